What follows belongs to an exercise in optimizing a design on an open flow for small area, a short achievable clock period and few clock cycles; a production flow would make more cautious choices.
At most, simulation tests tie the RTL to the original design; equivalence was not proved.
Runs are listed by start time; runs that overlapped did not see each other's results, and the first one shown may already differ from the original design.
The series may have gaps, and a smaller design here may also do less where the tests do not look.
Function not checked in run 2: the RTL went through the layout flow alone.
Power and IR drop assume default switching activity.

==> design/flow/design.v <==
module ALU(
    input [31:0] Src_A,
    input [31:0] Src_B,
    input [1:0] ALUControl,
    output reg [31:0] ALUResult,
    output [3:0] ALUFlags
    );
    wire N, Z, C, V;
    reg Cout;
    always @(*) begin
        Cout = 1'b0;
        case(ALUControl)
            2'b00:  {Cout, ALUResult} = Src_A + Src_B;
            2'b01:  {Cout, ALUResult} = Src_A + ~Src_B + 1'b1;
            2'b10:  ALUResult = Src_A & Src_B;
            2'b11:  ALUResult = Src_A | Src_B;
            default: ALUResult = 32'd0;
        endcase
    end 
    assign N = ALUResult[31];
    assign Z = ~(|ALUResult);
    assign C = (~ALUControl[1]) & (Cout); 
    assign V =  (~ALUControl[1]) & (Src_A[31] ^ ALUResult[31]) & ~(Src_A[31]^Src_B[31]^ALUControl[0]);
    assign ALUFlags = {N, Z, C, V};
endmodule
module Shifter(
    input [1:0] Sh, 
    input [4:0] Shamt5,
    input [31:0] ShIn,
    output reg [31:0] ShOut
    );
        wire [31:0] ShOutLSL;
        wire [31:0] ShOutLSR;
        wire [31:0] ShOutASR;
        wire [31:0] ShOutROR;
        wire [31:0] ShOutA_LSL;
        wire [31:0] ShOutB_LSL;
        wire [31:0] ShOutC_LSL;
        wire [31:0] ShOutD_LSL;
        wire [31:0] ShOutA_LSR;
        wire [31:0] ShOutB_LSR;
        wire [31:0] ShOutC_LSR;
        wire [31:0] ShOutD_LSR;
        wire [31:0] ShOutA_ASR;
        wire [31:0] ShOutB_ASR;
        wire [31:0] ShOutC_ASR;
        wire [31:0] ShOutD_ASR;
        wire [31:0] ShOutA_ROR;
        wire [31:0] ShOutB_ROR;
        wire [31:0] ShOutC_ROR;
        wire [31:0] ShOutD_ROR;    
        assign ShOutA_LSL = (~Shamt5[4])?(ShIn):({ShIn[15:0],16'b0});
        assign ShOutB_LSL = (~Shamt5[3])?(ShOutA_LSL):({ShOutA_LSL[23:0],8'b0});
        assign ShOutC_LSL = (~Shamt5[2])?(ShOutB_LSL):({ShOutB_LSL[27:0],4'b0});
        assign ShOutD_LSL = (~Shamt5[1])?(ShOutC_LSL):({ShOutC_LSL[29:0],2'b0});
        assign ShOutLSL = (~Shamt5[0])?(ShOutD_LSL):({ShOutD_LSL[30:0],1'b0});
        assign ShOutA_LSR = (~Shamt5[4])?(ShIn):({16'b0,ShIn[31:16]});
        assign ShOutB_LSR = (~Shamt5[3])?(ShOutA_LSR):({8'b0,ShOutA_LSR[31:8]});
        assign ShOutC_LSR = (~Shamt5[2])?(ShOutB_LSR):({4'b0,ShOutB_LSR[31:4]});
        assign ShOutD_LSR = (~Shamt5[1])?(ShOutC_LSR):({2'b0,ShOutC_LSR[31:2]});
        assign ShOutLSR = (~Shamt5[0])?(ShOutD_LSR):({1'b0,ShOutD_LSR[31:1]});
        assign ShOutA_ASR = (~Shamt5[4])?(ShIn):({{16{ShIn[31]}},ShIn[31:16]});
        assign ShOutB_ASR = (~Shamt5[3])?(ShOutA_ASR):({{8{ShIn[31]}},ShOutA_ASR[31:8]});
        assign ShOutC_ASR = (~Shamt5[2])?(ShOutB_ASR):({{4{ShIn[31]}},ShOutB_ASR[31:4]});
        assign ShOutD_ASR = (~Shamt5[1])?(ShOutC_ASR):({{2{ShIn[31]}},ShOutC_ASR[31:2]});
        assign ShOutASR = (~Shamt5[0])?(ShOutD_ASR):({{ShIn[31]},ShOutD_ASR[31:1]});
        assign ShOutA_ROR = (~Shamt5[4])?(ShIn):({ShIn[15:0],ShIn[31:16]});
        assign ShOutB_ROR = (~Shamt5[3])?(ShOutA_ROR):({ShOutA_ROR[7:0],ShOutA_ROR[31:8]});
        assign ShOutC_ROR = (~Shamt5[2])?(ShOutB_ROR):({ShOutB_ROR[3:0],ShOutB_ROR[31:4]});
        assign ShOutD_ROR = (~Shamt5[1])?(ShOutC_ROR):({ShOutC_ROR[1:0],ShOutC_ROR[31:2]});
        assign ShOutROR = (~Shamt5[0])?(ShOutD_ROR):({ShOutD_ROR[0],ShOutD_ROR[31:1]});    
        always@(*)begin
            case(Sh)
                2'b00: ShOut = ShOutLSL;
                2'b01: ShOut = ShOutLSR;
                2'b10: ShOut = ShOutASR;
                2'b11: ShOut = ShOutROR;
                default: ShOut = ShOutLSL;
            endcase
        end
endmodule 
module Extend(
    input [1:0] ImmSrc,
    input [23:0] InstrImm,
    output reg [31:0] ExtImm
    );  
     always@(*)begin
        case(ImmSrc)
            2'b00:  ExtImm = {24'b0,InstrImm[7:0]};
            2'b01:  ExtImm = {20'b0,InstrImm[11:0]};
            2'b10:  ExtImm = {{6{InstrImm[23]}},InstrImm[23:0],2'b0};
            default:  ExtImm = {24'b0,InstrImm[7:0]};
        endcase
    end
endmodule
module RegisterFile(
    input CLK,
    input WE3,  
    input [3:0] A1, 
    input [3:0] A2, 
    input [3:0] A3, 
    input [31:0] WD3, 
    input [31:0] R15, 
    output [31:0] RD1, 
    output [31:0] RD2 
    );
    reg [31:0] RegBank[0:14] ;
    assign RD1 = (A1== 4'd15)? R15:RegBank[A1];
    assign RD2 = (A2== 4'd15) ? R15: RegBank[A2];
    always@(posedge CLK)begin
        if(WE3)begin
            RegBank[A3] <= WD3;
        end
    end
endmodule
module ProgramCounter(
    input CLK,
    input Reset,
    input PCSrc,
    input [31:0] Result,
    input Busy,
    output reg [31:0] PC,
    output [31:0] PC_Plus_4
); 
always @(posedge CLK or posedge Reset)begin
    if(Reset)begin
        PC <= 32'b0;
    end
    else begin
       if(Busy)begin
        PC <= PC;
       end
       else if( PCSrc )begin
            PC <= Result;  
        end
        else         begin            PC <= PC_Plus_4;        end
    end
end
assign PC_Plus_4 = PC + 32'd4;
endmodule
module CondLogic(
    input CLK,
    input PCS,
    input RegW,
    input MemW,
    input [1:0] FlagW,
    input [3:0] Cond,
    input [3:0] ALUFlags, 
    input NoWrite,  
    output PCSrc,
    output RegWrite,
    output MemWrite,
    output reg CondEx
    ); 
    reg N, Z, C, V;
assign PCSrc = PCS & CondEx;
assign RegWrite = RegW & CondEx & ~NoWrite;
assign MemWrite = MemW & CondEx;
always @(posedge CLK) begin
    if(FlagW[1] & CondEx) {N, Z} <= ALUFlags[3:2];
    if(FlagW[0] & CondEx) {C, V} <= ALUFlags[1:0];
    else begin
        N <= N;
        Z <= Z;
        C <= C;
        V <= V;
    end
end
    always@(*)begin
        case(Cond)
            4'b0000: CondEx = Z;
            4'b0001: CondEx = ~Z;
            4'b0010: CondEx = C;
            4'b0011: CondEx = ~C;
            4'b0100: CondEx = N;
            4'b0101: CondEx = ~N;
            4'b0110: CondEx = V;
            4'b0111: CondEx = ~V;
            4'b1000: CondEx = (~Z)&C;
            4'b1001: CondEx = Z | (~C);
            4'b1010: CondEx = ~(N^V);
            4'b1011: CondEx = N^V;
            4'b1100: CondEx = (~Z)&(~(N^V));
            4'b1101: CondEx = Z | (N^V);
            4'b1110: CondEx = 1'b1;
            default: CondEx = 1'b1; 
        endcase
    end    
endmodule
module Decoder(
    input [31:0] Instr,
	input CondEx, 
    output PCS,
    output reg RegW, 
    output reg MemW, 
    output reg MemtoReg,
    output reg ALUSrc,
    output reg [1:0] ImmSrc,
    output reg [2:0] RegSrc,
    output reg [1:0] ALUControl,
    output reg [1:0] FlagW,
    output reg NoWrite,
    output reg M_Start,
    output reg MCycleOp,
    output reg Mwrite
    ); 
    reg [1:0] ALUOp; 
    reg Branch;
    wire [1:0] op = Instr[27:26];
    wire funct_I = Instr[25];
    wire [3:0] funct_cmd = Instr[24:21];
    wire funct_S = Instr[20];
    wire funct_U = Instr[23];
    assign PCS = ((Instr[15:12] == 4'd15)&RegW)|Branch;
    always@(*)   begin
        M_Start = 1'b0; MCycleOp = 1'b0; Mwrite = 1'b0;
        casex({op, funct_I, funct_U, funct_S})
            5'b00_0_x_x:begin     
               if( Instr[7:4]==4'b1001 && Instr[24:21] == 4'b0000)begin 
                   Branch = 1'b0;
                   MemtoReg = 1'b0;
                   MemW = 1'b0;
                   ALUSrc = 1'b0;
                   ImmSrc = 2'bxx;
                   RegW = 1'b1;
                   RegSrc[1:0] = 2'b00;
                   RegSrc[2] = CondEx;
                   M_Start = CondEx;
                   ALUOp = 2'b00;   
                   MCycleOp = 1'b0;
                   Mwrite = 1'b1;
               end
               else      begin  
                Branch = 1'b0;
                MemtoReg = 1'b0;
                MemW = 1'b0;
                ALUSrc = 1'b0;
                ImmSrc = 2'bxx;
                RegW = 1'b1;
                RegSrc = 3'b000;
                ALUOp = 2'b11;
                M_Start = 1'b0;
                MCycleOp = 1'b0;
                Mwrite = 1'b0;                
                end
        end
            5'b00_1_x_x:    begin             
            Branch = 1'b0;
            MemtoReg = 1'b0;
            MemW = 1'b0;
            ALUSrc = 1'b1;
            ImmSrc = 2'b00;
            RegW = 1'b1;
            RegSrc = 3'b0x0;
            ALUOp = 2'b11;
            M_Start = 1'b0;
            MCycleOp = 1'b0;
            Mwrite = 1'b0;   
            end
            5'b01_x_0_0:   begin 
            Branch = 1'b0;
            MemtoReg = 1'bx;
            MemW = 1'b1;
            ALUSrc = 1'b1;
            ImmSrc = 2'b01;
            RegW = 1'b0;
            RegSrc = 3'b010;
            ALUOp = 2'b01;
            M_Start = 1'b0;
            MCycleOp = 1'b0;
            Mwrite = 1'b0;   
            end
            5'b01_x_1_0:  begin 
            Branch = 1'b0;
            MemtoReg = 1'bx;
            MemW = 1'b1;
            ALUSrc = 1'b1;
            ImmSrc = 2'b01;
            RegW = 1'b0;
            RegSrc = 3'b010;
            ALUOp = 2'b00;
            M_Start = 1'b0;
            MCycleOp = 1'b0;
            Mwrite = 1'b0;   
            end
            5'b01_x_0_1:     begin 
             Branch = 1'b0;
             MemtoReg = 1'b1;
             MemW = 1'b0;
             ALUSrc = 1'b1;
             ImmSrc = 2'b01;
             RegW = 1'b1;
             RegSrc = 3'b0x0;
             ALUOp = 2'b01;
             M_Start = 1'b0;
             MCycleOp = 1'b0;
             Mwrite = 1'b0;   
            end
            5'b01_x_1_1:   
            begin
                    if(Instr[25:20] == 6'b111111 && Instr[7:4] == 4'b1111)begin 
                                Branch = 1'b0;
                                MemtoReg = 1'b1;
                                MemW = 1'b0;
                                ALUSrc = 1'b1;
                                ImmSrc = 2'b01;
                                RegW = 1'b1;
                                ALUOp = 2'b00;  
                                RegSrc[1:0] = 2'bx0;
                                RegSrc[2] = CondEx;
                                M_Start = CondEx;
                                ALUOp = 2'b00;   
                                MCycleOp = 1'b1;
                                Mwrite = 1'b1;
                     end
                     else         begin 
                    Branch = 1'b0;
                    MemtoReg = 1'b1;
                    MemW = 1'b0;
                    ALUSrc = 1'b1;
                    ImmSrc = 2'b01;
                    RegW = 1'b1;
                    RegSrc = 3'b0x0;
                    ALUOp = 2'b00;
                     M_Start = 1'b0;
                    MCycleOp = 1'b0;
                    Mwrite = 1'b0;  
                    end
              end
            5'b10_x_xx:    {Branch, MemtoReg, MemW, ALUSrc, ImmSrc, RegW, RegSrc, ALUOp,M_Start, MCycleOp,Mwrite}   = 15'b1_0_0_1_10_0_0x1_00_0_0_0;
            default:    {Branch, MemtoReg, MemW, ALUSrc, ImmSrc, RegW, RegSrc, ALUOp}   = 15'b0000xx100011000;
        endcase
    end
        always @(*) begin
            casex({ALUOp, funct_cmd, funct_S})
                7'b00_xxxx_x: {ALUControl, FlagW, NoWrite} = 5'b00_00_0;
                7'b01_xxxx_x: {ALUControl, FlagW, NoWrite} = 5'b01_00_0;
                7'b11_0100_0: {ALUControl, FlagW, NoWrite} = 5'b00_00_0;
                7'b11_0100_1: {ALUControl, FlagW, NoWrite} = 5'b00_11_0;
                7'b11_0010_0: {ALUControl, FlagW, NoWrite} = 5'b01_00_0;
                7'b11_0010_1: {ALUControl, FlagW, NoWrite} = 5'b01_11_0;
                7'b11_0000_0: {ALUControl, FlagW, NoWrite} = 5'b10_00_0;
                7'b11_0000_1: {ALUControl, FlagW, NoWrite} = 5'b10_10_0;
                7'b11_1100_0: {ALUControl, FlagW, NoWrite} = 5'b11_00_0;
                7'b11_1100_1: {ALUControl, FlagW, NoWrite} = 5'b11_10_0;
                7'b11_1010_1: {ALUControl, FlagW, NoWrite} = 5'b01_11_1;
                7'b11_1011_1: {ALUControl, FlagW, NoWrite} = 5'b00_11_1;
                default:   {ALUControl, FlagW, NoWrite} = 5'b11111;
            endcase
        end
endmodule
module ControlUnit(
    input [31:0] Instr,
    input [3:0] ALUFlags,
    input CLK,
    output MemtoReg,
    output MemWrite,
    output ALUSrc,
    output [1:0] ImmSrc,
    output RegWrite,
    output [2:0] RegSrc,
    output [1:0] ALUControl,	
    output PCSrc,
    output M_Start,
    output MCycleOp,
    output Mwrite
    ); 
    wire NoWrite;    
    wire [3:0] Cond;
    wire PCS, RegW, MemW;
    wire [1:0] FlagW;
    wire CondEx;
    assign Cond=Instr[31:28];
    CondLogic CondLogic1(
     CLK,
     PCS,
     RegW,
     MemW,
     FlagW,
     Cond,
     ALUFlags,
     NoWrite,
     PCSrc,
     RegWrite,
     MemWrite,
     CondEx
    );
    Decoder Decoder1(
     Instr,
      CondEx,
     PCS,
     RegW,
     MemW,
     MemtoReg,
     ALUSrc,
     ImmSrc,
     RegSrc,
     ALUControl,
     FlagW,
     NoWrite,
     M_Start,
     MCycleOp,
     Mwrite
    );
endmodule
module MCycle
  #(parameter width = 32)  
   (
     input CLK,    
     input RESET,  
     input Start,  
     input MCycleOp,  
     input [width-1:0] Operand1,  
     input [width-1:0] Operand2,  
     output [width-1:0] Result,   
     output reg Busy,  
     output reg done 
   );
  localparam IDLE = 1'b0;
  localparam COMPUTING = 1'b1;
  reg state, n_state;
  always @(posedge CLK or posedge RESET)
  begin
    if(RESET)
      state <= IDLE;
    else
      state <= n_state;
  end
  always @(*)
  begin
    case(state)
      IDLE:
      begin
        if(Start)
        begin
          n_state = COMPUTING;
          Busy = 1'b1;
        end
        else
        begin
          n_state = IDLE;
          Busy = 1'b0;
        end
      end
      COMPUTING:
      begin
        if(~done)
        begin
          n_state = COMPUTING ;
          Busy = 1'b1 ;
        end
        else
        begin
          n_state = IDLE;
          Busy = 1'b0;
        end
      end
    endcase
  end
  reg [5:0] count;  
  reg [2*width-1:0] temp_sum;
  reg [2*width-1:0] shifted_op1;
   wire signed [2*width:0] Remainder;   
   assign Remainder = $signed({{1'b0},temp_sum}) - $signed({{1'b0},shifted_op1}); 
  always@(posedge CLK or posedge RESET)
  begin: COMPUTING_PROCESS  
    if( RESET ) 
    begin
      count <= 0 ;
      temp_sum <= 0 ; 
      shifted_op1 <= 0 ;
      done <= 0;
    end
    else if(state == IDLE)
    begin
      if(n_state == COMPUTING)
      begin
        count <= 0 ;
        temp_sum <= {{width{1'b0}},Operand1} ; 
        shifted_op1 <= {  Operand2, {width{1'b0}} } ; 
        done <= 0;
      end
      else begin 
        count <= count ;
        temp_sum <= temp_sum ;
        shifted_op1 <= shifted_op1;
        done <= done;      
      end
    end
    else if(n_state == COMPUTING)
    begin
      if( ~MCycleOp )
      begin  
        if(count == width-1)
        begin  
          done <= 1'b1 ;
          count <= 0;
        end
        else
        begin
          done <= 1'b0;
          count <= count + 1;
        end
        if(temp_sum[0])begin  
            temp_sum <= (shifted_op1 + temp_sum)>>1;
        end
        else begin 
            temp_sum <= temp_sum>>1;
        end
      end
      else
      begin  
        if(count == width) 
        begin  
          done <= 1'b1 ;
          count <= 0;
        end
        else
        begin
          done <= 1'b0;
          count <= count + 1;
        end
        if(Remainder[2*width])begin  
            temp_sum <= temp_sum <<1;
        end
        else begin
            temp_sum <= {Remainder[2*width-2:0],1'b1}; 
        end
      end
    end
  end
  assign Result = temp_sum[width-1:0];
endmodule
module ARM(
    input CLK,
    input Reset,
    input [31:0] Instr,
    input [31:0] ReadData,
    output MemWrite,
    output [31:0] PC,
    output [31:0] ALUResult,
    output [31:0] WriteData
); 
    wire PCSrc;
    wire [31:0] Result, PC_Plus_4;
    wire Busy;
    ProgramCounter u_ProgramCounter(
    	.CLK       (CLK       ),
        .Reset     (Reset     ),
        .PCSrc     (PCSrc     ),
        .Result    (Result    ),
        .Busy(Busy),
        .PC        (PC        ),
        .PC_Plus_4 (PC_Plus_4 )
    );
    wire [3:0] ALUFlags;
    wire MemtoReg;
    wire ALUSrc;
    wire [1:0] ImmSrc;
    wire RegWrite;
    wire [2:0] RegSrc;
    wire [1:0] ALUControl;
    wire M_Start;
    wire MCycleOp;
    wire Mwrite;
    wire [31:0] M_result;
    wire done; 
    ControlUnit u_ControlUnit(
    	.Instr      (Instr      ),
        .ALUFlags   (ALUFlags   ),
        .CLK        (CLK        ),
        .MemtoReg   (MemtoReg   ),
        .MemWrite   (MemWrite   ),
        .ALUSrc     (ALUSrc     ),
        .ImmSrc     (ImmSrc     ),
        .RegWrite   (RegWrite   ),
        .RegSrc     (RegSrc     ),
        .ALUControl (ALUControl ),
        .PCSrc      (PCSrc      ),
        .M_Start(M_Start),
        .MCycleOp(MCycleOp),
        .Mwrite(Mwrite)
    );
    wire [31:0] Src_A, Src_B, RD2,RD1;
    wire [3:0] RA1;   assign RA1 = (RegSrc[2])?(Instr[11:8]):((RegSrc[0])?(4'd15):(Instr[19:16]));
    wire [3:0] RA2;   assign RA2 = (RegSrc[2])?(Instr[3:0]):((RegSrc[1])?(Instr[15:12]):(Instr[3:0]));
    wire [3:0] RA3;   assign RA3 = (RegSrc[2])?(Instr[19:16]):(Instr[15:12]);
    wire [31:0] PC_Plus_8;
    assign PC_Plus_8 = PC_Plus_4 + 32'd4;
    RegisterFile u_RegisterFile(
    	.CLK (CLK ),
        .WE3 (RegWrite & (~Busy) ), 
        .A1  (RA1  ),
        .A2  (RA2  ),
        .A3  (RA3  ),
        .WD3 (Result ),
        .R15 ( PC_Plus_8),
        .RD1 (RD1),
        .RD2 (RD2 )
    );
    assign WriteData = RD2;
    wire [31:0] ExtImm;
    wire [31:0] shift_output;
    assign Src_B = (ALUSrc) ? (ExtImm ): (shift_output);
    assign Src_A= RD1;
    Shifter u_Shifter(
    	.Sh     (Instr[6:5] ),
        .Shamt5 (Instr[11:7] ),
        .ShIn   (RD2   ),
        .ShOut  (shift_output )
    );
    Extend u_Extend(
    	.ImmSrc   (ImmSrc   ),
        .InstrImm (Instr[23:0] ),
        .ExtImm   (ExtImm   )
    );
    ALU u_ALU(
    	.Src_A      (Src_A      ),
        .Src_B      (Src_B      ),
        .ALUControl (ALUControl ),
        .ALUResult  (ALUResult  ),
        .ALUFlags   (ALUFlags   )
    );
    assign Result = (RegSrc[2])?(M_result):((MemtoReg)?(ReadData):(ALUResult)); 
        MCycle     #(.width(32))    u_MCycle(
         .CLK(CLK),    
         .RESET(Reset),  
         .Start(M_Start),  
         .MCycleOp(MCycleOp),  
         .Operand1(RD1),  
         .Operand2(RD2),  
         .Result(M_result),   
         .Busy(Busy)
    );
endmodule
==> design/flow/run.sh <==
#!/bin/bash
# synth_recipe.tcl (not shown) runs the flow's synth.tcl, then flattens the netlist and writes it again
# the make line also repeats each setting of config.mk as NAME=value (left out here)
make -C /OpenROAD-flow-scripts/flow DESIGN_CONFIG=/design/flow/config.mk WORK_HOME=/design/flow/orfs CLKGATE_MAP_FILE= SYNTH_SCRIPT=/design/flow/synth_recipe.tcl finish
==> design/flow/config.mk <==
export PLATFORM = sky130hd
export DESIGN_NAME = ARM
export DESIGN_NICKNAME = ARM
export VERILOG_FILES = /design/flow/design.v
export SDC_FILE = /design/flow/constraint.sdc
export NUM_CORES = 4
export LEC_CHECK = 0
export CAP_MARGIN = 20
export CORE_MARGIN = 2
export CORE_UTILIZATION = 35
export SETUP_SLACK_MARGIN = 0.8
export SLEW_MARGIN = 20
==> design/flow/constraint.sdc <==
create_clock -name core_clock -period 14.0 [get_ports {CLK}]
set_input_delay 2.8000 -clock core_clock [delete_from_list [all_inputs] [get_ports {CLK}]]
set_output_delay 2.8000 -clock core_clock [all_outputs]
set_load 0.01 [all_outputs]
==> results.sh, run 1 <==
export IMPL_crit_slowest_cell="mux4_2"
export IMPL_dieArea_sq_um=147000
export IMPL_worstSetupEndpoint="ALUResult[19]"
export IMPL_drv_slew=0
export IMPL_overflow=0
export IMPL_routed_via_density=6.49
export IMPL_yosys_cell_types_count=126
export IMPL_ys_flop_type="edfxtp_1"
export IMPL_clock_latency_ns=0.75
export IMPL_dp_hpwl_um=215000
export IMPL_finalCritPeriodShare_pct=93.9
export IMPL_globalplace_congestion=1.07
export IMPL_synth_most_common_cell="nand2_1"
export IMPL_cts_tree="built"
export IMPL_start_kind="input pin"
export IMPL_io_pins=163
export IMPL_layout_cells_non_filler=8709
export IMPL_async_flop_share_pct=21.9
export IMPL_rows=139
export IMPL_grt_pass1_wl_um=400000
export IMPL_routed_wl_um=288000
export IMPL_worst_hold_path_type="register to register"
export IMPL_synth_edff_count=484
export IMPL_syn2layout_area_growth_pct=30.6
export IMPL_drv_cap=0
export IMPL_arrival_ns=10.35
export IMPL_clk_path_buf_depth=3
export IMPL_synth_top_area_cell="edfxtp_1"
export IMPL_synth_simple_gate_area_share_pct=18.8
export IMPL_max_slew_margin_pct=19.0
export IMPL_yosysWarnings=8
export IMPL_netlist_top_cells_area="edfxtp_1, dfrtp_1, nand2_1"
export IMPL_clk_pin_slew_ns=0.05
export IMPL_required_ns=11.20
export IMPL_coreArea_sq_um=143000
export IMPL_startpoint="Instr[20]"
export IMPL_p_leak_nw=25.9
export IMPL_htreeDepth=3
export IMPL_synth_mux_area_share_pct=6.15
export IMPL_cp_common_cell="buf_4"
export IMPL_synth_common_cells="nand2_1, edfxtp_1, nor2_1, a21oi_1, o21ai_0"
export IMPL_setup_viol=0
export IMPL_r2r_end="u_ControlUnit.CondLogic1.Z"
export IMPL_worst_slew_pin_slew_ns=1.21
export IMPL_track_usage_pct=37.7
export IMPL_grt_pass1_vias=53100
export IMPL_ctsHoldBuffers=0
export IMPL_drive_gt1_share_pct=24.8
export IMPL_outcome="timing/DRC/antenna clean"
export IMPL_worst_slack_ns=0.849
export IMPL_dp_cells=8500
export IMPL_clkSinkCount=620
export IMPL_setup_worst_path_end_class="primary output"
export IMPL_postSynthAreaPerCell_sq_um=8.54
export IMPL_reg2regPathDepth=33
export IMPL_finClkSkew_ns=0.0886
export IMPL_grt_start_max_net_pins=76
export IMPL_port_buffers=162
export IMPL_grt_antenna_before_repair=18
export IMPL_dieWidth_um=384
export IMPL_dr_pass1_iters=6
export IMPL_path_max_fanout=7
export IMPL_r2r_start="u_ProgramCounter.PC[3]"
export IMPL_synth_xor_area_share_pct=1.97
export IMPL_ant_nets=0
export IMPL_dp_slack_ns=-0.730
export IMPL_drt_iter0_drc=7828
export IMPL_root_buffer="clkbuf_16"
export IMPL_cts_buffers=75
export IMPL_fin_crit_ns=13.15
export IMPL_synth_area_sq_um=50500
export IMPL_rsz0062_at_grt="yes"
export IMPL_ir_drop_v=0.000300
export IMPL_syn_inst=5916
export IMPL_max_stage_delay_ns=0.57
export IMPL_finalHoldViolCount=0
export IMPL_synth_compound_area_share_pct=27.4
export IMPL_synth_top_area_share_pct=28.8
export IMPL_synth_top_family_by_area="compound AO/OA/AOI/OAI gates"
export IMPL_powerDensity_nw_per_um2=134
export IMPL_drc=0
export IMPL_die_y_um=384
export IMPL_fmax_ghz=0.0760
export IMPL_criticalPathCategory="input pin to primary output"
export IMPL_wl_per_cell_um=33.1
export IMPL_nNetsFinal=6978
export IMPL_vias=56500
export IMPL_synth_seq_cells=620
export IMPL_synthAdderAreaFrac_pct=4.27
export IMPL_seq_area_frac_synth_pct=35.5
export IMPL_regToRegSetupSlack_ns=3.03
export IMPL_start_util_pct=35.2
[layout by cell type, fill, tap and decap left out, drive strengths merged, types with 67 or more instances in the layout]
| cell | Yosys | layout |
|---|---|---|
| buf | 164 | 1068 |
| nand2 | 822 | 822 |
| edfxtp | 484 | 484 |
| nor2 | 420 | 420 |
| a21oi | 388 | 388 |
| o21ai | 383 | 383 |
| inv | 251 | 254 |
| a211oi | 241 | 241 |
| mux2i | 206 | 206 |
| ha | 166 | 166 |
| nor3 | 151 | 151 |
| clkdlybuf4s50 | 0 | 140 |
| dfrtp | 136 | 136 |
| nand3 | 131 | 131 |
| a31oi | 121 | 121 |
| and3 | 101 | 101 |
| clkbuf | 316 | 99 |
| xnor2 | 74 | 74 |
| o211ai | 74 | 74 |
| a311oi | 67 | 67 |
[cell type report]
cell class,instances,area [sq um]
Inverter,253,955
Timing Repair Buffer,1228,10700
Tap cell,1903,2380
Sequential cell,620,17900
Antenna cell,5,12.5
Clock buffer,91,1970
Multi-Input combinational cell,4564,31400
Fill cell,14000,77500
Clock inverter,45,692
[cell families (layout without fill, tap and decap cells)]
family,Yosys count,after routing
buffers and inverters,733,1617
other,0,5
flip-flops,620,620
AND/OR/NAND/NOR,2008,2008
multiplexers,280,280
XOR/XNOR,111,111
adder cells (fa/ha/maj),170,170
AO/OA/AOI/OAI,1994,1995
[power breakdown]
part           total [mW]  internal, mW  leakage (nW)  switching [mW]
sequential           2.43          2.20          6.09           0.229
clock                2.14          1.23          1.29           0.914
combinational        4.26          1.66          18.5            2.60
total                8.83          5.09          25.9            3.74
[per-stage QoR]
| stage | hold WS, ns | setup TNS, ns | area [sq um] | power, mW | util [%] |
|---|---|---|---|---|---|
| CTS | 0.495 | 0 | 64700 | 8.64 | 45.1 |
| finish | 0.489 | 0 | 66000 | 8.83 | 46.0 |
| detailed placement | 0.483 | -5.85 | 61200 | 6.42 | 42.6 |
| global placement | 0.466 | -5.86 | 61100 | 6.41 | 42.6 |
| global route | 0.527 | 0 | 66000 | 9.13 | 46.0 |
| floorplan | 0.450 | 0 | 50500 | 4.41 | - |
[how the worst min path moves through the flow]
stage                              from                       end  slack (ns)  depth (start not counted)
2_1_floorplan  u_MCycle.shifted_op1[63]  u_MCycle.shifted_op1[63]        0.45                          2
3_3_place_gp   u_MCycle.shifted_op1[63]  u_MCycle.shifted_op1[63]        0.47                          2
3_5_place_dp   u_MCycle.shifted_op1[63]  u_MCycle.shifted_op1[63]        0.48                          2
4_1_cts        u_MCycle.shifted_op1[63]  u_MCycle.shifted_op1[63]        0.50                          2
5_1_grt        u_MCycle.shifted_op1[63]  u_MCycle.shifted_op1[63]        0.53                          2
6_report       u_MCycle.shifted_op1[63]  u_MCycle.shifted_op1[63]        0.49                          2
[worst max-delay path: cells and delay by family]
| family | cells | cell delay (ns) |
|---|---|---|
| AND/OR/NAND/NOR | 7 | 1.65 |
| AO/OA/AOI/OAI | 12 | 2.20 |
| multiplexers | 1 | 0.57 |
| adder cells (fa/ha/maj) | 1 | 0.36 |
| buffers and inverters | 15 | 2.73 |
[per-layer routing]
| layer | track usage [%] | vias to the layer above | wire (um) |
|---|---|---|---|
| li1 | - | 24100 | - |
| met1 | 48.3 | 27800 | 111000 |
| met2 | 57.1 | 3702 | 123000 |
| met3 | 8.53 | 876 | 30900 |
| met4 | 24.1 | 16 | 22700 |
| met5 | 0 | - | 95 |
[state kept, by name, indices dropped and copies added, names as in the netlist]
register / cells
u_ControlUnit.CondLogic1.V: 1
u_MCycle.count: 6
u_MCycle.temp_sum: 64
u_MCycle.shifted_op1: 32
u_ControlUnit.CondLogic1.Z: 1
u_RegisterFile.RegBank: 480
u_ProgramCounter.PC: 32
u_ControlUnit.CondLogic1.C: 1
u_MCycle.state: 1
u_ControlUnit.CondLogic1.N: 1
u_MCycle.done: 1
[repair_timing]
item                       CTS  global route
gates resized for setup    156           187
buffers inserted            25            36
cloned                       2             5
pin swaps                   36            69
setup endpoints to repair   29            26
Testbench counts, summed over its fixed seeds: cycles 44,737.
==> inputs of run 2 (changes only) <==
==> design/flow/design.v (replaced) <==
module ARM(
    input CLK,
    input Reset,
    input [31:0] Instr,
    input [31:0] ReadData,
    output MemWrite,
    output [31:0] PC,
    output [31:0] ALUResult,
    output [31:0] WriteData
);
    reg [31:0] pc_r;
    reg [31:0] ir;
    reg        id_valid;
    reg        ex_valid;
    reg [3:0]  ex_cond;
    reg        ex_dp, ex_ld, ex_st, ex_mul, ex_div, ex_b;
    reg [1:0]  ex_aluop;           
    reg        ex_fcv, ex_we;
    reg        ex_useimm;
    reg [7:0]  ex_imm8;
    reg [1:0]  ex_sh;
    reg [4:0]  ex_shamt;
    reg [3:0]  ex_rd;
    reg [31:0] ex_A, ex_B;
    reg [31:0] ex_addr;
    reg        fN, fZ, fC, fV;
    reg        m_busy;
    reg [31:0] m_R;
    reg [4:0]  m_cnt;
    reg [31:0] rf [0:14];
    assign PC = pc_r;
    reg cond_ok;
    always @(*) begin
        case (ex_cond)
            4'b0000: cond_ok = fZ;
            4'b0001: cond_ok = ~fZ;
            4'b0010: cond_ok = fC;
            4'b0011: cond_ok = ~fC;
            4'b0100: cond_ok = fN;
            4'b0101: cond_ok = ~fN;
            4'b0110: cond_ok = fV;
            4'b0111: cond_ok = ~fV;
            4'b1000: cond_ok = ~fZ & fC;
            4'b1001: cond_ok = fZ | ~fC;
            4'b1010: cond_ok = ~(fN ^ fV);
            4'b1011: cond_ok = fN ^ fV;
            4'b1100: cond_ok = ~fZ & ~(fN ^ fV);
            4'b1101: cond_ok = fZ | (fN ^ fV);
            default: cond_ok = 1'b1;
        endcase
    end
    wire ex_go = ex_valid & cond_ok;
    wire [4:0] sa = ex_shamt;
    wire [63:0] rot_in = {ex_B, ex_B};
    wire [31:0] ror_out = rot_in >> sa;
    wire [31:0] lsl_out = ex_B << sa;
    wire [31:0] lsr_out = ex_B >> sa;
    wire [31:0] asr_out = $signed(ex_B) >>> sa;
    reg  [31:0] sh_out;
    always @(*) begin
        case (ex_sh)
            2'b00: sh_out = lsl_out;
            2'b01: sh_out = lsr_out;
            2'b10: sh_out = asr_out;
            default: sh_out = ror_out;
        endcase
    end
    wire [31:0] srcB = ex_useimm ? {24'b0, ex_imm8} : sh_out;
    wire        sub  = ex_aluop[0];
    wire [32:0] sum  = {1'b0, ex_A} + {1'b0, sub ? ~srcB : srcB} + {32'b0, sub};
    reg  [31:0] alu_out;
    always @(*) begin
        case (ex_aluop)
            2'b10: alu_out = ex_A & srcB;
            2'b11: alu_out = ex_A | srcB;
            default: alu_out = sum[31:0];
        endcase
    end
    wire cout  = sum[32] ^ sub;
    wire aN    = alu_out[31];
    wire aZ    = ~|alu_out;
    wire aV    = (ex_A[31] ^ sum[31]) & ~(ex_A[31] ^ srcB[31] ^ sub);
    always @(posedge CLK) begin
        if (ex_go & ex_fcv) begin fN <= aN; fZ <= aZ; fC <= cout; fV <= aV; end
    end
    wire [31:0] m_P = m_busy ? m_R : 32'd0;
    wire [31:0] mul_res = m_P + (ex_B[0] ? ex_A : 32'd0)
                              + (ex_B[1] ? {ex_A[30:0], 1'b0} : 32'd0)
                              + (ex_B[2] ? {ex_A[29:0], 2'b0} : 32'd0)
                              + (ex_B[3] ? {ex_A[28:0], 3'b0} : 32'd0);
    wire mul_done = (ex_B[31:4] == 28'd0) | (ex_A[27:0] == 28'd0);
    function [5:0] clz32;
        input [31:0] x;
        integer k;
        begin
            clz32 = 6'd32;
            for (k = 0; k < 32; k = k + 1)
                if (x[k]) clz32 = 6'd31 - k[5:0];
        end
    endfunction
    wire [5:0] clzA = clz32(ex_A);
    wire [5:0] clzB = clz32(ex_B);
    wire       divB0 = (ex_B == 32'd0);
    wire       div_small = clzB < clzA;          
    wire [5:0] div_diff = clzB - clzA;
    wire       div_ge = ~cout;                    
    wire [31:0] div_q = {m_R[30:0], div_ge};
    wire       div_done = m_busy ? (m_cnt == 5'd0) : (divB0 | div_small);
    wire [31:0] div_res = m_busy ? div_q : {32{divB0}};
    wire m_done = ex_mul ? mul_done : div_done;
    wire stall_ex = ex_go & (ex_mul | ex_div) & ~m_done;
    assign ALUResult = ex_addr;
    assign WriteData = ex_B;
    assign MemWrite  = ex_go & ex_st;
    wire        wb_we = ex_go & ex_we & ~stall_ex;
    wire [31:0] wb_d  = ex_ld ? ReadData : ex_mul ? mul_res : ex_div ? div_res : alu_out;
    always @(posedge CLK)
        if (wb_we) rf[ex_rd] <= wb_d;
    wire br_taken = ex_go & ex_b;
    wire [3:0] d_cond = ir[31:28];
    wire [1:0] d_op   = ir[27:26];
    wire       d_I    = ir[25];
    wire [3:0] d_cmd  = ir[24:21];
    wire       d_S    = ir[20];
    wire       d_mul  = (d_op == 2'b00) & ~d_I & (ir[7:4] == 4'b1001) & (d_cmd == 4'b0000);
    wire       d_dp   = (d_op == 2'b00) & ~d_mul;
    wire       d_div  = (d_op == 2'b01) & (ir[25:20] == 6'b111111) & (ir[7:4] == 4'b1111);
    wire       d_mem  = (d_op == 2'b01) & ~d_div;
    wire       d_ld   = d_mem & ir[20];
    wire       d_st   = d_mem & ~ir[20];
    wire       d_b    = (d_op == 2'b10);
    wire       d_md   = d_mul | d_div;
    wire [3:0] ra1 = d_md ? ir[11:8] : ir[19:16];
    wire [3:0] ra2 = d_st ? ir[15:12] : ir[3:0];
    wire [3:0] d_rd = d_md ? ir[19:16] : ir[15:12];
    reg [1:0] d_aluop;
    always @(*) begin
        case (d_cmd)
            4'b0000: d_aluop = 2'b10;
            4'b1100: d_aluop = 2'b11;
            4'b0010, 4'b1010: d_aluop = 2'b01;
            default: d_aluop = 2'b00;
        endcase
        if (d_div) d_aluop = 2'b01;
    end
    wire d_arith = (d_cmd == 4'b0100) | (d_cmd == 4'b0010) | (d_cmd == 4'b1010) | (d_cmd == 4'b1011);
    wire d_cmpn  = (d_cmd[3:1] == 3'b101);
    wire d_fcv = d_dp & d_S & d_arith;
    wire d_we  = (d_dp & ~d_cmpn) | d_ld | d_md;
    wire [31:0] rf1 = rf[ra1];
    wire [31:0] rf2 = rf[ra2];
    wire [31:0] rd1 = (wb_we && ex_rd == ra1) ? wb_d : rf1;
    wire [31:0] rd2 = (wb_we && ex_rd == ra2) ? wb_d : rf2;
    wire [31:0] pc_plus4 = pc_r + 32'd4;
    wire [31:0] m_off = ir[23] ? {20'b0, ir[11:0]} : -{20'b0, ir[11:0]};
    wire [31:0] b_off = {{6{ir[23]}}, ir[23:0], 2'b00};
    wire [31:0] d_addr = d_b ? (pc_plus4 + b_off) : (rf1 + m_off);
    wire stall_id = id_valid & d_mem & ex_valid & ex_we & (ex_rd == ir[19:16]);
    always @(posedge CLK or posedge Reset) begin
        if (Reset) begin
            pc_r     <= 32'd0;
            id_valid <= 1'b0;
            ex_valid <= 1'b0;
            m_busy   <= 1'b0;
        end else begin
            m_busy <= stall_ex;
            if (br_taken) begin
                pc_r     <= ex_addr;
                id_valid <= 1'b0;
                ex_valid <= 1'b0;
            end else if (stall_ex) begin
            end else if (stall_id) begin
                ex_valid <= 1'b0;
            end else begin
                pc_r     <= pc_plus4;
                id_valid <= 1'b1;
                ex_valid <= id_valid;
            end
        end
    end
    always @(posedge CLK) begin
        if (~stall_ex & ~stall_id & ~br_taken)
            ir <= Instr;
        if (stall_ex) begin
            if (ex_mul) begin
                m_R  <= mul_res;
                ex_A <= {ex_A[27:0], 4'b0};
                ex_B <= {4'b0, ex_B[31:4]};
            end else if (~m_busy) begin
                m_R      <= 32'd0;
                m_cnt    <= div_diff[4:0];
                ex_shamt <= div_diff[4:0];
                ex_sh    <= 2'b00;
            end else begin
                m_R      <= div_q;
                m_cnt    <= m_cnt - 5'd1;
                if (div_ge) ex_A <= sum[31:0];
                ex_B     <= {1'b0, sh_out[31:1]};
                ex_shamt <= 5'd0;
            end
        end else begin
            ex_cond   <= d_cond;
            ex_dp     <= d_dp;
            ex_ld     <= d_ld;
            ex_st     <= d_st;
            ex_mul    <= d_mul;
            ex_div    <= d_div;
            ex_b      <= d_b;
            ex_aluop  <= d_aluop;
            ex_fcv    <= d_fcv;
            ex_we     <= d_we;
            ex_useimm <= d_I & d_dp;
            ex_imm8   <= ir[7:0];
            ex_sh     <= d_md ? 2'b00 : ir[6:5];
            ex_shamt  <= d_md ? 5'd0 : ir[11:7];
            ex_rd     <= d_rd;
            ex_A      <= rd1;
            ex_B      <= rd2;
            ex_addr   <= d_addr;
        end
    end
endmodule
==> run 2 against run 1 <==
  * Still clean on timing, DRC and antenna
  * Clock power down 11%
  * First-iteration DRC count decreased by 25%
  * Sequential power up 67%
  * Via count shrank 19%
  * Core utilization fell by 6.7 points
  * Synthesized cell count down 10%
  * Cell count is 16% lower
  * Count of clock-buffer cells in the layout up 1
  * Hold slack lost 0.069 ns
  * Worst setup slack better by 4.7 ns
  * Clock skew decreased by 0.047 ns
  * Critical endpoint is now rf[8][28]
==> results.sh, run 2 <==
export IMPL_syn2layout_area_growth_pct=11.5
export IMPL_grt_pass1_wl_um=301000
export IMPL_syn_inst=5295
export IMPL_routed_wl_um=208000
export IMPL_final_cell_mix="nand2_1, edfxtp_1, nor2_1, nand3_1, a21oi_1"
export IMPL_ir_drop_v=0.000199
export IMPL_nNetsFinal=5549
export IMPL_r2r_end="rf[8][28]"
export IMPL_clkPwrFrac_pct=10.8
export IMPL_p_sw_share_pct=50.4
export IMPL_synth_seq_cells=717
export IMPL_path_max_fanout=45
export IMPL_synth_xor_area_share_pct=3.67
export IMPL_fmax_ghz=0.119
export IMPL_n_fill_cell=14700
export IMPL_rsz0062_at_grt="no"
export IMPL_criticalPathCategory="register to register"
export IMPL_finalHoldViolCount=0
export IMPL_worst_hold_path_type="register to register"
export IMPL_vias=45600
export IMPL_r2r_start="ex_shamt[0]"
export IMPL_final_setup_tns_ns=0
export IMPL_seq_area_frac_synth_pct=40.5
export IMPL_ctsHoldBuffers=0
export IMPL_cts_setup_buffers=0
export IMPL_cts_resized=0
export IMPL_grt_antenna_before_repair=9
export IMPL_finClkSkew_ns=0.0417
export IMPL_routed_via_density=6.21
export IMPL_synthAdderAreaFrac_pct=7.07
export IMPL_p_leak_nw=21.5
export IMPL_arrival_ns=8.67
export IMPL_io_pins=163
export IMPL_drc=0
export IMPL_dp_slack_ns=5.87
export IMPL_yosysWarnings=1
export IMPL_synth_simple_gate_area_share_pct=17.2
export IMPL_track_usage_pct=26.4
export IMPL_p_int_mw=8.77
export IMPL_dieWidth_um=392
export IMPL_reg2regPathDepth=20
export IMPL_wl_per_cell_um=28.4
export IMPL_dieArea_sq_um=154000
export IMPL_coreArea_sq_um=150000
export IMPL_drt_iter0_drc=5839
export IMPL_fin_crit_ns=8.42
export IMPL_netSwitchingPower_mw=8.90
export IMPL_drive_gt1_share_pct=10.6
export IMPL_synth_top_family_by_area="simple AND/OR/NAND/NOR gates"
export IMPL_setup_viol=0
export IMPL_synth_top_area_cell="edfxtp_1"
export IMPL_clkSinkCount=717
export IMPL_powerDensity_nw_per_um2=301
export IMPL_clk_path_buf_depth=3
export IMPL_synth_top_area_share_pct=38.9
export IMPL_worst_slew_pin_slew_ns=1.30
export IMPL_start_kind="register"
export IMPL_regToRegSetupSlack_ns=5.58
export IMPL_clock_latency_ns=0.66
export IMPL_grt_start_max_net_pins=178
export IMPL_rows=142
export IMPL_max_slew_margin_pct=12.9
export IMPL_outcome="timing/DRC/antenna clean"
export IMPL_startpoint="ex_shamt[0]"
export IMPL_cts_tree="built"
export IMPL_finalCritPeriodShare_pct=60.1
export IMPL_cts_buffers=75
export IMPL_start_util_pct=35.2
export IMPL_synth_mux_area_share_pct=11.3
export IMPL_layout_commonest_cell="nand2_1"
export IMPL_setup_worst_path_end_class="register"
export IMPL_clk_pin_slew_ns=0.07
export IMPL_async_flop_share_pct=4.88
export IMPL_die_y_um=392
export IMPL_postSynthAreaPerCell_sq_um=9.95
export IMPL_largest_reg_flops=480
export IMPL_required_ns=14.25
export IMPL_synth_common_cells="nand2_1, edfxtp_1, nor2_1, clkbuf_1, nand3_1"
export IMPL_netlist_top_cells_area="edfxtp_1, mux4_2, nand2_1"
export IMPL_grt_pass1_vias=43200
export IMPL_worst_slack_ns=5.58
export IMPL_dp_hpwl_um=140000
export IMPL_ys_flop_type="edfxtp_1"
export IMPL_drv_slew=0
export IMPL_dr_pass1_iters=8
export IMPL_drv_cap=0
export IMPL_timing_hold_ws_ns=0.420
export IMPL_port_buffers=162
export IMPL_synth_most_common_cell="nand2_1"
export IMPL_globalplace_congestion=0.988
export IMPL_overflow=0
export IMPL_yosys_cell_types_count=100
export IMPL_synth_area_sq_um=52700
export IMPL_pwr_share_comb_pct=66.1
export IMPL_ant_nets=0
export IMPL_htreeDepth=3
export IMPL_regMostFlops="rf"
export IMPL_seqPwrFrac_pct=23.0
export IMPL_worstSetupEndpoint="rf[8][28]"
export IMPL_root_buffer="clkbuf_16"
export IMPL_synth_edff_count=682
export IMPL_synth_compound_area_share_pct=15.6
[run 2: cell type report]
cell class	instances	area, sq um	area share (%)
Multi-Input combinational cell	4023	29200	49.8
Tap cell	2016	2520	4.29
Clock inverter	41	319	0.543
Antenna cell	5	12.5	0.0213
Sequential cell	717	21400	36.4
Timing Repair Buffer	314	2840	4.83
Inverter	126	480	0.818
Clock buffer	92	1980	3.37
[run 2: worst min path at each step]
stage	startpoint	end	slack [ns]	cells past startpoint
finish	ir[30]	ex_cond[2]	0.42	0
global route	ir[31]	ex_cond[3]	0.43	0
CTS	ir[31]	ex_cond[3]	0.42	0
detailed placement	ir[31]	ex_cond[3]	0.41	0
floorplan	ir[28]	ex_cond[0]	0.40	0
global placement	ir[29]	ex_cond[1]	0.41	0
[run 2: cell families after synthesis]
kind of cell | after synthesis
AO/OA/AOI/OAI | 1211
XOR/XNOR | 221
AND/OR/NAND/NOR | 1991
flip-flops | 717
buffers and inverters | 555
multiplexers | 354
adder cells (fa/ha/maj) | 246
[run 2: power by group through the flow]
stage	combinational, mW	sequential (mW)	clock (mW)
finish	11.7	4.07	1.91
global route	12.4	4.08	2.02
CTS	11.3	4.05	1.94
detailed placement	11.2	4.09	0
global placement	11.2	4.09	0
floorplan	7.17	3.91	0
[run 2: metal layers]
metal | share of wire [%] | wire [um] | track usage [%] | vias up
met4 | 7.4 | 15500 | 17.1 | 4
met1 | 38 | 79400 | 34.1 | 22400
li1 | - | - | - | 19700
met2 | 44 | 92400 | 40.6 | 2857
met3 | 10 | 21000 | 5.03 | 636
met5 | 0.011 | 23 | 0 | -
[run 2: metrics by stage]
stage	cells	area [sq um]	power, mW	util (%)
after floorplan	5295	52700	11.1	-
after global placement	7195	56400	15.3	37.7
after detailed placement	7195	56400	15.3	37.7
after CTS	7328	58700	17.3	39.2
after global routing	7329	58700	18.5	39.3
final	7334	58800	17.7	39.3
[run 2: critical path, cell delays in order, from the launching register on]
cell      delay (ns)
edfxtp_1        0.32
buf_4           0.49
buf_4           0.69
mux2_2          0.28
nand3_1         0.17
a311oi_1        0.55
o21ai_0         0.15
a31oi_1         0.56
mux2i_1         0.41
xnor2_1         0.22
ha_1            0.39
and3_1          0.20
a221o_1         0.36
a22o_1          0.24
a221o_1         0.33
and3_1          0.19
or3_1           0.34
a31oi_1         0.41
a221oi_1        0.15
a221oi_1        1.01
inv_1           0.51
==> inputs of run 3 (changes only) <==
==> design/flow/design.v (replaced) <==
module ARM(
    input CLK,
    input Reset,
    input [31:0] Instr,
    input [31:0] ReadData,
    output MemWrite,
    output [31:0] PC,
    output [31:0] ALUResult,
    output [31:0] WriteData
);
    reg [31:0] pc_r;
    reg [31:0] ir;
    reg [3:0]  ra1, ra2;
    reg        id_valid;
    reg        ex_valid;
    reg [3:0]  ex_cond;
    reg        ex_ld, ex_st, ex_mul, ex_div, ex_b;
    reg [1:0]  ex_aluop;           
    reg        ex_fcv, ex_we;
    reg        ex_useimm;
    reg [7:0]  ex_imm8;
    reg [1:0]  ex_sh;              
    reg [4:0]  ex_shamt;           
    reg [4:0]  ex_rot;             
    reg [3:0]  ex_rd;
    reg [31:0] ex_A, ex_B;
    reg [31:0] ex_addr;            
    reg        fN, fZ, fC, fV;
    reg        m_busy;
    reg [4:0]  m_cnt;
    reg [31:0] rf [0:14];
    assign PC = pc_r;
    function cond_pass;
        input [3:0] c;
        input N, Z, C, V;
        begin
            case (c)
                4'b0000: cond_pass = Z;
                4'b0001: cond_pass = ~Z;
                4'b0010: cond_pass = C;
                4'b0011: cond_pass = ~C;
                4'b0100: cond_pass = N;
                4'b0101: cond_pass = ~N;
                4'b0110: cond_pass = V;
                4'b0111: cond_pass = ~V;
                4'b1000: cond_pass = ~Z & C;
                4'b1001: cond_pass = Z | ~C;
                4'b1010: cond_pass = ~(N ^ V);
                4'b1011: cond_pass = N ^ V;
                4'b1100: cond_pass = ~Z & ~(N ^ V);
                4'b1101: cond_pass = Z | (N ^ V);
                default: cond_pass = 1'b1;
            endcase
        end
    endfunction
    wire cond_ok = cond_pass(ex_cond, fN, fZ, fC, fV);
    wire ex_go = ex_valid & cond_ok;
    wire [31:0] r0 = ex_rot[4] ? {ex_B[15:0], ex_B[31:16]} : ex_B;
    wire [31:0] r1 = ex_rot[3] ? {r0[7:0], r0[31:8]} : r0;
    wire [31:0] r2 = ex_rot[2] ? {r1[3:0], r1[31:4]} : r1;
    wire [31:0] r3 = ex_rot[1] ? {r2[1:0], r2[31:2]} : r2;
    wire [31:0] rot = ex_rot[0] ? {r3[0], r3[31:1]} : r3;
    reg  [31:0] kill;
    integer i;
    always @(*) begin
        for (i = 0; i < 32; i = i + 1)
            kill[i] = ((ex_sh == 2'b00) & (i < ex_shamt)) |
                      (~ex_sh[1] & ex_sh[0] | ex_sh[1] & ~ex_sh[0]) & ((31 - i) < ex_shamt);
    end
    wire fill = (ex_sh == 2'b10) & ex_B[31];
    wire [31:0] sh_out = (rot & ~kill) | ({32{fill}} & kill);
    wire [31:0] srcB = ex_useimm ? {24'b0, ex_imm8} : sh_out;
    wire        sub  = ex_aluop[0];
    wire [32:0] sum  = {1'b0, ex_A} + {1'b0, sub ? ~srcB : srcB} + {32'b0, sub};
    reg  [31:0] alu_out;
    always @(*) begin
        case (ex_aluop)
            2'b10: alu_out = ex_A & srcB;
            2'b11: alu_out = ex_A | srcB;
            default: alu_out = sum[31:0];
        endcase
    end
    wire cout  = sum[32] ^ sub;
    wire aN    = sum[31];
    wire aZ    = ~|sum[31:0];
    wire aV    = (ex_A[31] ^ sum[31]) & ~(ex_A[31] ^ srcB[31] ^ sub);
    always @(posedge CLK) begin
        if (ex_go & ex_fcv) begin fN <= aN; fZ <= aZ; fC <= cout; fV <= aV; end
    end
    wire [31:0] m_P = m_busy ? ex_addr : 32'd0;
    wire [31:0] mul_res = m_P + (ex_B[0] ? ex_A : 32'd0)
                              + (ex_B[1] ? {ex_A[30:0], 1'b0} : 32'd0)
                              + (ex_B[2] ? {ex_A[29:0], 2'b0} : 32'd0)
                              + (ex_B[3] ? {ex_A[28:0], 3'b0} : 32'd0);
    wire mul_done = (ex_B[31:4] == 28'd0) | (ex_A[27:0] == 28'd0);
    function [5:0] clz32;
        input [31:0] x;
        reg [7:0] nz;
        reg [1:0] c [0:7];
        reg [2:0] f;
        integer k;
        begin
            for (k = 0; k < 8; k = k + 1) begin
                nz[k] = |x[4*k +: 4];
                c[k] = x[4*k+3] ? 2'd0 : x[4*k+2] ? 2'd1 : x[4*k+1] ? 2'd2 : 2'd3;
            end
            f = nz[7] ? 3'd0 : nz[6] ? 3'd1 : nz[5] ? 3'd2 : nz[4] ? 3'd3 :
                nz[3] ? 3'd4 : nz[2] ? 3'd5 : nz[1] ? 3'd6 : 3'd7;
            clz32 = (nz == 8'd0) ? 6'd32 : {1'b0, f, c[7 - f]};
        end
    endfunction
    wire [5:0] clzA = clz32(ex_A);
    wire [5:0] clzB = clz32(ex_B);
    wire       divB0 = (ex_B == 32'd0);
    wire       div_small = clzB < clzA;          
    wire [5:0] div_diff = clzB - clzA;
    wire       div_ge = ~cout;                    
    wire [31:0] div_q = {ex_addr[30:0], div_ge};
    wire       div_done = m_busy ? (m_cnt == 5'd0) : (divB0 | div_small);
    wire [31:0] div_res = m_busy ? div_q : {32{divB0}};
    wire m_done = ex_mul ? mul_done : div_done;
    wire stall_ex = ex_go & (ex_mul | ex_div) & ~m_done;
    assign ALUResult = ex_addr;
    assign WriteData = ex_B;
    assign MemWrite  = ex_go & ex_st;
    wire        wb_we = ex_go & ex_we & ~stall_ex;
    wire [31:0] md_res = ex_mul ? mul_res : div_res;
    wire [31:0] wb_d  = ex_ld ? ReadData : (ex_mul | ex_div) ? md_res : alu_out;
    always @(posedge CLK)
        if (wb_we) rf[ex_rd] <= wb_d;
    wire br_taken = ex_go & ex_b;
    wire       i_md  = ((Instr[27:25] == 3'b000) & (Instr[7:4] == 4'b1001) & (Instr[24:21] == 4'b0000)) |
                       ((Instr[27:20] == 8'b01111111) & (Instr[7:4] == 4'b1111));
    wire       i_st  = (Instr[27:26] == 2'b01) & ~Instr[20];
    wire [3:0] i_ra1 = i_md ? Instr[11:8] : Instr[19:16];
    wire [3:0] i_ra2 = i_st ? Instr[15:12] : Instr[3:0];
    wire [3:0] d_cond = ir[31:28];
    wire [1:0] d_op   = ir[27:26];
    wire       d_I    = ir[25];
    wire [3:0] d_cmd  = ir[24:21];
    wire       d_S    = ir[20];
    wire       d_mul  = (d_op == 2'b00) & ~d_I & (ir[7:4] == 4'b1001) & (d_cmd == 4'b0000);
    wire       d_dp   = (d_op == 2'b00) & ~d_mul;
    wire       d_div  = (d_op == 2'b01) & (ir[25:20] == 6'b111111) & (ir[7:4] == 4'b1111);
    wire       d_mem  = (d_op == 2'b01) & ~d_div;
    wire       d_ld   = d_mem & ir[20];
    wire       d_st   = d_mem & ~ir[20];
    wire       d_b    = (d_op == 2'b10);
    wire       d_md   = d_mul | d_div;
    wire [3:0] d_rd = d_md ? ir[19:16] : ir[15:12];
    reg [1:0] d_aluop;
    always @(*) begin
        case (d_cmd)
            4'b0000: d_aluop = 2'b10;
            4'b1100: d_aluop = 2'b11;
            4'b0010, 4'b1010: d_aluop = 2'b01;
            default: d_aluop = 2'b00;
        endcase
        if (d_div) d_aluop = 2'b01;
    end
    wire d_arith = (d_cmd == 4'b0100) | (d_cmd == 4'b0010) | (d_cmd == 4'b1010) | (d_cmd == 4'b1011);
    wire d_cmpn  = (d_cmd[3:1] == 3'b101);
    wire d_fcv = d_dp & d_S & d_arith;
    wire d_we  = (d_dp & ~d_cmpn) | d_ld | d_md;
    wire       d_shreg = d_dp & ~d_I;
    wire [4:0] d_shamt = d_shreg ? ir[11:7] : 5'd0;
    wire [1:0] d_sh    = d_shreg ? ir[6:5] : 2'b11;
    wire [4:0] d_rot   = (d_sh == 2'b00) ? (5'd0 - d_shamt) : d_shamt;
    wire [31:0] rf1 = rf[ra1];
    wire [31:0] rf2 = rf[ra2];
    wire [31:0] rd1 = (wb_we && ex_rd == ra1) ? wb_d : rf1;
    wire [31:0] rd2 = (wb_we && ex_rd == ra2) ? wb_d : rf2;
    wire [31:0] pc_plus4 = pc_r + 32'd4;
    wire [31:0] m_off = ir[23] ? {20'b0, ir[11:0]} : -{20'b0, ir[11:0]};
    wire [31:0] b_off = {{6{ir[23]}}, ir[23:0], 2'b00};
    wire [31:0] d_addr = d_b ? (pc_plus4 + b_off) : (rf1 + m_off);
    wire stall_id = id_valid & d_mem & ex_valid & ex_we & (ex_rd == ir[19:16]);
    wire id_bres  = id_valid & d_b & ~(ex_valid & ex_fcv) & ~stall_ex;
    wire id_btake = id_bres & cond_pass(d_cond, fN, fZ, fC, fV);
    always @(posedge CLK or posedge Reset) begin
        if (Reset) begin
            pc_r     <= 32'd0;
            id_valid <= 1'b0;
            ex_valid <= 1'b0;
            m_busy   <= 1'b0;
        end else begin
            m_busy <= stall_ex;
            if (br_taken) begin
                pc_r     <= ex_addr;
                id_valid <= 1'b0;
                ex_valid <= 1'b0;
            end else if (stall_ex) begin
            end else if (id_btake) begin
                pc_r     <= d_addr;
                id_valid <= 1'b0;
                ex_valid <= 1'b0;
            end else if (stall_id) begin
                ex_valid <= 1'b0;
            end else begin
                pc_r     <= pc_plus4;
                id_valid <= 1'b1;
                ex_valid <= id_valid;
            end
        end
    end
    always @(posedge CLK) begin
        if (~stall_ex & ~stall_id) begin
            ir  <= Instr;
            ra1 <= i_ra1;
            ra2 <= i_ra2;
        end
        if (stall_ex) begin
            if (ex_mul) begin
                ex_addr <= mul_res;
                ex_A    <= {ex_A[27:0], 4'b0};
                ex_B    <= {4'b0, ex_B[31:4]};
            end else if (~m_busy) begin
                ex_addr <= 32'd0;
                m_cnt   <= div_diff[4:0];
                ex_rot  <= 5'd0 - div_diff[4:0];    
            end else begin
                ex_addr <= div_q;
                m_cnt   <= m_cnt - 5'd1;
                if (div_ge) ex_A <= sum[31:0];
                ex_B    <= {1'b0, sh_out[31:1]};
                ex_rot  <= 5'd0;
            end
        end else begin
            ex_cond   <= d_cond;
            ex_ld     <= d_ld;
            ex_st     <= d_st;
            ex_mul    <= d_mul;
            ex_div    <= d_div;
            ex_b      <= d_b & ~id_bres;
            ex_aluop  <= d_aluop;
            ex_fcv    <= d_fcv;
            ex_we     <= d_we;
            ex_useimm <= d_I & d_dp;
            ex_imm8   <= ir[7:0];
            ex_sh     <= d_sh;
            ex_shamt  <= d_shamt;
            ex_rot    <= d_rot;
            ex_rd     <= d_rd;
            ex_A      <= rd1;
            ex_B      <= rd2;
            ex_addr   <= d_addr;
        end
    end
endmodule
==> run 3 against run 2 <==
  * Clock skew decreased by 0.0093 ns
  * Hold slack improved by 0.10 ns
  * Die area decreased by 6.7%
  * Highest routed layer unchanged
  * Register-to-register slack improved by 0.77 ns
  * Core utilization increased by 0.77 points
==> results.sh, run 3 <==
export IMPL_outcome="timing/DRC/antenna clean"
export IMPL_p_leak_nw=20.3
export IMPL_async_flop_share_pct=4.96
export IMPL_power_mw=9.18
export IMPL_synth_top_family_by_area="multiplexers"
export IMPL_seq_area_frac_synth_pct=42.0
export IMPL_rsz0062_at_grt="no"
export IMPL_routed_via_density=6.23
export IMPL_syn_inst=4369
export IMPL_coreArea_sq_um=139000
export IMPL_io_pins=163
export IMPL_routed_wl_um=199000
export IMPL_setup_worst_path_end_class="register"
export IMPL_fin_crit_ns=7.65
export IMPL_grt_start_max_net_pins=73
export IMPL_final_cell_mix="edfxtp_1, nand2_1, o21ai_0, mux4_2, nor2_1"
export IMPL_netSwitchingPower_mw=3.75
export IMPL_regMostFlops="rf"
export IMPL_path_max_fanout=42
export IMPL_clkPwrFrac_pct=23.9
export IMPL_p_sw_share_pct=40.9
export IMPL_start_util_pct=35.2
export IMPL_ir_drop_v=0.000115
export IMPL_nNetsFinal=4746
export IMPL_required_ns=14.36
export IMPL_finish_utilization_pct=40.0
export IMPL_synth_common_cells="edfxtp_1, nand2_1, o21ai_0, nor2_1, mux4_2"
export IMPL_port_buffers=162
export IMPL_yosysWarnings=3
export IMPL_drv_cap=0
export IMPL_die_y_um=379
export IMPL_synth_xor_area_share_pct=3.39
export IMPL_overflow=0
export IMPL_root_buffer="clkbuf_16"
export IMPL_postSynthAreaPerCell_sq_um=11.2
export IMPL_n_fill_cell=13200
export IMPL_globalplace_congestion=1.05
export IMPL_reg2regPathDepth=19
export IMPL_clkSinkCount=706
export IMPL_ctsHoldBuffers=0
export IMPL_synth_mux_area_share_pct=18.0
export IMPL_clock_latency_ns=0.70
export IMPL_finClkSkew_ns=0.0324
export IMPL_synth_seq_cells=706
export IMPL_rows=137
export IMPL_criticalPathCategory="register to register"
export IMPL_drive_gt1_share_pct=14.2
export IMPL_setup_viol=0
export IMPL_synth_edff_count=631
export IMPL_largest_reg_flops=480
export IMPL_layout_cells_non_filler=6400
export IMPL_cts_resized=0
export IMPL_finalHoldViolCount=0
export IMPL_fmax_ghz=0.131
export IMPL_synth_compound_area_share_pct=14.0
export IMPL_synth_area_sq_um=49100
export IMPL_cts_setup_buffers=0
export IMPL_worstHoldStart="ra2[3]"
export IMPL_regArea_sq_um=20600
export IMPL_regToRegSetupSlack_ns=6.35
export IMPL_grt_pass1_wl_um=280000
export IMPL_max_slew_margin_pct=10.1
export IMPL_dieWidth_um=379
export IMPL_startpoint="ex_rot[4]"
export IMPL_design_area_sq_um=55800
export IMPL_ys_flop_type="edfxtp_1"
export IMPL_dp_cells=6241
export IMPL_yosys_cell_types_count=82
export IMPL_cts_tree="built"
export IMPL_dp_hpwl_um=144000
export IMPL_drc=0
export IMPL_grt_pass1_vias=38200
export IMPL_seqPwrFrac_pct=33.5
export IMPL_arrival_ns=8.01
export IMPL_vias=39900
export IMPL_final_setup_tns_ns=0
export IMPL_finalCritPeriodShare_pct=54.7
export IMPL_syn2layout_area_growth_pct=13.6
export IMPL_netlist_top_cells_area="edfxtp_1, mux4_2, fa_1"
export IMPL_drt_iter0_drc=5873
export IMPL_p_int_mw=5.42
export IMPL_clk_path_buf_depth=3
export IMPL_htreeDepth=3
export IMPL_r2r_start="ex_rot[4]"
export IMPL_wl_per_cell_um=31.0
export IMPL_worst_slew_pin_slew_ns=1.33
export IMPL_place_area_sq_um=53100
export IMPL_dieArea_sq_um=143000
export IMPL_worst_slack_ns=6.35
export IMPL_pwr_share_comb_pct=42.7
export IMPL_track_usage_pct=27.2
export IMPL_layout_commonest_cell="edfxtp_1"
export IMPL_synth_most_common_cell="edfxtp_1"
export IMPL_r2r_end="rf[9][0]"
export IMPL_dp_slack_ns=6.55
export IMPL_synth_top_area_share_pct=38.6
export IMPL_start_kind="register"
export IMPL_clk_pin_slew_ns=0.06
export IMPL_drv_slew=0
export IMPL_synthAdderAreaFrac_pct=7.67
export IMPL_timing_hold_ws_ns=0.523
export IMPL_synth_simple_gate_area_share_pct=11.3
export IMPL_powerDensity_nw_per_um2=164
export IMPL_ant_nets=0
export IMPL_worstSetupEndpoint="rf[9][0]"
export IMPL_multi_input_area_sq_um=26900
export IMPL_cts_buffers=83
export IMPL_dr_pass1_iters=8
export IMPL_synth_top_area_cell="edfxtp_1"
export IMPL_grt_antenna_before_repair=12
export IMPL_worst_hold_path_type="register to register"
-- run 3: cells by family after synthesis --
logic type / Yosys count
DFF: 706
and+or+nand+nor: 1170
xor gates and xnor gates: 190
AOI/OAI and AO/OA: 1072
buffers and inverters: 467
adders and majority gates: 250
muxes: 514
-- run 3: final cells by class --
class	instances	area share, %
Timing Repair Buffer	272	4.39
Inverter	191	1.29
Sequential cell	706	37.0
Clock inverter	53	0.957
Clock buffer	102	3.94
Multi-Input combinational cell	3196	48.2
Tap cell	1876	4.21
Antenna cell	4	0.0179
-- run 3: worst min path at each step --
stage                            end  cells after the start
after floorplan           ex_cond[2]                      0
after global placement    ex_cond[0]                      0
after detailed placement  ex_cond[0]                      0
after CTS                 ex_cond[0]                      0
final                       register                      1
after global routing        register                      1
-- run 3: power groups by stage --
stage,Clock (mW),Sequential (mW),Combinational [mW]
6_report,2.19,3.07,3.92
5_1_grt,2.29,3.07,4.16
4_1_cts,2.21,3.05,3.80
3_5_place_dp,0,3.10,3.78
3_3_place_gp,0,3.09,3.76
2_1_floorplan,0,2.94,2.33
-- run 3: worst max-delay path, stage by stage (launching register included) --
cell and delay, ns:
edfxtp_1 0.32, buf_4 0.50, mux4_2 0.61, mux2_2 0.31, mux4_2 0.50, mux2i_1 0.22, o21ai_0 0.17, xnor2_1 0.19
ha_1 0.40, o21ai_0 0.15, o21ai_0 0.24, a31oi_1 0.27, a211oi_1 0.57, o211ai_1 0.35, a2111o_1 0.54, a21boi_0 0.33
a311oi_1 0.16, xnor2_1 0.41, a21oi_1 0.27, nor2_1 0.76
-- run 3: per-layer routing --
layer | vias up | GRT usage, % | part of all wire, %
li1 | 16900 | - | -
met1 | 20000 | 36.2 | 39
met4 | 18 | 13.2 | 5.6
met3 | 525 | 7.00 | 11
met5 | - | 0.652 | 0.14
met2 | 2407 | 41.2 | 44
Testbench counts for the RTL of run 3, summed over its fixed seeds: cycles 19,950.
==> inputs of run 4 (changes only) <==
==> design/flow/flow/run.sh (new file) <==
#!/bin/bash
set -euo pipefail
cd "$(dirname "$0")/.."
bash standard.sh SETUP_SLACK_MARGIN=8 finish > flow_standard.log 2>&1
==> design/flow/standard.sh (new file) <==
#!/bin/bash
# synth_recipe.tcl (not shown) runs the flow's synth.tcl, then flattens the netlist and writes it again
# the make line also repeats each setting of config.mk as NAME=value (left out here)
make -C /OpenROAD-flow-scripts/flow DESIGN_CONFIG=/design/flow/config.mk WORK_HOME=/design/flow/orfs CLKGATE_MAP_FILE= SYNTH_SCRIPT=/design/flow/synth_recipe.tcl "${@:-finish}"
--- a/design/flow/config.mk
+++ b/design/flow/config.mk
@@ -8,5 +8,4 @@
 export CAP_MARGIN = 20
 export CORE_MARGIN = 2
 export CORE_UTILIZATION = 35
-export SETUP_SLACK_MARGIN = 0.8
 export SLEW_MARGIN = 20
removed: design/flow/run.sh
==> run 4 against run 3 <==
  * Die area is the same
  * Via count is 2.5% higher
  * Clock power decreased by 5%
  * Largest cell class unchanged
  * Largest power group unchanged
  * Critical path type unchanged
==> results.sh, run 4 <==
export IMPL_fin_crit_ns=6.10
export IMPL_synth_common_cells="edfxtp_1, nand2_1, o21ai_0, nor2_1, mux4_2"
export IMPL_drt_iter0_drc=5986
export IMPL_finClkSkew_ns=0.0372
export IMPL_dieWidth_um=379
export IMPL_setup_viol=0
export IMPL_cts_buffers=81
export IMPL_ant_nets=0
export IMPL_synth_edff_count=631
export IMPL_syn_inst=4369
export IMPL_ys_flop_type="edfxtp_1"
export IMPL_synth_seq_cells=706
export IMPL_synth_most_common_cell="edfxtp_1"
export IMPL_synth_area_sq_um=49100
export IMPL_routed_wl_um=207000
export IMPL_p_leak_nw=21.5
export IMPL_regArea_sq_um=20600
export IMPL_final_cell_mix="edfxtp_1, nand2_1, mux4_2, nor2_1, o21ai_0"
export IMPL_drv_cap=0
export IMPL_grt_antenna_before_repair=7
export IMPL_synth_top_area_cell="edfxtp_1"
export IMPL_wl_per_cell_um=31.6
export IMPL_worst_hold_path_type="register to register"
export IMPL_ctsHoldBuffers=0
export IMPL_async_flop_share_pct=4.96
export IMPL_regMostFlops="rf"
export IMPL_synth_top_area_share_pct=38.6
export IMPL_io_pins=163
export IMPL_start_kind="register"
export IMPL_dp_hpwl_um=144000
export IMPL_max_slew_margin_pct=23.5
export IMPL_outcome="timing/DRC/antenna clean"
export IMPL_wl_met3_um=23800
export IMPL_criticalPathCategory="register to register"
export IMPL_overflow=0
export IMPL_vias=40900
export IMPL_postSynthAreaPerCell_sq_um=11.2
export IMPL_dr_pass1_iters=8
export IMPL_fmax_ghz=0.164
export IMPL_finalHoldViolCount=0
export IMPL_layout_commonest_cell="edfxtp_1"
export IMPL_drv_slew=0
export IMPL_nNetsFinal=4914
export IMPL_dp_slack_ns=6.42
export IMPL_clkSinkCount=706
export IMPL_dieArea_sq_um=143000
export IMPL_clock_latency_ns=0.68
export IMPL_powerDensity_nw_per_um2=162
export IMPL_regToRegSetupSlack_ns=7.90
export IMPL_worst_slew_pin_slew_ns=1.15
export IMPL_arrival_ns=6.59
export IMPL_setup_worst_path_end_class="register"
export IMPL_finish_utilization_pct=42.2
export IMPL_port_buffers=162
export IMPL_required_ns=14.48
export IMPL_worst_slack_ns=7.90
export IMPL_top_layer_used="met5"
export IMPL_htreeDepth=3
export IMPL_drc=0
export IMPL_track_usage_pct=28.1
export IMPL_final_setup_tns_ns=0
export IMPL_coreArea_sq_um=139000
export IMPL_met2_length_um=90700
export IMPL_finalCritPeriodShare_pct=43.6
export IMPL_root_buffer="clkbuf_16"
export IMPL_start_util_pct=35.2
export IMPL_globalplace_congestion=1.03
export IMPL_netlist_top_cells_area="edfxtp_1, mux4_2, fa_1"
export IMPL_yosys_cell_types_count=82
export IMPL_n_fill_cell=13000
export IMPL_seq_area_frac_synth_pct=42.0
export IMPL_drive_gt1_share_pct=21.0
export IMPL_grt_pass1_vias=38700
export IMPL_syn2layout_area_growth_pct=19.8
export IMPL_path_max_fanout=12
export IMPL_rows=137
export IMPL_yosysWarnings=3
export IMPL_multi_input_area_sq_um=28100
export IMPL_die_y_um=379
export IMPL_cts_tree="built"
export IMPL_largest_reg_flops=480
export IMPL_rsz0062_at_grt="yes"
export IMPL_routed_via_density=6.22
export IMPL_ir_drop_v=0.000110
export IMPL_grt_start_max_net_pins=124
export IMPL_grt_pass1_wl_um=288000
export IMPL_met1Wirelength_um=80700
export IMPL_clk_path_buf_depth=3
export IMPL_clk_pin_slew_ns=0.06
run 4: cell type report:
| cell class | count | area share [%] |
|---|---|---|
| clock buffers | 101 | 3.59 |
| repair buffers | 437 | 7.43 |
| repair inverters | 2 | 0.0276 |
| clock inverters | 45 | 0.755 |
| well taps | 1876 | 3.99 |
| inverters | 191 | 1.27 |
| diodes | 9 | 0.0383 |
| multi-input cells | 3199 | 47.8 |
| flip-flops and latches | 706 | 35.1 |
run 4: final timing paths:
path | from | end | depth (start not counted)
setup / recovery | ex_B[23] | fZ | 18
setup reg to reg | ex_B[23] | fZ | 18
min in group asynchronous | Reset | pc_r[7] | 3
hold reg to reg | ir[30] | ex_cond[2] | 0
max in group asynchronous | Reset | m_busy | 3
hold / removal | ir[30] | ex_cond[2] | 0
run 4: critical path, stage by stage (launching register included):
cell and delay [ns]:
edfxtp_1 0.56, buf_4 0.22, mux4_2 0.49, mux2_2 0.28, mux2i_1 0.21, mux2i_1 0.14
mux2i_2 0.34, nor2_2 0.15, xnor2_2 0.20, ha_4 0.40, nand4_1 0.17, or3_1 0.43
a211oi_2 0.23, nor2_1 0.11, xnor2_2 0.19, or4_1 0.59, or4_4 0.54, or4_4 0.51
nor4_4 0.13
run 4: cell families after synthesis:
logic type,count (synthesis),share of synthesized area [%]
AND/OR/NAND/NOR,1170,11.3
AO/OA/AOI/OAI,1072,14.0
flip-flops,706,42.0
multiplexers,514,18.0
buffers and inverters,467,3.60
adder cells (fa/ha/maj),250,7.67
XOR/XNOR,190,3.39
run 4: through the flow:
stage	hold WS, ns	area, sq um	power, mW	cells
after CTS	0.524	57600	9.19	6503
final	0.518	58900	9.55	6566
after global placement	0.509	53100	6.84	6237
after global routing	0.533	58800	9.88	6557
after floorplan	0.452	49200	5.27	4369
after detailed placement	0.511	53100	6.86	6237
run 4: where the power goes:
| part | internal (mW) | switching, mW | leakage, nW |
|---|---|---|---|
| sequential | 2.72 | 0.308 | 6.68 |
| clock | 1.17 | 0.919 | 1.23 |
| combinational | 1.72 | 2.71 | 13.6 |
| total | 5.61 | 3.94 | 21.5 |
run 4: layer usage:
layer / vias up / track usage, %
met5: - / 0
met4: 4 / 13.2
met3: 542 / 7.39
met2: 2547 / 42.9
met1: 20500 / 37.1
li1: 17200 / -
run 4: repair_timing:
item | in CTS | in global routing
buffers inserted | 108 | 46
cloned | 12 | 8
pin swaps | 31 | 62
setup endpoints to repair | 1101 | 1026
gates resized for setup | 193 | 166
==> inputs of run 5 (changes only) <==
--- a/design/flow/design.v
+++ b/design/flow/design.v
@@ -11,6 +11,7 @@
     reg [31:0] pc_r;
     reg [31:0] ir;
     reg [3:0]  ra1, ra2;
+    reg [14:0] oh1, oh2;           
     reg        id_valid;
     reg        ex_valid;
     reg [3:0]  ex_cond;
@@ -82,12 +83,15 @@
     end
     wire cout  = sum[32] ^ sub;
     wire aN    = sum[31];
-    wire aZ    = ~|sum[31:0];
+    wire [31:0] z_x = sub ? ~srcB : srcB;
+    wire [31:0] z_p = ex_A ^ z_x;
+    wire [31:0] z_k = {ex_A[30:0] | z_x[30:0], sub};
+    wire aZ    = ~|(z_p ^ z_k);
     wire aV    = (ex_A[31] ^ sum[31]) & ~(ex_A[31] ^ srcB[31] ^ sub);
     always @(posedge CLK) begin
         if (ex_go & ex_fcv) begin fN <= aN; fZ <= aZ; fC <= cout; fV <= aV; end
     end
-    wire [31:0] m_P = m_busy ? ex_addr : 32'd0;
+    wire [31:0] m_P = m_busy ? ex_addr : 32'd0;    
     wire [31:0] mul_res = m_P + (ex_B[0] ? ex_A : 32'd0)
                               + (ex_B[1] ? {ex_A[30:0], 1'b0} : 32'd0)
                               + (ex_B[2] ? {ex_A[29:0], 2'b0} : 32'd0)
@@ -112,13 +116,26 @@
     wire [5:0] clzA = clz32(ex_A);
     wire [5:0] clzB = clz32(ex_B);
     wire       divB0 = (ex_B == 32'd0);
-    wire       div_small = clzB < clzA;          
+    function [31:0] smear;
+        input [31:0] x;
+        reg [31:0] t;
+        begin
+            t = x | (x >> 1);
+            t = t | (t >> 2);
+            t = t | (t >> 4);
+            t = t | (t >> 8);
+            smear = t | (t >> 16);
+        end
+    endfunction
+    wire [31:0] smA = smear(ex_A);
+    wire       div_small = |(ex_B & ~smA);        
     wire [5:0] div_diff = clzB - clzA;
     wire       div_ge = ~cout;                    
     wire [31:0] div_q = {ex_addr[30:0], div_ge};
     wire       div_done = m_busy ? (m_cnt == 5'd0) : (divB0 | div_small);
     wire [31:0] div_res = m_busy ? div_q : {32{divB0}};
-    wire m_done = ex_mul ? mul_done : div_done;
+    wire mul_swap = ~m_busy & ~mul_done & (|(ex_B & ~{smA[27:0], 4'hF}));
+    wire m_done = ex_mul ? (mul_done & ~mul_swap) : div_done;
     wire stall_ex = ex_go & (ex_mul | ex_div) & ~m_done;
     assign ALUResult = ex_addr;
     assign WriteData = ex_B;
@@ -134,6 +151,14 @@
     wire       i_st  = (Instr[27:26] == 2'b01) & ~Instr[20];
     wire [3:0] i_ra1 = i_md ? Instr[11:8] : Instr[19:16];
     wire [3:0] i_ra2 = i_st ? Instr[15:12] : Instr[3:0];
+    function [14:0] onehot15;
+        input [3:0] a;
+        integer k;
+        begin
+            for (k = 0; k < 15; k = k + 1)
+                onehot15[k] = (a == k);
+        end
+    endfunction
     wire [3:0] d_cond = ir[31:28];
     wire [1:0] d_op   = ir[27:26];
     wire       d_I    = ir[25];
@@ -166,14 +191,24 @@
     wire [4:0] d_shamt = d_shreg ? ir[11:7] : 5'd0;
     wire [1:0] d_sh    = d_shreg ? ir[6:5] : 2'b11;
     wire [4:0] d_rot   = (d_sh == 2'b00) ? (5'd0 - d_shamt) : d_shamt;
-    wire [31:0] rf1 = rf[ra1];
-    wire [31:0] rf2 = rf[ra2];
+    reg [31:0] rf1, rf2;
+    integer j;
+    always @(*) begin
+        rf1 = 32'd0;
+        rf2 = 32'd0;
+        for (j = 0; j < 15; j = j + 1) begin
+            rf1 = rf1 | (rf[j] & {32{oh1[j]}});
+            rf2 = rf2 | (rf[j] & {32{oh2[j]}});
+        end
+    end
     wire [31:0] rd1 = (wb_we && ex_rd == ra1) ? wb_d : rf1;
     wire [31:0] rd2 = (wb_we && ex_rd == ra2) ? wb_d : rf2;
     wire [31:0] pc_plus4 = pc_r + 32'd4;
     wire [31:0] m_off = ir[23] ? {20'b0, ir[11:0]} : -{20'b0, ir[11:0]};
     wire [31:0] b_off = {{6{ir[23]}}, ir[23:0], 2'b00};
-    wire [31:0] d_addr = d_b ? (pc_plus4 + b_off) : (rf1 + m_off);
+    wire [31:0] a_base = d_b ? pc_plus4 : rf1;
+    wire [31:0] a_off  = d_b ? b_off : m_off;
+    wire [31:0] d_addr = a_base + a_off;
     wire stall_id = id_valid & d_mem & ex_valid & ex_we & (ex_rd == ir[19:16]);
     wire id_bres  = id_valid & d_b & ~(ex_valid & ex_fcv) & ~stall_ex;
     wire id_btake = id_bres & cond_pass(d_cond, fN, fZ, fC, fV);
@@ -208,9 +243,15 @@
             ir  <= Instr;
             ra1 <= i_ra1;
             ra2 <= i_ra2;
+            oh1 <= onehot15(i_ra1);
+            oh2 <= onehot15(i_ra2);
         end
         if (stall_ex) begin
-            if (ex_mul) begin
+            if (ex_mul & mul_swap) begin
+                ex_addr <= 32'd0;
+                ex_A    <= ex_B;
+                ex_B    <= ex_A;
+            end else if (ex_mul) begin
                 ex_addr <= mul_res;
                 ex_A    <= {ex_A[27:0], 4'b0};
                 ex_B    <= {4'b0, ex_B[31:4]};
--- a/design/flow/config.mk
+++ b/design/flow/config.mk
@@ -5,7 +5,8 @@
 export SDC_FILE = /design/flow/constraint.sdc
 export NUM_CORES = 4
 export LEC_CHECK = 0
+export ABC_AREA = 1
 export CAP_MARGIN = 20
 export CORE_MARGIN = 2
-export CORE_UTILIZATION = 35
+export CORE_UTILIZATION = 55
 export SLEW_MARGIN = 20
==> run 5 against run 4 <==
  * Still clean on timing, DRC and antenna
  * Clock skew down 0.0075 ns
  * Register-to-register slack better by 0.14 ns
  * Via count up 18%
  * Non-clock buffer count down 122
  * Global-route usage up 19 points
  * Power down 3.5%
  * First-iteration DRC count up 37%
  * Flip-flop and latch count up 22
  * Critical path depth up 2
  * Sequential share of layout area up 3.9 points
  * Sequential power up 4%
  * Critical path type unchanged
  * Largest cell class unchanged
==> results.sh, run 5 <==
export IMPL_clk_path_buf_depth=3
export IMPL_largest_reg_flops=480
export IMPL_worst_slack_ns=8.03
export IMPL_synth_most_common_cell="nand2_1"
export IMPL_netlist_top_cells_area="edfxtp_1, nand2_1, inv_1"
export IMPL_r2r_end="ex_A[14]"
export IMPL_max_slew_margin_pct=16.2
export IMPL_regToRegSetupSlack_ns=8.03
export IMPL_path_max_fanout=17
export IMPL_fin_crit_ns=5.97
export IMPL_grt_pass1_wl_um=309000
export IMPL_synth_edff_count=661
export IMPL_hold_depth=0
export IMPL_drv_slew=0
export IMPL_criticalPathCategory="register to register"
export IMPL_ys_flop_type="edfxtp_1"
export IMPL_cp_common_cell="o21ai_0"
export IMPL_syn2layout_area_growth_pct=11.6
export IMPL_path_cells="nand2_2 > clkinvlp_4 > o21ai_0 > o21ai_1 > or2_1 > nand2_1 > ha_1 > a21oi_1 > o21ai_2 > a21boi_2 > o21ai_4 > a21oi_2 > xor2_1 > nand2_1 > nand2_1 > o21ai_1 > o21ai_0 > inv_2 > o21ai_0 > o21ai_0"
export IMPL_ir_drop_v=0.000144
export IMPL_arrival_ns=6.35
export IMPL_io_pins=163
export IMPL_layout_commonest_cell="nand2_1"
export IMPL_ctsHoldBuffers=0
export IMPL_timing_critical_path_buf_inv=2
export IMPL_worstHoldStart="ir[3]"
export IMPL_wl_per_cell_um=30.1
export IMPL_root_buffer="clkbuf_16"
export IMPL_reg2regPathDepth=20
export IMPL_clock_latency_ns=0.65
export IMPL_grt_pass1_vias=44600
export IMPL_grt_antenna_before_repair=11
export IMPL_vias=48400
export IMPL_syn_inst=5982
export IMPL_drt_iter0_drc=8206
export IMPL_cts_tree="built"
export IMPL_regMostFlops="rf"
export IMPL_synth_seq_cells=728
export IMPL_dr_pass1_iters=26
export IMPL_die_y_um=303
export IMPL_nNetsFinal=6360
export IMPL_synth_top_area_share_pct=40.4
export IMPL_routed_via_density=6.63
export IMPL_start_util_pct=55.5
export IMPL_dieWidth_um=303
export IMPL_worst_slew_pin_slew_ns=1.26
export IMPL_outcome="timing/DRC/antenna clean"
export IMPL_dp_hpwl_um=155000
export IMPL_final_cell_mix="nand2_1, edfxtp_1, inv_1, nand3_1, o21ai_0"
export IMPL_async_flop_share_pct=4.81
export IMPL_setup_worst_path_end_class="register"
export IMPL_drv_cap=0
export IMPL_setup_viol=0
export IMPL_crit_slowest_cell="o21ai_0"
export IMPL_ant_nets=0
export IMPL_required_ns=14.38
export IMPL_multi_input_area_sq_um=24300
export IMPL_dieArea_sq_um=91800
export IMPL_rsz0062_at_grt="yes"
export IMPL_r2r_start="ex_B[31]"
export IMPL_drc=0
export IMPL_cts_buffers=73
export IMPL_grt_start_max_net_pins=72
export IMPL_coreArea_sq_um=88500
export IMPL_htreeDepth=3
export IMPL_port_buffers=162
export IMPL_rows=109
export IMPL_worst_hold_path_type="register to register"
export IMPL_p_leak_nw=22.9
export IMPL_postSynthAreaPerCell_sq_um=8.22
export IMPL_dp_slack_ns=7.22
export IMPL_fmax_ghz=0.168
export IMPL_synth_area_sq_um=49100
export IMPL_globalplace_congestion=1.14
export IMPL_clk_pin_slew_ns=0.07
export IMPL_cp_top_family="compound AO/OA/AOI/OAI gates"
export IMPL_finalHoldViolCount=0
export IMPL_final_setup_tns_ns=0
export IMPL_seq_area_frac_synth_pct=43.5
export IMPL_n_fill_cell=7727
export IMPL_overflow=0
export IMPL_powerDensity_nw_per_um2=168
export IMPL_clkSinkCount=728
export IMPL_synth_common_cells="nand2_1, edfxtp_1, inv_1, nand3_1, nor2_1"
export IMPL_finClkSkew_ns=0.0296
export IMPL_yosys_cell_types_count=82
export IMPL_start_kind="register"
export IMPL_yosysWarnings=3
export IMPL_synth_top_area_cell="edfxtp_1"
export IMPL_finalCritPeriodShare_pct=42.6
export IMPL_track_usage_pct=47.1
export IMPL_min_to="ex_imm8[3]"
export IMPL_routed_wl_um=219000
export IMPL_drive_gt1_share_pct=7.65
export IMPL_regArea_sq_um=21400
export IMPL_max_stage_delay_ns=0.70
## run 5: cell count changes after synthesis, sizes merged, moves of 114 or more
cell,before,now
a221oi,25,181
nand2,378,1718
mux4,289,0
nand3,62,360
inv,187,658
o21ai,298,434
mux2i,169,12
and2,130,1
nand4,17,131
## run 5: repair_timing
action | 4_1_cts | 5_1_grt
resized for setup | 25 | 81
setup endpoints to repair | 350 | 368
setup buffers | 9 | 16
pin swaps | 0 | 4
gates cloned | 1 | 3
## run 5: how the worst max path moves through the flow
stage | startpoint | end | cells after the start
3_3_place_gp | ex_rot[1] | rf[0][22] | 26
5_1_grt | ex_A[5] | ex_A[22] | 27
6_report | ex_B[31] | ex_A[14] | 20
4_1_cts | ex_B[31] | ex_B[24] | 23
2_1_floorplan | ex_B[10] | ex_valid | 17
3_5_place_dp | ex_rot[1] | ex_A[14] | 26
## run 5: layout make-up
class                      count  share of cell area, %
clock inverter                42                  0.561
clock buffer                  88                   3.58
timing repair inverter         4                 0.0456
multi-input combinational   4279                   44.3
tap                         1165                   2.66
sequential                   728                   38.9
timing repair buffer         315                   5.23
inverter                     664                   4.67
antenna                        7                 0.0319
## run 5: logic make-up after synthesis
kind of cell	Yosys count	share of synthesized area [%]
xor gates and xnor gates	158	2.82
DFF	728	43.5
adders and majority gates	229	7.22
AOI/OAI and AO/OA	1217	15.4
buffers and inverters	975	7.84
and+or+nand+nor	2663	23.0
muxes	12	0.244
## run 5: routing by layer
layer | vias up | wire, um | track usage (%)
li1 | 20700 | - | -
met1 | 22600 | 76200 | 59.1
met2 | 4028 | 92700 | 69.7
met3 | 964 | 30900 | 13.8
met4 | 12 | 19300 | 34.0
met5 | - | 81 | 0
## run 5: worst register-to-register path, cell delays in order, from the launching register on
cell	delay, ns
edfxtp_1	0.69
nand2_2	0.43
clkinvlp_4	0.39
o21ai_0	0.70
o21ai_1	0.19
or2_1	0.27
nand2_1	0.17
ha_1	0.36
a21oi_1	0.20
o21ai_2	0.11
a21boi_2	0.30
o21ai_4	0.13
a21oi_2	0.24
xor2_1	0.47
nand2_1	0.12
nand2_1	0.08
o21ai_1	0.07
o21ai_0	0.19
inv_2	0.26
o21ai_0	0.23
o21ai_0	0.11
## run 5: where the power goes
group	internal (mW)	switching, mW
combinational	1.26	2.90
clock	1.05	0.870
sequential	2.84	0.295
## run 5: per-stage QoR
step	std cells	utilization (%)	hold WS, ns	power, mW	instance area, sq um
2_1_floorplan	5982	-	0.444	5.28	49100
3_3_place_gp	7125	58.7	0.514	6.95	52000
3_5_place_dp	7125	58.7	0.501	6.97	52000
4_1_cts	7265	61.5	0.521	8.87	54400
5_1_grt	7285	62.0	0.548	9.49	54900
6_report	7292	62.0	0.539	9.21	54900
Testbench counts for the RTL of run 5, summed over its fixed seeds: cycles 19,626.
==> inputs of run 6 (changes only) <==
--- a/design/flow/design.v
+++ b/design/flow/design.v
@@ -18,17 +18,14 @@
     reg        ex_ld, ex_st, ex_mul, ex_div, ex_b;
     reg [1:0]  ex_aluop;           
     reg        ex_fcv, ex_we;
-    reg        ex_useimm;
-    reg [7:0]  ex_imm8;
-    reg [1:0]  ex_sh;              
-    reg [4:0]  ex_shamt;           
-    reg [4:0]  ex_rot;             
     reg [3:0]  ex_rd;
     reg [31:0] ex_A, ex_B;
     reg [31:0] ex_addr;            
     reg        fN, fZ, fC, fV;
     reg        m_busy;
     reg [4:0]  m_cnt;
+    reg        m_norm;             
+    reg [4:0]  m_rot;              
     reg [31:0] rf [0:14];
     assign PC = pc_r;
     function cond_pass;
@@ -56,21 +53,7 @@
     endfunction
     wire cond_ok = cond_pass(ex_cond, fN, fZ, fC, fV);
     wire ex_go = ex_valid & cond_ok;
-    wire [31:0] r0 = ex_rot[4] ? {ex_B[15:0], ex_B[31:16]} : ex_B;
-    wire [31:0] r1 = ex_rot[3] ? {r0[7:0], r0[31:8]} : r0;
-    wire [31:0] r2 = ex_rot[2] ? {r1[3:0], r1[31:4]} : r1;
-    wire [31:0] r3 = ex_rot[1] ? {r2[1:0], r2[31:2]} : r2;
-    wire [31:0] rot = ex_rot[0] ? {r3[0], r3[31:1]} : r3;
-    reg  [31:0] kill;
-    integer i;
-    always @(*) begin
-        for (i = 0; i < 32; i = i + 1)
-            kill[i] = ((ex_sh == 2'b00) & (i < ex_shamt)) |
-                      (~ex_sh[1] & ex_sh[0] | ex_sh[1] & ~ex_sh[0]) & ((31 - i) < ex_shamt);
-    end
-    wire fill = (ex_sh == 2'b10) & ex_B[31];
-    wire [31:0] sh_out = (rot & ~kill) | ({32{fill}} & kill);
-    wire [31:0] srcB = ex_useimm ? {24'b0, ex_imm8} : sh_out;
+    wire [31:0] srcB = ex_B;
     wire        sub  = ex_aluop[0];
     wire [32:0] sum  = {1'b0, ex_A} + {1'b0, sub ? ~srcB : srcB} + {32'b0, sub};
     reg  [31:0] alu_out;
@@ -132,7 +115,7 @@
     wire [5:0] div_diff = clzB - clzA;
     wire       div_ge = ~cout;                    
     wire [31:0] div_q = {ex_addr[30:0], div_ge};
-    wire       div_done = m_busy ? (m_cnt == 5'd0) : (divB0 | div_small);
+    wire       div_done = m_busy ? (~m_norm & (m_cnt == 5'd0)) : (divB0 | div_small);
     wire [31:0] div_res = m_busy ? div_q : {32{divB0}};
     wire mul_swap = ~m_busy & ~mul_done & (|(ex_B & ~{smA[27:0], 4'hF}));
     wire m_done = ex_mul ? (mul_done & ~mul_swap) : div_done;
@@ -150,7 +133,8 @@
                        ((Instr[27:20] == 8'b01111111) & (Instr[7:4] == 4'b1111));
     wire       i_st  = (Instr[27:26] == 2'b01) & ~Instr[20];
     wire [3:0] i_ra1 = i_md ? Instr[11:8] : Instr[19:16];
-    wire [3:0] i_ra2 = i_st ? Instr[15:12] : Instr[3:0];
+    wire       i_dpimm = (Instr[27:25] == 3'b001);
+    wire [3:0] i_ra2 = i_st ? Instr[15:12] : i_dpimm ? 4'd15 : Instr[3:0];
     function [14:0] onehot15;
         input [3:0] a;
         integer k;
@@ -201,15 +185,34 @@
             rf2 = rf2 | (rf[j] & {32{oh2[j]}});
         end
     end
+    wire [31:0] s_in  = m_norm ? ex_B : rf2;
+    wire [4:0]  s_rot = m_norm ? m_rot : d_rot;
+    wire [31:0] r0 = s_rot[4] ? {s_in[15:0], s_in[31:16]} : s_in;
+    wire [31:0] r1 = s_rot[3] ? {r0[7:0], r0[31:8]} : r0;
+    wire [31:0] r2 = s_rot[2] ? {r1[3:0], r1[31:4]} : r1;
+    wire [31:0] r3 = s_rot[1] ? {r2[1:0], r2[31:2]} : r2;
+    wire [31:0] rot = s_rot[0] ? {r3[0], r3[31:1]} : r3;
+    reg  [31:0] kill;
+    integer i;
+    always @(*) begin
+        for (i = 0; i < 32; i = i + 1)
+            kill[i] = ~m_norm & (((d_sh == 2'b00) & (i < d_shamt)) |
+                      (~d_sh[1] & d_sh[0] | d_sh[1] & ~d_sh[0]) & ((31 - i) < d_shamt));
+    end
+    wire fill = (d_sh == 2'b10) & s_in[31];
+    wire [31:0] sh_out = (rot & ~kill) | ({32{fill}} & kill);
+    wire [31:0] d_opB  = sh_out | ((d_I & d_dp) ? {24'b0, ir[7:0]} : 32'd0);
     wire [31:0] rd1 = (wb_we && ex_rd == ra1) ? wb_d : rf1;
-    wire [31:0] rd2 = (wb_we && ex_rd == ra2) ? wb_d : rf2;
+    wire [31:0] rd2 = (wb_we && ex_rd == ra2) ? wb_d : d_opB;
     wire [31:0] pc_plus4 = pc_r + 32'd4;
     wire [31:0] m_off = ir[23] ? {20'b0, ir[11:0]} : -{20'b0, ir[11:0]};
     wire [31:0] b_off = {{6{ir[23]}}, ir[23:0], 2'b00};
     wire [31:0] a_base = d_b ? pc_plus4 : rf1;
     wire [31:0] a_off  = d_b ? b_off : m_off;
     wire [31:0] d_addr = a_base + a_off;
-    wire stall_id = id_valid & d_mem & ex_valid & ex_we & (ex_rd == ir[19:16]);
+    wire stall_id = id_valid & ex_valid & ex_we &
+                    ((d_mem & (ex_rd == ir[19:16])) |
+                     (d_shreg & (d_shamt != 5'd0) & (ex_rd == ra2)));
     wire id_bres  = id_valid & d_b & ~(ex_valid & ex_fcv) & ~stall_ex;
     wire id_btake = id_bres & cond_pass(d_cond, fN, fZ, fC, fV);
     always @(posedge CLK or posedge Reset) begin
@@ -218,8 +221,10 @@
             id_valid <= 1'b0;
             ex_valid <= 1'b0;
             m_busy   <= 1'b0;
+            m_norm   <= 1'b0;
         end else begin
             m_busy <= stall_ex;
+            m_norm <= stall_ex & ex_div & ~m_busy;
             if (br_taken) begin
                 pc_r     <= ex_addr;
                 id_valid <= 1'b0;
@@ -258,13 +263,14 @@
             end else if (~m_busy) begin
                 ex_addr <= 32'd0;
                 m_cnt   <= div_diff[4:0];
-                ex_rot  <= 5'd0 - div_diff[4:0];    
+                m_rot   <= 5'd0 - div_diff[4:0];    
+            end else if (m_norm) begin
+                ex_B    <= sh_out;
             end else begin
                 ex_addr <= div_q;
                 m_cnt   <= m_cnt - 5'd1;
                 if (div_ge) ex_A <= sum[31:0];
-                ex_B    <= {1'b0, sh_out[31:1]};
-                ex_rot  <= 5'd0;
+                ex_B    <= {1'b0, ex_B[31:1]};
             end
         end else begin
             ex_cond   <= d_cond;
@@ -276,11 +282,6 @@
             ex_aluop  <= d_aluop;
             ex_fcv    <= d_fcv;
             ex_we     <= d_we;
-            ex_useimm <= d_I & d_dp;
-            ex_imm8   <= ir[7:0];
-            ex_sh     <= d_sh;
-            ex_shamt  <= d_shamt;
-            ex_rot    <= d_rot;
             ex_rd     <= d_rd;
             ex_A      <= rd1;
             ex_B      <= rd2;
==> design/flow/flow/run.sh (replaced) <==
#!/bin/bash
set -euo pipefail
cd "$(dirname "$0")/.."
bash standard.sh SETUP_SLACK_MARGIN=9 finish > flow_standard.log 2>&1
==> run 6 against run 5 <==
  * Fmax up 16%
  * Wire length up 12%
  * Non-clock buffer count grew 108
  * Sequential power increased by 2%
  * Via count increased by 11%
  * Sequential share of layout area down 3.6 points
  * Still clean
  * Worst setup slack improved by 0.81 ns
  * Cell area up 9.7%
  * Largest cell class unchanged
  * Highest routed layer unchanged
  * Largest power group unchanged
  * Count of clock-buffer cells in the layout grew 9
  * Critical path depth down 1
  * Global-route usage increased by 2.6 points
==> results.sh, run 6 <==
export IMPL_outcome="timing/DRC/antenna clean"
export IMPL_setup_worst_path_end_class="register"
export IMPL_finalHoldViolCount=0
export IMPL_overflow=0
export IMPL_place_area_sq_um=54300
export IMPL_max_slew_margin_pct=16.2
export IMPL_grt_antenna_before_repair=15
export IMPL_dp_hpwl_um=168000
export IMPL_largest_reg_flops=480
export IMPL_syn2layout_area_growth_pct=17.1
export IMPL_n_fill_cell=8053
export IMPL_finish_utilization_pct=64.8
export IMPL_worst_hold_path_type="register to register"
export IMPL_synth_area_sq_um=51400
export IMPL_nNetsFinal=7221
export IMPL_synth_most_common_cell="nand2_1"
export IMPL_design_area_sq_um=60200
export IMPL_synth_seq_cells=713
export IMPL_dieWidth_um=310
export IMPL_drc=0
export IMPL_vias=53800
export IMPL_drive_gt1_share_pct=11.9
export IMPL_grt_start_max_net_pins=81
export IMPL_grt_pass1_wl_um=341000
export IMPL_arrival_ns=5.67
export IMPL_layout_cells_non_filler=8239
export IMPL_htreeDepth=3
export IMPL_drv_slew=0
export IMPL_clk_path_buf_depth=3
export IMPL_port_buffers=162
export IMPL_p_leak_nw=26.0
export IMPL_synth_common_cells="nand2_1, inv_1, edfxtp_1, nand3_1, nor2_1"
export IMPL_root_buffer="clkbuf_16"
export IMPL_criticalPathCategory="register to register"
export IMPL_final_cell_mix="nand2_1, edfxtp_1, inv_1, nand3_1, nor2_1"
export IMPL_worst_slew_pin_slew_ns=1.25
export IMPL_clk_pin_slew_ns=0.06
export IMPL_cts_buffers=76
export IMPL_powerDensity_nw_per_um2=178
export IMPL_clkSinkCount=713
export IMPL_reg2regPathDepth=19
export IMPL_required_ns=14.52
export IMPL_clock_latency_ns=0.68
export IMPL_ir_drop_v=0.000129
export IMPL_yosysWarnings=3
export IMPL_seq_area_frac_synth_pct=41.3
export IMPL_synth_edff_count=677
export IMPL_start_kind="register"
export IMPL_cts_tree="built"
export IMPL_ctsHoldBuffers=0
export IMPL_setup_viol=0
export IMPL_final_setup_tns_ns=0
export IMPL_netlist_top_cells_area="edfxtp_1, nand2_1, nand3_1"
export IMPL_layout_commonest_cell="nand2_1"
export IMPL_postSynthAreaPerCell_sq_um=7.64
export IMPL_start_util_pct=55.3
export IMPL_coreArea_sq_um=92900
export IMPL_path_max_fanout=51
export IMPL_drt_iter0_drc=10200
export IMPL_ys_flop_type="edfxtp_1"
export IMPL_io_pins=163
export IMPL_wl_per_cell_um=29.7
export IMPL_syn_inst=6730
export IMPL_finalCritPeriodShare_pct=36.8
export IMPL_routed_wl_um=245000
export IMPL_yosys_cell_types_count=73
export IMPL_fin_crit_ns=5.15
export IMPL_dp_cells=7944
export IMPL_rsz0062_at_grt="yes"
export IMPL_fmax_ghz=0.194
export IMPL_track_usage_pct=49.8
export IMPL_hold_depth=0
export IMPL_regMostFlops="rf"
export IMPL_synth_top_area_cell="edfxtp_1"
export IMPL_die_y_um=310
export IMPL_routed_via_density=6.53
export IMPL_drv_cap=0
export IMPL_dr_pass1_iters=7
export IMPL_synth_top_area_share_pct=39.6
export IMPL_power_mw=10.7
export IMPL_grt_pass1_vias=49700
export IMPL_ant_nets=0
export IMPL_async_flop_share_pct=5.05
export IMPL_globalplace_congestion=1.09
export IMPL_finClkSkew_ns=0.0357
export IMPL_dieArea_sq_um=95900
export IMPL_rows=112
-- run 6: logic make-up (layout without fill, tap and decap cells) --
kind of cell               count (synthesis)  count (layout)  share of synthesized area [%]
other                                      0               6                              0
DFF                                      713             713                           41.3
and+or+nand+nor                         3595            3595                           29.6
muxes                                      6               6                          0.122
xor gates and xnor gates                 148             148                           2.52
adders and majority gates                231             231                           6.95
buffers and inverters                   1043            1292                           7.92
AOI/OAI and AO/OA                        994             994                           11.6
-- run 6: where the power goes --
| part | internal [mW] | switching (mW) |
|---|---|---|
| Combinational | 1.88 | 3.64 |
| Sequential | 2.84 | 0.371 |
| Clock | 1.09 | 0.887 |
| Total | 5.81 | 4.89 |
-- run 6: worst paths after layout --
| path | from | end | slack [ns] |
|---|---|---|---|
| min reg2reg | ir[30] | ex_cond[2] | 0.48 |
| max in group asynchronous | Reset | m_busy | 10.98 |
| max reg2reg | ex_A[24] | ex_addr[24] | 8.85 |
| min | ir[30] | ex_cond[2] | 0.48 |
| min in group asynchronous | Reset | pc_r[17] | 2.58 |
| max | ex_A[24] | ex_addr[24] | 8.85 |
-- run 6: worst max-delay path: stages (launching register included) --
cell and delay [ns]:
edfxtp_1 0.71, clkinvlp_4 0.44, nand2_1 0.15, nor2_1 0.07
nand2_1 0.25, nor2_1 0.18, nand2_1 0.09, nand2_1 0.07
nor2_1 0.12, nand2_1 0.08, nor2_1 0.24, nand3_1 0.24
nand2_2 0.14, nand2_4 0.27, inv_4 0.47, buf_6 0.50
nand2_4 0.24, clkinvlp_4 0.34, nand3_1 0.23, o21ai_0 0.12
-- run 6: per-layer routing --
layer | wire length, um | GRT usage, %
met5 | 92 | 0
met4 | 24800 | 40.5
met3 | 38200 | 16.0
met2 | 100000 | 71.8
met1 | 81600 | 61.0
-- run 6: layout make-up --
class / instances / area, sq um / area share [%]
Timing Repair inverter: 11 / 77.6 / 0.129
Inverter: 725 / 2830 / 4.70
Clock inverter: 36 / 314 / 0.522
Tap cell: 1254 / 1570 / 2.61
Sequential cell: 713 / 21200 / 35.3
Clock buffer: 97 / 2030 / 3.38
Multi-Input combinational cell: 4974 / 28000 / 46.6
Timing Repair Buffer: 423 / 4060 / 6.75
Antenna cell: 6 / 15.0 / 0.0250
-- run 6: timing repair --
action                                  in CTS  in global routing
setup buffers                               63                 75
pin swaps                                   19                137
gates resized for setup                    216                347
cloned                                      13                  5
endpoints found under the setup margin     531                996
-- run 6: stage by stage --
step	hold WS (ns)	worst slack, ns
after floorplan	0.438	9.02
after global placement	0.460	8.04
after detailed placement	0.465	7.93
after CTS	0.478	8.87
after global routing	0.498	8.77
final	0.483	8.85
Testbench counts for the RTL of run 6, summed over its fixed seeds: cycles 20,099.
==> inputs of run 7 (changes only) <==
--- a/design/flow/design.v
+++ b/design/flow/design.v
@@ -15,7 +15,7 @@
     reg        id_valid;
     reg        ex_valid;
     reg [3:0]  ex_cond;
-    reg        ex_ld, ex_st, ex_mul, ex_div, ex_b;
+    reg        ex_ld, ex_st, ex_mul, ex_div, ex_b, ex_alu;
     reg [1:0]  ex_aluop;           
     reg        ex_fcv, ex_we;
     reg [3:0]  ex_rd;
@@ -24,8 +24,6 @@
     reg        fN, fZ, fC, fV;
     reg        m_busy;
     reg [4:0]  m_cnt;
-    reg        m_norm;             
-    reg [4:0]  m_rot;              
     reg [31:0] rf [0:14];
     assign PC = pc_r;
     function cond_pass;
@@ -74,7 +72,7 @@
     always @(posedge CLK) begin
         if (ex_go & ex_fcv) begin fN <= aN; fZ <= aZ; fC <= cout; fV <= aV; end
     end
-    wire [31:0] m_P = m_busy ? ex_addr : 32'd0;    
+    wire [31:0] m_P = ex_addr;    
     wire [31:0] mul_res = m_P + (ex_B[0] ? ex_A : 32'd0)
                               + (ex_B[1] ? {ex_A[30:0], 1'b0} : 32'd0)
                               + (ex_B[2] ? {ex_A[29:0], 2'b0} : 32'd0)
@@ -115,7 +113,7 @@
     wire [5:0] div_diff = clzB - clzA;
     wire       div_ge = ~cout;                    
     wire [31:0] div_q = {ex_addr[30:0], div_ge};
-    wire       div_done = m_busy ? (~m_norm & (m_cnt == 5'd0)) : (divB0 | div_small);
+    wire       div_done = m_busy ? (m_cnt == 5'd0) : (divB0 | div_small);
     wire [31:0] div_res = m_busy ? div_q : {32{divB0}};
     wire mul_swap = ~m_busy & ~mul_done & (|(ex_B & ~{smA[27:0], 4'hF}));
     wire m_done = ex_mul ? (mul_done & ~mul_swap) : div_done;
@@ -124,8 +122,8 @@
     assign WriteData = ex_B;
     assign MemWrite  = ex_go & ex_st;
     wire        wb_we = ex_go & ex_we & ~stall_ex;
-    wire [31:0] md_res = ex_mul ? mul_res : div_res;
-    wire [31:0] wb_d  = ex_ld ? ReadData : (ex_mul | ex_div) ? md_res : alu_out;
+    wire [31:0] wb_d  = ({32{ex_mul}} & mul_res) | ({32{ex_div}} & div_res) |
+                        ({32{ex_ld}} & ReadData) | ({32{ex_alu}} & alu_out);
     always @(posedge CLK)
         if (wb_we) rf[ex_rd] <= wb_d;
     wire br_taken = ex_go & ex_b;
@@ -185,8 +183,9 @@
             rf2 = rf2 | (rf[j] & {32{oh2[j]}});
         end
     end
+    wire        m_norm = ex_go & ex_div & ~m_busy & ~divB0 & ~div_small;
     wire [31:0] s_in  = m_norm ? ex_B : rf2;
-    wire [4:0]  s_rot = m_norm ? m_rot : d_rot;
+    wire [4:0]  s_rot = m_norm ? (clzA[4:0] - clzB[4:0]) : d_rot;
     wire [31:0] r0 = s_rot[4] ? {s_in[15:0], s_in[31:16]} : s_in;
     wire [31:0] r1 = s_rot[3] ? {r0[7:0], r0[31:8]} : r0;
     wire [31:0] r2 = s_rot[2] ? {r1[3:0], r1[31:4]} : r1;
@@ -221,10 +220,8 @@
             id_valid <= 1'b0;
             ex_valid <= 1'b0;
             m_busy   <= 1'b0;
-            m_norm   <= 1'b0;
         end else begin
             m_busy <= stall_ex;
-            m_norm <= stall_ex & ex_div & ~m_busy;
             if (br_taken) begin
                 pc_r     <= ex_addr;
                 id_valid <= 1'b0;
@@ -263,8 +260,6 @@
             end else if (~m_busy) begin
                 ex_addr <= 32'd0;
                 m_cnt   <= div_diff[4:0];
-                m_rot   <= 5'd0 - div_diff[4:0];    
-            end else if (m_norm) begin
                 ex_B    <= sh_out;
             end else begin
                 ex_addr <= div_q;
@@ -275,6 +270,7 @@
         end else begin
             ex_cond   <= d_cond;
             ex_ld     <= d_ld;
+            ex_alu    <= d_dp;
             ex_st     <= d_st;
             ex_mul    <= d_mul;
             ex_div    <= d_div;
@@ -285,7 +281,7 @@
             ex_rd     <= d_rd;
             ex_A      <= rd1;
             ex_B      <= rd2;
-            ex_addr   <= d_addr;
+            ex_addr   <= d_mul ? 32'd0 : d_addr;
         end
     end
 endmodule
--- a/design/flow/config.mk
+++ b/design/flow/config.mk
@@ -8,5 +8,5 @@
 export ABC_AREA = 1
 export CAP_MARGIN = 20
 export CORE_MARGIN = 2
-export CORE_UTILIZATION = 55
+export CORE_UTILIZATION = 45
 export SLEW_MARGIN = 20
==> run 7 against run 6 <==
  * Critical path depth shrank 4
  * Clock skew decreased by 0.0043 ns
  * Power grew 3.9%
  * Wire length rose by 1.2%
  * Worst setup slack improved by 0.13 ns
  * Core utilization fell by 9.8 points
  * Register-to-register slack better by 0.13 ns
  * Flip-flop and latch count fell by 5
  * Synthesized cell count is 7.0% lower
  * Cell count is 3.1% lower
  * Highest routed layer unchanged
==> results.sh, run 7 <==
export IMPL_outcome="timing/DRC/antenna clean"
export IMPL_required_ns=14.28
export IMPL_synth_most_common_cell="nand2_1"
export IMPL_worst_hold_path_type="register to register"
export IMPL_start_kind="register"
export IMPL_globalplace_congestion=1.07
export IMPL_met1Wirelength_um=88900
export IMPL_largest_reg_flops=480
export IMPL_synth_area_sq_um=49100
export IMPL_worst_slew_pin_slew_ns=1.14
export IMPL_worstHoldStart="ir[31]"
export IMPL_port_buffers=162
export IMPL_yosysWarnings=3
export IMPL_cts_tree="built"
export IMPL_multi_input_area_sq_um=27800
export IMPL_yosys_cell_types_count=67
export IMPL_drt_iter0_drc=7324
export IMPL_final_setup_tns_ns=0
export IMPL_synth_common_cells="nand2_1, edfxtp_1, inv_1, nand3_1, nor2_1"
export IMPL_syn_inst=6262
export IMPL_rows=121
export IMPL_regMostFlops="rf"
export IMPL_wl_met3_um=29700
export IMPL_die_y_um=334
export IMPL_synth_top_area_cell="edfxtp_1"
export IMPL_max_stage_delay_ns=0.76
export IMPL_dr_pass1_iters=8
export IMPL_io_pins=163
export IMPL_min_to="ex_cond[3]"
export IMPL_drv_cap=0
export IMPL_top_layer_used="met5"
export IMPL_routed_wl_um=248000
export IMPL_ctsHoldBuffers=0
export IMPL_r2r_end="rf[13][17]"
export IMPL_n_fill_cell=10100
export IMPL_place_area_sq_um=52500
export IMPL_p_sw_share_pct=46.4
export IMPL_coreArea_sq_um=109000
export IMPL_regArea_sq_um=20500
export IMPL_regToRegSetupSlack_ns=8.98
export IMPL_cts_buffers=78
export IMPL_async_flop_share_pct=4.94
export IMPL_pwr_share_comb_pct=54.9
export IMPL_layout_commonest_cell="nand2_1"
export IMPL_final_cell_mix="nand2_1, edfxtp_1, inv_1, nand3_1, nor2_1"
export IMPL_vias=51500
export IMPL_drv_slew=0
export IMPL_drc=0
export IMPL_p_leak_nw=25.2
export IMPL_r2r_start="ex_A[3]"
export IMPL_synth_edff_count=609
export IMPL_clkPwrFrac_pct=19.1
export IMPL_dieWidth_um=334
export IMPL_finalHoldViolCount=0
export IMPL_synth_top_area_share_pct=37.2
export IMPL_design_area_sq_um=59600
export IMPL_postSynthAreaPerCell_sq_um=7.85
export IMPL_crit_slowest_cell="o311ai_2"
export IMPL_path_max_fanout=32
export IMPL_cp_top_family="simple AND/OR/NAND/NOR gates"
export IMPL_synth_seq_cells=708
export IMPL_clk_path_buf_depth=3
export IMPL_wl_per_cell_um=31.1
export IMPL_finClkSkew_ns=0.0314
export IMPL_powerDensity_nw_per_um2=186
export IMPL_clkSinkCount=708
export IMPL_track_usage_pct=42.7
export IMPL_path_cells="buf_12 > buf_4 > nor2_4 > nand3_1 > nor2_1 > nand2_1 > o311ai_2 > a21oi_2 > nand2_8 > buf_8 > nand2_2 > inv_1 > nand3_1 > nor2_4 > buf_4"
export IMPL_overflow=0
export IMPL_clock_latency_ns=0.67
export IMPL_drive_gt1_share_pct=15.7
export IMPL_seqPwrFrac_pct=25.9
export IMPL_syn2layout_area_growth_pct=21.4
export IMPL_nNetsFinal=6801
export IMPL_setup_worst_path_end_class="register"
export IMPL_dp_hpwl_um=168000
export IMPL_timing_critical_path_buf_inv=5
export IMPL_arrival_ns=5.31
export IMPL_finalCritPeriodShare_pct=35.9
export IMPL_criticalPathCategory="register to register"
export IMPL_ir_drop_v=0.000131
export IMPL_ant_nets=0
export IMPL_clk_pin_slew_ns=0.07
export IMPL_hold_depth=0
export IMPL_routed_via_density=6.45
export IMPL_root_buffer="clkbuf_16"
export IMPL_p_int_mw=5.96
export IMPL_met2_length_um=106000
export IMPL_grt_pass1_wl_um=342000
export IMPL_rsz0062_at_grt="yes"
export IMPL_ys_flop_type="edfxtp_1"
export IMPL_netlist_top_cells_area="edfxtp_1, nand2_1, nand3_1"
export IMPL_max_slew_margin_pct=23.3
export IMPL_grt_start_max_net_pins=77
export IMPL_fin_crit_ns=5.02
export IMPL_setup_viol=0
export IMPL_grt_antenna_before_repair=13
export IMPL_netSwitchingPower_mw=5.16
export IMPL_htreeDepth=3
export IMPL_reg2regPathDepth=15
export IMPL_dieArea_sq_um=112000
export IMPL_start_util_pct=45.3
export IMPL_fmax_ghz=0.199
export IMPL_seq_area_frac_synth_pct=41.6
export IMPL_grt_pass1_vias=47200
run 7: cell types whose count changed in the layout (fill, tap and decap cells not counted), sizes merged, moves of 40 or more:
cell / delta
edfxtp: -68
nand3: -40
a221oi: +47
inv: -124
nor2: -72
dfxtp: +64
a21oi: +52
nand2: -342
buf: +66
run 7: through the flow:
step | cells | setup slack [ns] | hold WS (ns) | util (%) | total power, mW
after floorplan | 6262 | 9.02 | 0.426 | - | 5.82
after global placement | 7650 | 7.05 | 0.447 | 48.3 | 7.81
after detailed placement | 7655 | 7.20 | 0.449 | 48.4 | 7.83
after CTS | 7888 | 8.91 | 0.464 | 52.4 | 10.4
after global routing | 7975 | 8.84 | 0.478 | 54.9 | 11.6
final | 7982 | 8.98 | 0.462 | 54.9 | 11.1
run 7: cell families (layout without fill, tap and decap cells):
group / after synthesis / after routing / synth area share [%]
flops: 708 / 708 / 41.6
buf+inv: 937 / 1227 / 7.45
mux: 2 / 2 / 0.0407
other cells: 0 / 7 / 0
xor+xnor: 139 / 139 / 2.48
compound gates: 1140 / 1142 / 14.4
simple gates: 3101 / 3108 / 26.6
fa+ha+maj: 235 / 235 / 7.39
run 7: layout make-up:
| class | count | share of cell area (%) |
|---|---|---|
| well taps | 1414 | 2.97 |
| clock inverters | 50 | 0.864 |
| clock buffers | 91 | 3.42 |
| repair buffers | 489 | 7.91 |
| flip-flops and latches | 708 | 34.3 |
| inverters | 595 | 3.85 |
| repair inverters | 2 | 0.0252 |
| diodes | 7 | 0.0294 |
| multi-input cells | 4626 | 46.6 |
run 7: how the worst max path moves through the flow:
| stage | startpoint | endpoint | slack, ns | cells after the start |
|---|---|---|---|---|
| finish | ex_A[3] | rf[13][17] | 8.98 | 15 |
| floorplan | ex_B[1] | ex_A[19] | 9.02 | 21 |
| global placement | ex_A[2] | ex_B[18] | 7.05 | 14 |
| detailed placement | ir[23] | ex_B[5] | 7.20 | 22 |
| CTS | ex_A[13] | ex_B[5] | 8.91 | 36 |
| global route | ex_A[11] | ex_B[12] | 8.84 | 35 |
run 7: worst register-to-register path: stages, from the launching register on:
cell and delay, ns:
edfxtp_1 0.43, buf_12 0.17, buf_4 0.14, nor2_4 0.10, nand3_1 0.22, nor2_1 0.18, nand2_1 0.20, o311ai_2 0.76
a21oi_2 0.38, nand2_8 0.28, buf_8 0.28, nand2_2 0.22, inv_1 0.15, nand3_1 0.34, nor2_4 0.17, buf_4 0.57
run 7: power groups by stage:
stage	Sequential [mW]	Combinational, mW	Clock (mW)
floorplan	2.80	3.01	0
CTS	2.86	5.37	2.13
global route	2.88	6.49	2.21
finish	2.88	6.11	2.13
global placement	2.95	4.87	0
detailed placement	2.94	4.89	0
run 7: per-layer routing:
layer	global-route usage, %	vias up
li1	-	22000
met1	53.0	24700
met2	64.4	3798
met3	10.2	1010
met4	32.5	12
met5	0.0868	-
run 7: timing repair:
item | 4_1_cts | 5_1_grt
resized for setup | 235 | 502
buffers inserted | 82 | 79
endpoints found under the setup margin | 1022 | 758
cloned | 10 | 6
pin swaps | 33 | 142
Testbench counts for the RTL of run 7, summed over its fixed seeds: cycles 19,913.
==> inputs of run 8 (changes only) <==
--- a/design/flow/design.v
+++ b/design/flow/design.v
@@ -209,7 +209,7 @@
     wire [31:0] a_base = d_b ? pc_plus4 : rf1;
     wire [31:0] a_off  = d_b ? b_off : m_off;
     wire [31:0] d_addr = a_base + a_off;
-    wire stall_id = id_valid & ex_valid & ex_we &
+    wire stall_id = id_valid & ex_go & ex_we &
                     ((d_mem & (ex_rd == ir[19:16])) |
                      (d_shreg & (d_shamt != 5'd0) & (ex_rd == ra2)));
     wire id_bres  = id_valid & d_b & ~(ex_valid & ex_fcv) & ~stall_ex;
==> run 8 against run 7 <==
  * Sequential share of layout area about the same
  * Wire length rose by 2.2%
  * Flip-flop and latch count unchanged
  * Die area grew 1.3%
  * Combinational power shrank 4.7%
  * Clock power grew 2%
  * Critical endpoint is now MemWrite
  * Highest routed layer unchanged
==> results.sh, run 8 <==
export IMPL_start_util_pct=45.2
export IMPL_dp_hpwl_um=178000
export IMPL_finalHoldViolCount=0
export IMPL_powerDensity_nw_per_um2=183
export IMPL_design_area_sq_um=59700
export IMPL_max_slew_margin_pct=17.0
export IMPL_drt_iter0_drc=7721
export IMPL_synth_area_sq_um=49800
export IMPL_drive_gt1_share_pct=13.6
export IMPL_cts_buffers=79
export IMPL_seqPwrFrac_pct=26.7
export IMPL_arrival_ns=2.43
export IMPL_setup_worst_path_end_class="primary output"
export IMPL_drv_slew=0
export IMPL_p_leak_nw=25.5
export IMPL_ys_flop_type="edfxtp_1"
export IMPL_dieWidth_um=337
export IMPL_synth_seq_cells=708
export IMPL_largest_reg_flops=480
export IMPL_final_cell_mix="nand2_1, edfxtp_1, inv_1, nand3_1, nor2_1"
export IMPL_synth_top_family_by_area="simple AND/OR/NAND/NOR gates"
export IMPL_layout_cells_non_filler=8169
export IMPL_timing_hold_ws_ns=0.495
export IMPL_outcome="timing/DRC/antenna clean"
export IMPL_p_int_mw=5.86
export IMPL_synth_simple_gate_area_share_pct=26.4
export IMPL_finClkSkew_ns=0.0517
export IMPL_startpoint="fN"
export IMPL_synth_most_common_cell="nand2_1"
export IMPL_clock_latency_ns=0.70
export IMPL_synth_top_area_share_pct=36.7
export IMPL_netSwitchingPower_mw=5.05
export IMPL_grt_start_max_net_pins=70
export IMPL_final_setup_tns_ns=0
export IMPL_yosys_cell_types_count=72
export IMPL_required_ns=11.20
export IMPL_min_to="ex_cond[2]"
export IMPL_drc=0
export IMPL_coreArea_sq_um=110000
export IMPL_io_pins=163
export IMPL_synth_edff_count=609
export IMPL_grt_pass1_vias=47200
export IMPL_synth_mux_area_share_pct=0.0402
export IMPL_dp_cells=7826
export IMPL_synth_common_cells="nand2_1, inv_1, edfxtp_1, nand3_1, nor2_1"
export IMPL_worst_slew_pin_slew_ns=1.24
export IMPL_reg2regPathDepth=20
export IMPL_syn2layout_area_growth_pct=19.9
export IMPL_async_flop_share_pct=4.94
export IMPL_dr_pass1_iters=6
export IMPL_regMostFlops="rf"
export IMPL_netlist_top_cells_area="edfxtp_1, nand2_1, nand3_1"
export IMPL_synth_top_area_cell="edfxtp_1"
export IMPL_routed_via_density=6.31
export IMPL_nNetsFinal=6909
export IMPL_hold_depth=0
export IMPL_vias=51600
export IMPL_drv_cap=0
export IMPL_clk_path_buf_depth=3
export IMPL_htreeDepth=3
export IMPL_synthAdderAreaFrac_pct=7.29
export IMPL_cts_tree="built"
export IMPL_globalplace_congestion=1.04
export IMPL_criticalPathCategory="register to primary output"
export IMPL_die_y_um=337
export IMPL_rsz0062_at_grt="yes"
export IMPL_syn_inst=6367
export IMPL_place_area_sq_um=53200
export IMPL_fmax_ghz=0.191
export IMPL_postSynthAreaPerCell_sq_um=7.82
export IMPL_worstHoldStart="ir[30]"
export IMPL_routed_wl_um=253000
export IMPL_top_layer_used="met5"
export IMPL_synth_compound_area_share_pct=14.6
export IMPL_setup_viol=0
export IMPL_r2r_start="ex_B[1]"
export IMPL_dieArea_sq_um=113000
export IMPL_met1Wirelength_um=90800
export IMPL_grt_antenna_before_repair=18
export IMPL_met2_length_um=109000
export IMPL_layout_commonest_cell="nand2_1"
export IMPL_p_sw_share_pct=46.3
export IMPL_regToRegSetupSlack_ns=8.95
export IMPL_r2r_end="ex_B[15]"
export IMPL_finalCritPeriodShare_pct=37.3
export IMPL_clkSinkCount=708
export IMPL_ctsHoldBuffers=0
export IMPL_yosysWarnings=3
export IMPL_start_kind="register"
export IMPL_ant_nets=0
export IMPL_synth_xor_area_share_pct=2.62
export IMPL_overflow=0
export IMPL_pwr_share_comb_pct=53.4
export IMPL_clk_pin_slew_ns=0.07
export IMPL_root_buffer="clkbuf_16"
export IMPL_ir_drop_v=0.000136
export IMPL_wl_per_cell_um=31.0
export IMPL_rows=122
export IMPL_grt_pass1_wl_um=348000
export IMPL_wl_met3_um=29500
export IMPL_path_max_fanout=5
export IMPL_worst_hold_path_type="register to register"
export IMPL_fin_crit_ns=5.23
export IMPL_port_buffers=162
export IMPL_seq_area_frac_synth_pct=41.1
export IMPL_power_mw=10.9
export IMPL_track_usage_pct=43.3
export IMPL_clkPwrFrac_pct=20.0
run 8: changes by cell type in the layout (fill, tap and decap cells not counted), moves of 24 or more:
cell     previous run  this run
nand2_1          1738      1762
nand3_1           375       440
buf_4             243       273
inv_1             552       608
nand3_2           122        80
o22ai_1            49        74
nand2_2           100        73
run 8: worst max path at each step:
stage / to / slack, ns / cells after the start
after global placement: ex_A[19] / 7.47 / 19
final: MemWrite / 8.77 / 11
after global routing: MemWrite / 8.69 / 11
after CTS: MemWrite / 8.78 / 11
after floorplan: ex_A[23] / 9.00 / 24
after detailed placement: ex_A[19] / 7.36 / 19
run 8: worst max-delay path, cell delays in order (launching register included):
cell and delay (ns):
edfxtp_1 0.48, inv_2 0.10, nand2_2 0.06, nand2_2 0.10, nand3_1 0.07, nand3_1 0.11, a21oi_2 0.06, nor2_2 0.12
buf_6 0.17, clkinvlp_4 0.13, nor2_4 0.18, buf_6 0.14
run 8: kinds of logic (layout without fill, tap and decap cells):
kind of cell / Yosys count / after routing
mux: 2 / 2
other cells: 0 / 8
flops: 708 / 708
compound gates: 1161 / 1161
buf+inv: 1007 / 1307
xor+xnor: 149 / 149
fa+ha+maj: 235 / 235
simple gates: 3105 / 3111
run 8: through the flow:
step | util (%) | worst slack (ns)
6_report | 54.2 | 8.77
5_1_grt | 54.2 | 8.69
4_1_cts | 52.4 | 8.78
3_5_place_dp | 48.3 | 7.36
3_3_place_gp | 48.2 | 7.47
2_1_floorplan | - | 9.00
run 8: power groups by stage:
stage          Clock (mW)  Combinational, mW  Sequential (mW)
2_1_floorplan           0               2.99             2.80
3_3_place_gp            0               4.79             2.98
3_5_place_dp            0               4.79             2.98
4_1_cts              2.19               5.11             2.88
5_1_grt              2.26               6.21             2.91
6_report             2.18               5.82             2.91
run 8: area by class of cell:
cell class / instances / area (sq um)
fill: 10500 / 50500
inverter: 656 / 2530
multi-input combinational: 4658 / 27400
timing repair inverter: 3 / 17.5
clock buffer: 95 / 2100
timing repair buffer: 502 / 4760
clock inverter: 51 / 551
sequential: 708 / 20500
tap: 1488 / 1860
antenna: 8 / 20.0
run 8: repair_timing:
| action | CTS | global route |
|---|---|---|
| endpoints found under the setup margin | 555 | 971 |
| pin swaps | 30 | 102 |
| resized for setup | 188 | 336 |
| buffers inserted | 110 | 66 |
| cloned | 10 | 3 |
run 8: per-layer routing:
metal  track usage [%]  up-vias
met3              10.2      973
met5                 0        -
met4              33.6       12
li1                  -    22300
met2              65.9     3754
met1              53.2    24600
Testbench counts for the RTL of run 8, summed over its fixed seeds: cycles 19,864.
==> inputs of run 9 (changes only) <==
--- a/design/flow/design.v
+++ b/design/flow/design.v
@@ -8,7 +8,7 @@
     output [31:0] ALUResult,
     output [31:0] WriteData
 );
-    reg [31:0] pc_r;
+    reg [31:2] pc_r;               
     reg [31:0] ir;
     reg [3:0]  ra1, ra2;
     reg [14:0] oh1, oh2;           
@@ -25,7 +25,7 @@
     reg        m_busy;
     reg [4:0]  m_cnt;
     reg [31:0] rf [0:14];
-    assign PC = pc_r;
+    assign PC = {pc_r, 2'b00};
     function cond_pass;
         input [3:0] c;
         input N, Z, C, V;
@@ -203,7 +203,7 @@
     wire [31:0] d_opB  = sh_out | ((d_I & d_dp) ? {24'b0, ir[7:0]} : 32'd0);
     wire [31:0] rd1 = (wb_we && ex_rd == ra1) ? wb_d : rf1;
     wire [31:0] rd2 = (wb_we && ex_rd == ra2) ? wb_d : d_opB;
-    wire [31:0] pc_plus4 = pc_r + 32'd4;
+    wire [31:0] pc_plus4 = {pc_r + 30'd1, 2'b00};
     wire [31:0] m_off = ir[23] ? {20'b0, ir[11:0]} : -{20'b0, ir[11:0]};
     wire [31:0] b_off = {{6{ir[23]}}, ir[23:0], 2'b00};
     wire [31:0] a_base = d_b ? pc_plus4 : rf1;
@@ -216,25 +216,25 @@
     wire id_btake = id_bres & cond_pass(d_cond, fN, fZ, fC, fV);
     always @(posedge CLK or posedge Reset) begin
         if (Reset) begin
-            pc_r     <= 32'd0;
+            pc_r     <= 30'd0;
             id_valid <= 1'b0;
             ex_valid <= 1'b0;
             m_busy   <= 1'b0;
         end else begin
             m_busy <= stall_ex;
             if (br_taken) begin
-                pc_r     <= ex_addr;
+                pc_r     <= ex_addr[31:2];
                 id_valid <= 1'b0;
                 ex_valid <= 1'b0;
             end else if (stall_ex) begin
             end else if (id_btake) begin
-                pc_r     <= d_addr;
+                pc_r     <= d_addr[31:2];
                 id_valid <= 1'b0;
                 ex_valid <= 1'b0;
             end else if (stall_id) begin
                 ex_valid <= 1'b0;
             end else begin
-                pc_r     <= pc_plus4;
+                pc_r     <= pc_plus4[31:2];
                 id_valid <= 1'b1;
                 ex_valid <= id_valid;
             end
==> run 9 against run 8 <==
  * Area after synthesis decreased by 1.5%
  * Flip-flop and latch count is 2 lower
  * Count of clock-buffer cells in the layout rose by 10
  * Synthesized cell count down 2.5%
  * Critical path type unchanged
  * Largest cell class unchanged
==> results.sh, run 9 <==
export IMPL_outcome="timing/DRC/antenna clean"
export IMPL_coreArea_sq_um=109000
export IMPL_synth_area_sq_um=49000
export IMPL_finalHoldViolCount=0
export IMPL_routed_via_density=6.47
export IMPL_drive_gt1_share_pct=16.2
export IMPL_finish_utilization_pct=55.4
export IMPL_overflow=0
export IMPL_crit_slowest_cell="edfxtp_1"
export IMPL_ir_drop_v=0.000207
export IMPL_drt_iter0_drc=7878
export IMPL_r2r_start="ex_B[1]"
export IMPL_syn_inst=6206
export IMPL_async_flop_share_pct=4.67
export IMPL_synth_top_area_cell="edfxtp_1"
export IMPL_globalplace_congestion=1.10
export IMPL_setup_worst_path_end_class="primary output"
export IMPL_r2r_end="rf[4][18]"
export IMPL_p_leak_nw=25.1
export IMPL_setup_viol=0
export IMPL_max_slew_margin_pct=20.8
export IMPL_timing_hold_ws_ns=0.504
export IMPL_yosys_cell_types_count=70
export IMPL_finalCritPeriodShare_pct=36.3
export IMPL_drv_slew=0
export IMPL_synth_most_common_cell="nand2_1"
export IMPL_drv_cap=0
export IMPL_worstHoldStart="id_valid"
export IMPL_n_fill_cell=10000
export IMPL_clk_pin_slew_ns=0.07
export IMPL_reg2regPathDepth=21
export IMPL_worst_slew_pin_slew_ns=1.18
export IMPL_cp_common_cell="nand2_2"
export IMPL_clkSinkCount=706
export IMPL_vias=51600
export IMPL_dp_hpwl_um=172000
export IMPL_start_kind="register"
export IMPL_syn2layout_area_growth_pct=22.6
export IMPL_dieArea_sq_um=112000
export IMPL_htreeDepth=3
export IMPL_die_y_um=334
export IMPL_root_buffer="clkbuf_16"
export IMPL_regMostFlops="rf"
export IMPL_clock_latency_ns=0.69
export IMPL_netlist_top_cells_area="edfxtp_1, nand2_1, nand3_1"
export IMPL_ctsHoldBuffers=0
export IMPL_grt_pass1_wl_um=346000
export IMPL_nNetsFinal=6790
export IMPL_synth_common_cells="nand2_1, edfxtp_1, inv_1, nand3_1, nor2_1"
export IMPL_cts_tree="built"
export IMPL_power_mw=11.8
export IMPL_grt_antenna_before_repair=10
export IMPL_grt_pass1_vias=47400
export IMPL_largest_reg_flops=480
export IMPL_final_setup_tns_ns=0
export IMPL_dieWidth_um=334
export IMPL_synth_edff_count=609
export IMPL_yosysWarnings=3
export IMPL_path_cells="nand2_2 > nand2_2 > nand2_2 > nand2_1 > nand3_2 > a21oi_2 > nor2_4 > clkinvlp_4 > nor2_4 > buf_6"
export IMPL_ant_nets=0
export IMPL_required_ns=11.20
export IMPL_drc=0
export IMPL_rsz0062_at_grt="yes"
export IMPL_arrival_ns=2.28
export IMPL_wl_per_cell_um=31.7
export IMPL_path_max_fanout=5
export IMPL_layout_commonest_cell="nand2_1"
export IMPL_synth_top_area_share_pct=37.3
export IMPL_startpoint="fV"
export IMPL_grt_start_max_net_pins=71
export IMPL_finClkSkew_ns=0.0394
export IMPL_dr_pass1_iters=7
export IMPL_cts_buffers=81
export IMPL_io_pins=163
export IMPL_track_usage_pct=43.5
export IMPL_synth_seq_cells=706
export IMPL_start_util_pct=45.2
export IMPL_regToRegSetupSlack_ns=8.94
export IMPL_ys_flop_type="edfxtp_1"
export IMPL_max_stage_delay_ns=0.48
export IMPL_routed_wl_um=253000
export IMPL_hold_depth=2
export IMPL_final_cell_mix="nand2_1, edfxtp_1, inv_1, nand3_1, nor2_1"
export IMPL_rows=121
export IMPL_clk_path_buf_depth=3
export IMPL_worst_hold_path_type="register to register"
export IMPL_postSynthAreaPerCell_sq_um=7.90
export IMPL_seq_area_frac_synth_pct=41.6
export IMPL_criticalPathCategory="register to primary output"
export IMPL_port_buffers=160
export IMPL_fin_crit_ns=5.08
export IMPL_fmax_ghz=0.197
export IMPL_powerDensity_nw_per_um2=196
export IMPL_worstSetupEndpoint="MemWrite"
run 9: cell types whose count changed after synthesis, moves of 23 or more:
cell,change
nand2_1,-92
a22o_1,-23
nand3_1,-33
nor2_1,+25
inv_1,-30
nand4_1,-24
run 9: kinds of logic after synthesis:
group	after synthesis	synth area share [%]
adder cells (fa/ha/maj)	235	7.40
flip-flops	706	41.6
AO/OA/AOI/OAI	1158	14.9
AND/OR/NAND/NOR	2996	25.8
multiplexers	4	0.0816
XOR/XNOR	138	2.46
buffers and inverters	968	7.82
other	1	0.00765
run 9: metal layers:
metal,track usage [%],vias to the layer above,share of wire (%)
li1,-,21900,-
met4,33.9,4,9.7
met3,10.2,1088,12
met2,66.4,3950,43
met1,53.2,24700,35
met5,0,-,0.011
run 9: final cells by class:
class	instances	area, sq um	area share (%)
diodes	8	20.0	0.0333
clock buffers	105	2180	3.63
clock inverters	45	528	0.878
inverters	625	2400	3.99
multi-input cells	4540	27600	46.0
flip-flops and latches	706	20400	34.0
well taps	1414	1770	2.94
repair buffers	533	5150	8.57
repair inverters	2	12.5	0.0208
run 9: report_power, final:
part / switching [mW] / internal, mW / leakage [nW]
sequential: 0.334 / 2.54 / 6.77
clock: 0.948 / 1.26 / 1.31
combinational: 4.09 / 2.61 / 17.1
total: 5.37 / 6.42 / 25.1
run 9: worst min-delay path by stage:
stage                     slack, ns          to
final                          0.50    id_valid
after floorplan                0.45  ex_cond[2]
after global routing           0.54  ex_cond[2]
after detailed placement       0.48  ex_cond[2]
after global placement         0.47    id_valid
after CTS                      0.50    id_valid
run 9: what timing repair did:
item / 4_1_cts / 5_1_grt
gates cloned: 9 / 9
gates resized for setup: 243 / 468
buffers inserted: 89 / 116
pin swaps: 71 / 150
endpoints found under the setup margin: 490 / 302
run 9: through the flow:
step	instances	worst slack (ns)	cell area, sq um
detailed placement	7596	7.53	52300
floorplan	6207	9.08	49100
CTS	7844	8.81	57000
global route	7972	8.80	60100
finish	7978	8.92	60100
global placement	7594	7.28	52300
run 9: worst max-delay path: cells and delay by family (launching register included):
| family | cells | cell delay, ns |
|---|---|---|
| AND/OR/NAND/NOR | 7 | 0.75 |
| flip-flops | 1 | 0.48 |
| buffers and inverters | 2 | 0.28 |
| AO/OA/AOI/OAI | 1 | 0.07 |
Testbench counts for the RTL of run 9, summed over its fixed seeds: cycles 19,864.
==> inputs of run 10 (changes only) <==
--- a/design/flow/config.mk
+++ b/design/flow/config.mk
@@ -8,5 +8,5 @@
 export ABC_AREA = 1
 export CAP_MARGIN = 20
 export CORE_MARGIN = 2
-export CORE_UTILIZATION = 45
+export CORE_UTILIZATION = 40
 export SLEW_MARGIN = 20
==> run 10 against run 9 <==
  * Core utilization is 6.5 points lower
  * Clock power down about 10%
  * Fmax shrank 2.7%
  * Count of clock-buffer cells in the layout fell by 7
  * Still clean on timing, DRC and antenna
  * Cell count rose by 2.2%
  * Critical path type unchanged
  * First-iteration DRC count up 6.7%
  * Cell area down 0.98%
==> results.sh, run 10 <==
export IMPL_timing_critical_path_buf_inv=3
export IMPL_setup_viol=0
export IMPL_clock_latency_ns=0.67
export IMPL_fmax_ghz=0.191
export IMPL_finalHoldViolCount=0
export IMPL_ir_drop_v=0.000172
export IMPL_dieWidth_um=354
export IMPL_synth_common_cells="nand2_1, edfxtp_1, inv_1, nand3_1, nor2_1"
export IMPL_p_sw_share_pct=46.4
export IMPL_netlist_top_cells_area="edfxtp_1, nand2_1, nand3_1"
export IMPL_drv_cap=0
export IMPL_powerDensity_nw_per_um2=187
export IMPL_worst_slack_ns=8.78
export IMPL_path_depth=9
export IMPL_yosys_cell_types_count=70
export IMPL_cp_top_family="simple AND/OR/NAND/NOR gates"
export IMPL_regMostFlops="rf"
export IMPL_dr_pass1_iters=9
export IMPL_design_area_sq_um=59500
export IMPL_clkSinkCount=706
export IMPL_synth_top_area_share_pct=37.3
export IMPL_max_stage_delay_ns=0.45
export IMPL_io_pins=163
export IMPL_clk_path_buf_depth=3
export IMPL_timing_hold_ws_ns=0.497
export IMPL_rsz0062_at_grt="yes"
export IMPL_nNetsFinal=6760
export IMPL_start_util_pct=40.3
export IMPL_syn_inst=6206
export IMPL_htreeDepth=3
export IMPL_routed_via_density=6.27
export IMPL_grt_antenna_before_repair=13
export IMPL_rows=128
export IMPL_synth_area_sq_um=49000
export IMPL_dieArea_sq_um=125000
export IMPL_drt_iter0_drc=8408
export IMPL_fin_crit_ns=5.22
export IMPL_final_setup_tns_ns=0
export IMPL_seqPwrFrac_pct=25.8
export IMPL_drv_slew=0
export IMPL_yosysWarnings=3
export IMPL_outcome="timing/DRC/antenna clean"
export IMPL_arrival_ns=2.42
export IMPL_pwr_share_comb_pct=56.4
export IMPL_drive_gt1_share_pct=14.9
export IMPL_netSwitchingPower_mw=5.17
export IMPL_grt_pass1_vias=47300
export IMPL_globalplace_congestion=1.06
export IMPL_seq_area_frac_synth_pct=41.6
export IMPL_worst_hold_path_type="register to register"
export IMPL_crit_slowest_cell="edfxtp_1"
export IMPL_required_ns=11.20
export IMPL_n_fill_cell=11800
export IMPL_layout_commonest_cell="nand2_1"
export IMPL_overflow=0
export IMPL_synth_most_common_cell="nand2_1"
export IMPL_drc=0
export IMPL_port_buffers=160
export IMPL_track_usage_pct=38.8
export IMPL_syn2layout_area_growth_pct=21.4
export IMPL_vias=51100
export IMPL_clkPwrFrac_pct=17.8
export IMPL_cts_buffers=79
export IMPL_grt_pass1_wl_um=349000
export IMPL_hold_depth=2
export IMPL_dp_slack_ns=7.21
export IMPL_place_area_sq_um=52700
export IMPL_clk_pin_slew_ns=0.06
export IMPL_coreArea_sq_um=122000
export IMPL_ctsHoldBuffers=0
export IMPL_p_leak_nw=24.8
export IMPL_dp_cells=7817
export IMPL_finalCritPeriodShare_pct=37.3
export IMPL_setup_worst_path_end_class="primary output"
export IMPL_die_y_um=354
export IMPL_criticalPathCategory="register to primary output"
export IMPL_async_flop_share_pct=4.67
export IMPL_finClkSkew_ns=0.0305
export IMPL_power_mw=11.1
export IMPL_grt_start_max_net_pins=71
export IMPL_max_slew_margin_pct=15.2
export IMPL_reg2regPathDepth=26
export IMPL_cts_tree="built"
export IMPL_wl_per_cell_um=31.2
export IMPL_postSynthAreaPerCell_sq_um=7.90
export IMPL_p_int_mw=5.96
export IMPL_synth_edff_count=609
export IMPL_layout_cells_non_filler=8153
export IMPL_synth_top_area_cell="edfxtp_1"
export IMPL_start_kind="register"
export IMPL_routed_wl_um=254000
export IMPL_largest_reg_flops=480
export IMPL_final_cell_mix="nand2_1, edfxtp_1, inv_1, nand3_1, nor2_1"
export IMPL_dp_hpwl_um=175000
export IMPL_worst_slew_pin_slew_ns=1.27
export IMPL_path_cells="buf_4 > nand2_1 > nand3_1 > nand3_1 > a21oi_2 > nor2_4 > clkinvlp_4 > nor2_4 > buf_6"
export IMPL_ys_flop_type="edfxtp_1"
export IMPL_path_max_fanout=4
export IMPL_ant_nets=0
export IMPL_root_buffer="clkbuf_16"
export IMPL_synth_seq_cells=706
export IMPL_finish_utilization_pct=48.9
run 10: cell counts after synthesis:
Identical to the previous run, type by type.
run 10: path summary, 6_finish.rpt:
| path | from | endpoint | slack, ns |
|---|---|---|---|
| setup / recovery | fV | MemWrite | 8.78 |
| hold / removal | id_valid | id_valid | 0.50 |
| setup reg to reg | ex_B[1] | ex_A[28] | 8.79 |
| hold reg to reg | id_valid | id_valid | 0.50 |
| max in group asynchronous | Reset | pc_r[2] | 11.05 |
| min in group asynchronous | Reset | pc_r[12] | 2.56 |
run 10: repair_timing:
| item | CTS | global route |
|---|---|---|
| setup endpoints to repair | 563 | 371 |
| pin swaps | 46 | 143 |
| gates resized for setup | 235 | 409 |
| buffers inserted | 76 | 91 |
| gates cloned | 12 | 6 |
| endpoints found under the hold margin | 0 | 0 |
run 10: worst min-delay path, delay by kind of cell (launching register included):
| kind | cells | cell delay [ns] |
|---|---|---|
| compound gates | 1 | 0.07 |
| simple gates | 1 | 0.05 |
| flops | 1 | 0.34 |
run 10: metal layers:
| metal | global-route usage (%) | share of wire, % | vias up |
|---|---|---|---|
| met5 | 0 | 0.050 | - |
| met4 | 26.5 | 8.5 | 16 |
| met3 | 11.0 | 13 | 1065 |
| met2 | 58.4 | 43 | 3902 |
| met1 | 48.4 | 36 | 24300 |
| li1 | - | - | 21900 |
run 10: kinds of logic after synthesis:
kind of cell | count (synthesis) | synth area share (%)
multiplexers | 4 | 0.0816
other | 1 | 0.00765
buffers and inverters | 968 | 7.82
adder cells (fa/ha/maj) | 235 | 7.40
AO/OA/AOI/OAI | 1158 | 14.9
flip-flops | 706 | 41.6
AND/OR/NAND/NOR | 2996 | 25.8
XOR/XNOR | 138 | 2.46
run 10: area by class of cell:
cell class                      count  area (sq um)  share of cell area [%]
Timing Repair Buffer              502          4820                    8.10
Antenna cell                        5          12.5                  0.0210
Sequential cell                   706         20400                    34.3
Clock inverter                     47           325                   0.546
Timing Repair inverter              1          5.00                 0.00841
Tap cell                         1625          2030                    3.42
Inverter                          625          2390                    4.01
Clock buffer                       98          2060                    3.46
Multi-Input combinational cell   4544         27500                    46.1
run 10: power by group through the flow:
| stage | clock, mW | sequential, mW | combinational (mW) |
|---|---|---|---|
| 6_report | 1.98 | 2.87 | 6.28 |
| 5_1_grt | 2.07 | 2.86 | 6.62 |
| 4_1_cts | 2.00 | 2.84 | 5.32 |
| 3_5_place_dp | 0 | 2.89 | 4.68 |
| 3_3_place_gp | 0 | 2.89 | 4.71 |
| 2_1_floorplan | 0 | 2.77 | 2.84 |

[afterwards: timing with drivers on the ports]
The flow's constraints put no driver on any port. The routed layouts listed below were extracted and timed again, unchanged, in two steps.
Step 1 assumes that a clkbuf_16 drives the clock port and a buf_2 every other input.
Step 2 adds t to the input delays and takes it off the output delays; t is the mean of the earliest and latest rising clock arrival at the registers after step 1. Input paths then give back, and output paths get back, about the clock's delay inside the block.
Slacks: no drivers / after step 1 / after step 2; pairs: no drivers / after step 1.
run	shift t [ns]	setup WS [ns]	worst data-port slew with drivers (ns)
run 1	0.782	0.849 / 0.822 / 0.822	0.22
run 2	0.712	5.580 / 5.580 / 5.580	0.04
run 3	0.755	6.347 / 6.347 / 6.347	0.05
run 4	0.738	7.897 / 7.897 / 7.897	0.06
run 5	0.698	8.034 / 8.034 / 8.034	0.06
run 6	0.730	8.847 / 8.794 / 8.525	0.08
run 7	0.722	8.976 / 8.921 / 8.551	0.05
run 8	0.746	8.771 / 8.698 / 8.591	0.06
run 9	0.744	8.918 / 8.850 / 8.537	0.07
run 10	0.726	8.778 / 8.706 / 8.605	0.09
After both steps setup and hold are still met in every run listed. For run 7, which loses most, drivers alone change the setup slack by -0.055 ns; drivers and shift together by -0.425 ns.
